From an optimization exercise on the open Yosys and OpenROAD flow, aimed at small area and a short achievable clock period; shortcuts taken in it are not production practice. The RTL was checked by simulation tests, not by an equivalence proof against the original design. Runs are listed by start time; runs that overlapped did not see each other's results, and the first one shown may already differ from the original design. The series may have gaps, and a smaller design here may also do less where the tests do not look.

--- design/flow/design.v ---
package tiny_nn_pkg;
  parameter FPExpWidth  = 8;
  parameter FPMantWidth = 7;
  parameter FPWidth     = 1 + FPExpWidth + FPMantWidth;
  parameter FPSgnBit = FPWidth - 1;
  parameter FPExpLsb = FPMantWidth;
  parameter FPExpMsb = FPMantWidth + FPExpWidth - 1;
  parameter logic [FPWidth-1:0] FPZero   = {1'b0, {FPExpWidth{1'b0}}, {FPMantWidth{1'b0}}};
  parameter logic [FPWidth-1:0] FPStdNaN = {1'b1, {FPExpWidth{1'b1}}, {FPMantWidth{1'b1}}};
  parameter logic [FPWidth-1:0] FPPosInf = {1'b0, {FPExpWidth{1'b1}}, {FPMantWidth{1'b0}}};
  parameter logic [FPWidth-1:0] FPNegInf = {1'b1, {FPExpWidth{1'b1}}, {FPMantWidth{1'b0}}};
  function automatic logic is_nan(logic [FPWidth-1:0] x);
    if (x[FPExpMsb:FPExpLsb] == {FPExpWidth{1'b0}}) begin
      if (x[FPMantWidth-1:0] != {FPMantWidth{1'b0}}) begin
        is_nan = 1'b1;
      end else if (x[FPSgnBit] == 1'b1) begin
        is_nan = 1'b1;
      end else begin
        is_nan = 1'b0;
      end
    end else if (x[FPExpMsb:FPExpLsb] == {FPExpWidth{1'b1}}) begin
      if (x[FPMantWidth-1:0] != {FPMantWidth{1'b0}}) begin
        is_nan = 1'b1;
      end else begin
        is_nan = 1'b0;
      end
    end else begin
      is_nan = 1'b0;
    end
  endfunction
  function automatic logic is_inf(logic [FPWidth-1:0] x);
    is_inf = (x == FPPosInf) || (x == FPNegInf);
  endfunction
  parameter logic [3:0] CmdOpConvolve    = 4'h1;
  parameter logic [3:0] CmdOpAccumulate  = 4'h2;
  parameter logic [3:0] CmdOpMulAcc      = 4'h3;
  parameter logic [3:0] CmdOpFixedMulAcc = 4'h4;
  parameter logic [3:0] CmdOpMaxPool     = 4'h5;
  parameter logic [3:0] CmdOpTest        = 4'hf;
endpackage
module fp_add (
  input  logic [15:0] op_a_i,
  input  logic [15:0] op_b_i,
  output logic [15:0] result_o
);
  localparam FPExpWidth  = tiny_nn_pkg::FPExpWidth;
  localparam FPMantWidth = tiny_nn_pkg::FPMantWidth;
  localparam ShiftWidth  = $clog2(FPMantWidth);
  logic [15:0] op_x, op_y;
  localparam FPMantWidthExt = 1 + 1 + 1 + FPMantWidth + 1;
  logic [FPMantWidthExt-1:0]        op_x_full_mant, op_y_full_mant;
  logic [FPMantWidthExt-1:0]        op_y_full_mant_signed;
  logic [FPMantWidthExt-1:0]        op_x_full_mant_signed;
  logic signed [FPMantWidthExt-1:0] foo;
  logic [FPMantWidthExt-1:0]        op_y_full_mant_signed_shifted;
  logic [FPMantWidth-1:0]           op_y_dropped_bits;
  logic [FPExpWidth-1:0]            full_mant_shift;
  logic [ShiftWidth-1:0]            mant_shift;
  logic [FPMantWidthExt-1:0] mant_add_signed;
  logic [FPMantWidthExt-1:0] mant_add;
  logic                      mant_add_sign;
  logic [FPMantWidth:0]      mant_add_norm;
  logic [ShiftWidth-1:0] exp_change;
  logic [FPMantWidth-1:0] result_mant;
  logic [FPExpWidth-1:0]  result_exp;
  always_comb begin
    if (op_a_i[14:7] >= op_b_i[14:7]) begin
      op_x = op_a_i;
      op_y = op_b_i;
    end else begin
      op_x = op_b_i;
      op_y = op_a_i;
    end
  end
  assign op_x_full_mant = {3'b001, op_x[6:0], 1'b0};
  assign op_y_full_mant = {3'b001, op_y[6:0], 1'b0};
  assign full_mant_shift = op_x[14:7] - op_y[14:7];
  assign mant_shift = full_mant_shift[ShiftWidth-1:0];
  assign op_x_full_mant_signed = op_x[15] ? ~(op_x_full_mant - 1'b1) : op_x_full_mant;
  assign op_y_full_mant_signed = op_y[15] ? ~(op_y_full_mant - 1'b1) : op_y_full_mant;
  always_comb begin
    op_y_dropped_bits = '0;
    for (int i = 0;i < FPMantWidth; ++i) begin
      if (mant_shift >= ShiftWidth'(i + 1)) begin
        op_y_dropped_bits[i] = op_y_full_mant_signed[i];
      end
    end
  end
  assign foo = $signed(op_y_full_mant_signed) >>> mant_shift;
  assign op_y_full_mant_signed_shifted =
    full_mant_shift <= FPExpWidth'(FPMantWidth) ?
      $unsigned(foo)                                          :
      {FPMantWidthExt{1'b0}};
  assign mant_add_signed = op_x_full_mant_signed + $unsigned(op_y_full_mant_signed_shifted);
  assign mant_add_sign = mant_add_signed[FPMantWidthExt-1];
  always_comb begin
    if (mant_add_sign) begin
      if (|op_y_dropped_bits && full_mant_shift <= FPExpWidth'(FPMantWidth)) begin
        mant_add = ~mant_add_signed;
      end else begin
        mant_add = ~mant_add_signed + 1'b1;
      end
    end else begin
      mant_add = mant_add_signed;
    end
  end
  logic [FPMantWidthExt+FPMantWidth-1:0] mant_add_ext;
  assign mant_add_ext = {mant_add, {FPMantWidth{1'b0}}};
  always_comb begin
    exp_change    = '0;
    mant_add_norm = '0;
    for(int i = 0;i < FPMantWidth + 3;i++) begin
      if (mant_add[i]) begin
        mant_add_norm = mant_add_ext[i +: FPMantWidth + 1];
        if (i <= FPMantWidth) begin
          exp_change = ShiftWidth'(FPMantWidth - i);
        end
      end
    end
  end
  assign result_exp = mant_add[FPMantWidth + 2] ? op_x[14:7] + 1'b1 :
                      mant_add[FPMantWidth + 1] ? op_x[14:7] :
                                                  op_x[14:7] - 1'b1 - FPExpWidth'(exp_change);
  assign result_mant = mant_add_norm[FPMantWidth-1:0];
  always_comb begin
    if (tiny_nn_pkg::is_nan(op_a_i) || tiny_nn_pkg::is_nan(op_b_i)) begin
      result_o = tiny_nn_pkg::FPStdNaN;
    end else if (tiny_nn_pkg::is_inf(op_a_i) && tiny_nn_pkg::is_inf(op_b_i)) begin
      if (op_a_i[15] != op_b_i[15]) begin
        result_o = tiny_nn_pkg::FPStdNaN;
      end else begin
        result_o = op_a_i;
      end
    end else if (tiny_nn_pkg::is_inf(op_a_i)) begin
      result_o = op_a_i;
    end else if (tiny_nn_pkg::is_inf(op_b_i)) begin
      result_o = op_b_i;
    end else if (op_a_i == tiny_nn_pkg::FPZero) begin
      result_o = op_b_i;
    end else if (op_b_i == tiny_nn_pkg::FPZero) begin
      result_o = op_a_i;
    end else if (mant_add_signed == '0) begin
      result_o = tiny_nn_pkg::FPZero;
    end else if (mant_add[FPMantWidth + 2] && op_x[14:7] == ({FPExpWidth{1'b1}} - 1'b1)) begin
      result_o = mant_add_sign ? tiny_nn_pkg::FPNegInf : tiny_nn_pkg::FPPosInf;
    end else if ((mant_add[FPMantWidth + 1 +: 2] == '0) && ((1'b1 + FPExpWidth'(exp_change)) >= op_x[14:7])) begin
      result_o = tiny_nn_pkg::FPZero;
    end else begin
      result_o = {mant_add_sign, result_exp, result_mant};
    end
  end
endmodule
module fp_mul (
  input  logic [15:0] op_a_i,
  input  logic [15:0] op_b_i,
  output logic [15:0] result_o
);
  localparam FPExpWidth  = tiny_nn_pkg::FPExpWidth;
  localparam FPMantWidth = tiny_nn_pkg::FPMantWidth;
  logic [FPMantWidth:0] op_a_full_mant, op_b_full_mant;
  logic [FPMantWidth*2+1:0] mant_mul;
  logic [FPExpWidth:0]      exp_add;
  logic [FPExpWidth:0]      exp_add_raw;
  logic [FPMantWidth-1:0] result_mant;
  logic [FPExpWidth-1:0]  result_exp;
  logic                   result_sgn;
  logic shift_output_mant;
  assign op_a_full_mant = {1'b1, op_a_i[FPMantWidth-1:0]};
  assign op_b_full_mant = {1'b1, op_b_i[FPMantWidth-1:0]};
  assign mant_mul    = op_a_full_mant * op_b_full_mant;
  assign exp_add_raw = op_a_i[14:7] + op_b_i[14:7] + (shift_output_mant ? {{(FPExpWidth){1'b0}}, 1'b1} : '0);
  assign exp_add     = exp_add_raw - {2'b00, {(FPExpWidth - 1){1'b1}}};
  assign shift_output_mant = mant_mul[FPMantWidth*2+1];
  assign result_mant = shift_output_mant ? mant_mul[FPMantWidth*2:FPMantWidth+1] :
                                           mant_mul[FPMantWidth*2-1:FPMantWidth];
  assign result_exp = exp_add[FPExpWidth-1:0];
  assign result_sgn = op_a_i[15] ^ op_b_i[15];
  always_comb begin
    result_o = tiny_nn_pkg::FPStdNaN;
    if (tiny_nn_pkg::is_nan(op_a_i) || tiny_nn_pkg::is_nan(op_b_i)) begin
      result_o = tiny_nn_pkg::FPStdNaN;
    end else if ((op_a_i == tiny_nn_pkg::FPZero) || (op_b_i == tiny_nn_pkg::FPZero)) begin
      result_o = tiny_nn_pkg::FPZero;
    end else if (tiny_nn_pkg::is_inf(op_a_i) || tiny_nn_pkg::is_inf(op_b_i)) begin
      result_o = result_sgn ? tiny_nn_pkg::FPNegInf : tiny_nn_pkg::FPPosInf;
    end else if (exp_add_raw <= {2'b00, {(FPExpWidth - 1){1'b1}}}) begin
      result_o = tiny_nn_pkg::FPZero;
    end else if (exp_add >= {1'b0, {(FPExpWidth){1'b1}}}) begin
      result_o = result_sgn ? tiny_nn_pkg::FPNegInf : tiny_nn_pkg::FPPosInf;
    end else begin
      result_o = {result_sgn, result_exp, result_mant};
    end
  end
endmodule
module fp_cmp (
  input  logic [15:0] op_a_i,
  input  logic [15:0] op_b_i,
  output logic op_a_greater_o,
  output logic invalid_nan_o
);
  always_comb begin
    op_a_greater_o = 1'b0;
    invalid_nan_o = 1'b0;
    if (tiny_nn_pkg::is_nan(op_a_i) || tiny_nn_pkg::is_nan(op_b_i)) begin
      invalid_nan_o = 1'b1;
    end else if (op_a_i == op_b_i) begin
      op_a_greater_o = 1'b0;
    end else if (tiny_nn_pkg::is_inf(op_a_i)) begin
      op_a_greater_o = op_a_i[15] ? 1'b0 : 1'b1;
    end else if (tiny_nn_pkg::is_inf(op_b_i)) begin
      op_a_greater_o = op_b_i[15] ? 1'b1 : 1'b0;
    end else if (op_a_i == tiny_nn_pkg::FPZero) begin
      op_a_greater_o = op_b_i[15] ? 1'b1 : 1'b0;
    end else if (op_b_i == tiny_nn_pkg::FPZero) begin
      op_a_greater_o = op_a_i[15] ? 1'b0 : 1'b1;
    end else if (op_a_i[15] != op_b_i[15]) begin
      op_a_greater_o = op_a_i[15] ? 1'b0 : 1'b1;
    end else if (op_a_i[14:7] > op_b_i[14:7]) begin
      op_a_greater_o = op_a_i[15] ? 1'b0 : 1'b1;
    end else if (op_a_i[14:7] < op_b_i[14:7]) begin
      op_a_greater_o = op_a_i[15] ? 1'b1 : 1'b0;
    end else if (op_a_i[6:0] > op_b_i[6:0]) begin
      op_a_greater_o = op_a_i[15] ? 1'b0 : 1'b1;
    end
  end
endmodule
module tiny_nn_core #(
  parameter int unsigned ValArrayWidth = 4,
  parameter int unsigned ValArrayHeight = 2
) (
  input clk_i,
  input rst_ni,
  input logic [15:0]               val_i,
  input logic [ValArrayHeight-1:0] val_shift_i,
  input logic [15:0]                                 param_i,
  input logic [ValArrayHeight * ValArrayWidth - 1:0] param_write_i,
  input logic mul_row_sel_i,
  input logic mul_en_i,
  input logic accumulate_loopback_i,
  input logic accumulate_out_relu_i,
  input logic [15:0] mul_add_op_a_din_i,
  input logic [15:0] mul_add_op_b_din_i,
  input logic        mul_add_op_a_en_i,
  input logic        mul_add_op_b_en_i,
  input logic [15:0] accumulate_level_0_din_i,
  input              accumulate_level_0_en_i,
  input logic [1:0]   accumulate_mode_0_en_i,
  input logic [1:0]   accumulate_mode_1_en_i,
  input logic [1:0]   accumulate_mode_2_en_i,
  output logic [15:0] accumulate_o
);
  localparam int unsigned ValArraySize = ValArrayWidth * ValArrayHeight;
  localparam int unsigned NumAdd       = ValArrayWidth / 2;
  logic [ValArraySize*16-1:0] mul_val_op_q;
  logic [ValArraySize*16-1:0] param_val_op_q;
  for (genvar y = 0;y < ValArrayHeight; ++y) begin : g_val_row
    for (genvar x = 0;x < ValArrayWidth; ++x) begin : g_val_col
      always_ff @(posedge clk_i or negedge rst_ni) begin
        if (!rst_ni) begin
          param_val_op_q[(x * ValArrayHeight + y) * 16 +: 16] <= '0;
        end else if (param_write_i[x * ValArrayHeight +  y]) begin
          param_val_op_q[(x * ValArrayHeight + y) * 16 +: 16] <= param_i;
        end
      end
      if (x == (ValArrayWidth - 1)) begin : g_last
        always_ff @(posedge clk_i or negedge rst_ni) begin
          if (!rst_ni) begin
            mul_val_op_q[(x * ValArrayHeight + y) * 16 +: 16] <= '0;
          end else if (val_shift_i[y]) begin
            mul_val_op_q[(x * ValArrayHeight + y) * 16 +: 16] <= val_i;
          end
        end
      end else begin : g_shift
        always_ff @(posedge clk_i or negedge rst_ni) begin
          if (!rst_ni) begin
            mul_val_op_q[(x * ValArrayHeight + y) * 16 +: 16] <= '0;
          end else if (val_shift_i[y]) begin
            mul_val_op_q[(x * ValArrayHeight + y) * 16 +: 16] <=
              mul_val_op_q[((x + 1) * ValArrayHeight + y) * 16 +: 16];
          end
        end
      end
    end
  end
  logic [ValArrayWidth*16-1:0] mul_op_a;
  logic [ValArrayWidth*16-1:0] mul_op_b;
  logic [ValArrayWidth*16-1:0] mul_result;
  for (genvar x = 0;x < ValArrayWidth; ++x) begin : g_mul
    assign mul_op_a[x*16 +: 16] = mul_row_sel_i ? mul_val_op_q[(x * ValArrayHeight) * 16 +: 16] :
                                                  mul_val_op_q[(x * ValArrayHeight + 1) * 16 +: 16];
    assign mul_op_b[x*16 +: 16] = mul_row_sel_i ? param_val_op_q[(x * ValArrayHeight) * 16 +: 16] :
                                                  param_val_op_q[(x * ValArrayHeight + 1) * 16 +: 16];
    fp_mul u_mul (
      .op_a_i  (mul_op_a[x*16 +: 16]),
      .op_b_i  (mul_op_b[x*16 +: 16]),
      .result_o(mul_result[x*16 +: 16])
    );
  end
  logic [NumAdd-1:0]    mul_add_op_a_en, mul_add_op_b_en;
  logic [NumAdd*16-1:0] mul_add_op_a_q;
  logic [NumAdd*16-1:0] mul_add_op_a_d;
  logic [NumAdd*16-1:0] mul_add_op_b_q;
  logic [NumAdd*16-1:0] mul_add_op_b_d;
  logic [NumAdd*16-1:0] mul_add_op_a;
  logic [NumAdd*16-1:0] mul_add_result;
  logic [NumAdd-1:0]    accumulate_level_0_en;
  logic [NumAdd*16-1:0] accumulate_level_0_q;
  logic [NumAdd*16-1:0] accumulate_level_0_d;
  for (genvar x = 0;x < NumAdd; ++x) begin : g_accumulate_level_0_inner
    if (x == 1) begin : g_ext
      assign mul_add_op_a_d[x*16 +: 16] = mul_add_op_a_en_i ? mul_add_op_a_din_i :
                                                              mul_result[(x * 2) * 16 +: 16];
      assign mul_add_op_b_d[x*16 +: 16] = mul_add_op_b_en_i ? mul_add_op_b_din_i :
                                                              mul_result[(x * 2 + 1) * 16 +: 16];
      assign mul_add_op_a_en[x] = mul_en_i | mul_add_op_a_en_i;
      assign mul_add_op_b_en[x] = mul_en_i | mul_add_op_b_en_i;
      assign mul_add_op_a[x*16 +: 16] = accumulate_loopback_i ? accumulate_level_0_q[x*16 +: 16] :
                                                                mul_add_op_a_q[x*16 +: 16];
    end else begin : g_int
      assign mul_add_op_a_d[x*16 +: 16] = mul_result[(x * 2) * 16 +: 16];
      assign mul_add_op_b_d[x*16 +: 16] = mul_result[(x * 2 + 1) * 16 +: 16];
      assign mul_add_op_a_en[x] = mul_en_i;
      assign mul_add_op_b_en[x] = mul_en_i;
      assign mul_add_op_a[x*16 +: 16] = mul_add_op_a_q[x*16 +: 16];
    end
    always_ff @(posedge clk_i or negedge rst_ni) begin
      if (!rst_ni) begin
        mul_add_op_a_q[x*16 +: 16] <= '0;
      end else if (mul_add_op_a_en[x]) begin
        mul_add_op_a_q[x*16 +: 16] <= mul_add_op_a_d[x*16 +: 16];
      end
    end
    always_ff @(posedge clk_i or negedge rst_ni) begin
      if (!rst_ni) begin
        mul_add_op_b_q[x*16 +: 16] <= '0;
      end else if (mul_add_op_b_en[x]) begin
        mul_add_op_b_q[x*16 +: 16] <= mul_add_op_b_d[x*16 +: 16];
      end
    end
    fp_add u_add (
      .op_a_i  (mul_add_op_a[x*16 +: 16]),
      .op_b_i  (mul_add_op_b_q[x*16 +: 16]),
      .result_o(mul_add_result[x*16 +: 16])
    );
    if (x == 0) begin : g_en0
      assign accumulate_level_0_en[x] = accumulate_level_0_en_i | accumulate_mode_0_en_i[0];
      assign accumulate_level_0_d[x*16 +: 16] = accumulate_level_0_en_i ? accumulate_level_0_din_i :
                                                                          mul_add_result[x*16 +: 16];
    end else begin : g_en1
      assign accumulate_level_0_en[x] = accumulate_mode_2_en_i[0] | accumulate_mode_1_en_i[0] |
                                        accumulate_mode_0_en_i[0];
      assign accumulate_level_0_d[x*16 +: 16]  = mul_add_result[x*16 +: 16];
    end
    always_ff @(posedge clk_i or negedge rst_ni) begin
      if (!rst_ni) begin
        accumulate_level_0_q[x*16 +: 16] <= '0;
      end else if (accumulate_level_0_en[x]) begin
        accumulate_level_0_q[x*16 +: 16] <= accumulate_level_0_d[x*16 +: 16];
      end
    end
  end
  logic [15:0]                  accumulate_level_0_result;
  logic [ValArrayHeight*16-1:0] accumulate_level_1_q;
  logic [ValArrayHeight-1:0]    accumulate_level_1_en;
  fp_add u_add (
    .op_a_i  (accumulate_level_0_q[15:0]),
    .op_b_i  (accumulate_level_0_q[31:16]),
    .result_o(accumulate_level_0_result)
  );
  for (genvar y = 0;y < ValArrayHeight; ++y) begin : g_level_1
    assign accumulate_level_1_en[y] = (accumulate_mode_0_en_i[0] & (mul_row_sel_i == y));
    always_ff @(posedge clk_i or negedge rst_ni) begin
      if (!rst_ni) begin
        accumulate_level_1_q[y*16 +: 16] <= '0;
      end else if (accumulate_level_1_en[y]) begin
        accumulate_level_1_q[y*16 +: 16] <= accumulate_level_0_result;
      end
    end
  end
  logic [15:0] accumulate_final_q, accumulate_final_d, accumulate_final_result;
  logic        accumulate_final_en;
  fp_add u_add_accumulate_final (
    .op_a_i  (accumulate_level_1_q[15:0]),
    .op_b_i  (accumulate_level_1_q[31:16]),
    .result_o(accumulate_final_result)
  );
  always_comb begin
    if (accumulate_mode_1_en_i[1]) begin
      if (accumulate_out_relu_i && accumulate_level_0_result[15]) begin
        accumulate_final_d = tiny_nn_pkg::FPZero;
      end else begin
        accumulate_final_d = accumulate_level_0_result;
      end
    end else if (accumulate_mode_2_en_i[1]) begin
      accumulate_final_d = mul_add_result[31:16];
    end else begin
      accumulate_final_d = accumulate_final_result;
    end
  end
  assign accumulate_final_en = accumulate_mode_0_en_i[1] | accumulate_mode_1_en_i[1] |
                               accumulate_mode_2_en_i[1];
  always_ff @(posedge clk_i or negedge rst_ni) begin
    if (!rst_ni) begin
      accumulate_final_q <= '0;
    end else if (accumulate_final_en) begin
      accumulate_final_q <= accumulate_final_d;
    end
  end
  assign accumulate_o = accumulate_final_q;
endmodule
module tiny_nn_top #(
  parameter int unsigned ValArrayWidth  = 4,
  parameter int unsigned ValArrayHeight = 2
) (
  input clk_i,
  input rst_ni,
  input  logic [15:0] data_i,
  output logic [7:0]  data_o
);
  localparam int unsigned ValArraySize = ValArrayWidth * ValArrayHeight;
  localparam int unsigned CountWidth   = 8;
  logic                    phase_q, phase_d;
  logic [CountWidth-1:0]   counter_q, counter_d;
  logic [CountWidth-1:0]   start_count_q, start_count_d;
  logic [ValArraySize-1:0] param_write_q, param_write_d;
  logic                    relu_q, relu_d;
  logic                    convolve_run;
  logic [15:0]             max_val_q, max_val_d;
  logic [7:0]              max_val_skid_q, max_val_skid_d;
  logic [ValArrayHeight-1:0] core_val_shift;
  logic                      core_mul_row_sel, core_mul_en;
  logic [15:0]               core_accumulate_result;
  logic                      core_mul_add_op_a_en;
  logic                      core_mul_add_op_b_en;
  logic [1:0]                core_accumulate_mode_0_en;
  logic [1:0]                core_accumulate_mode_1_en;
  logic [1:0]                core_accumulate_mode_2_en;
  logic                      core_accumulate_loopback;
  logic                      core_accumulate_out_relu;
  logic                      core_accumulate_level_0_en;
  logic data_i_q_is_greater;
  logic [15:0] data_i_q;
  logic [7:0]  data_o_d, data_o_q;
  localparam logic [4:0] NNIdle               = 5'h00;
  localparam logic [4:0] NNConvolveParamIn    = 5'h01;
  localparam logic [4:0] NNConvolveExec       = 5'h02;
  localparam logic [4:0] NNConvolveExecEnd    = 5'h03;
  localparam logic [4:0] NNAccumulateBiasIn   = 5'h04;
  localparam logic [4:0] NNAccumulateExec     = 5'h05;
  localparam logic [4:0] NNAccumulateExecEnd  = 5'h06;
  localparam logic [4:0] NNMulAccBiasIn       = 5'h07;
  localparam logic [4:0] NNMulAccExec         = 5'h08;
  localparam logic [4:0] NNMulAccExecEnd      = 5'h09;
  localparam logic [4:0] NNFixedMulAccParamIn = 5'h0a;
  localparam logic [4:0] NNFixedMulAccExec    = 5'h0b;
  localparam logic [4:0] NNFixedMulAccExecEnd = 5'h0c;
  localparam logic [4:0] NNMaxPoolExec        = 5'h0d;
  localparam logic [4:0] NNMaxPoolExecEnd     = 5'h0e;
  localparam logic [4:0] NNTestCount          = 5'h1d;
  localparam logic [4:0] NNTestPulse          = 5'h1e;
  localparam logic [4:0] NNTestASCII          = 5'h1f;
  logic [4:0] state_q, state_d;
  always_ff @(posedge clk_i or negedge rst_ni) begin
    if (!rst_ni) begin
      data_i_q <= '0;
    end else begin
      data_i_q <= data_i;
    end
  end
  always_comb begin
    state_d       = state_q;
    counter_d     = counter_q;
    start_count_d = start_count_q;
    phase_d       = 1'b0;
    param_write_d = param_write_q;
    convolve_run  = 1'b0;
    relu_d        = relu_q;
    max_val_d     = max_val_q;
    core_val_shift             = '0;
    core_mul_row_sel           = 1'b0;
    core_mul_en                = 1'b0;
    core_mul_add_op_a_en       = 1'b0;
    core_mul_add_op_b_en       = 1'b0;
    core_accumulate_mode_0_en  = '0;
    core_accumulate_mode_1_en  = '0;
    core_accumulate_mode_2_en  = '0;
    core_accumulate_loopback   = 1'b0;
    core_accumulate_out_relu   = 1'b0;
    core_accumulate_level_0_en = 1'b0;
    case (state_q)
      NNIdle: begin
        case (data_i_q[15:12])
          tiny_nn_pkg::CmdOpConvolve: begin
            state_d   = NNConvolveParamIn;
            param_write_d    = '0;
            param_write_d[0] = 1'b1;
          end
          tiny_nn_pkg::CmdOpAccumulate: begin
            start_count_d = data_i_q[CountWidth-1:0];
            counter_d     = CountWidth'(1'b1);
            state_d       = NNAccumulateBiasIn;
            relu_d        = data_i_q[8];
          end
          tiny_nn_pkg::CmdOpTest: begin
            case (data_i_q[11:8])
              4'hf: begin
                state_d   = NNTestASCII;
                counter_d = 8'd3;
              end
              4'h1: begin
                state_d   = NNTestCount;
                counter_d = data_i_q[CountWidth-1:0];
              end
              4'h0: begin
                state_d   = NNTestPulse;
                counter_d = 8'd1;
              end
              default: ;
            endcase
          end
          tiny_nn_pkg::CmdOpMulAcc: begin
            state_d       = NNMulAccBiasIn;
            relu_d        = data_i_q[8];
            phase_d       = 1'b0;
            counter_d     = CountWidth'(2'd3);
          end
          tiny_nn_pkg::CmdOpFixedMulAcc: begin
            start_count_d    = data_i_q[CountWidth-1:0];
            counter_d        = CountWidth'(2'd2);
            state_d          = NNFixedMulAccParamIn;
            param_write_d[6] = 1'b1;
          end
          tiny_nn_pkg::CmdOpMaxPool: begin
            max_val_d     = tiny_nn_pkg::FPNegInf;
            start_count_d = data_i_q[CountWidth-1:0];
            counter_d     = data_i_q[CountWidth-1:0];
            state_d       = NNMaxPoolExec;
          end
          default: ;
        endcase
      end
      NNConvolveParamIn: begin
        if (param_write_q[ValArraySize-1]) begin
          param_write_d = '0;
          state_d = NNConvolveExec;
        end else begin
          param_write_d = {param_write_q[ValArraySize-2:0], 1'b0};
        end
      end
      NNConvolveExec, NNConvolveExecEnd: begin
        phase_d      = ~phase_q;
        convolve_run = 1'b1;
        core_val_shift[0] = ~phase_q;
        core_val_shift[1] =  phase_q;
        core_mul_row_sel  =  phase_q;
        core_mul_en       = 1'b1;
        core_accumulate_mode_0_en[0] = 1'b1;
        core_accumulate_mode_0_en[1] = phase_q;
        if (state_q == NNConvolveExec) begin
          if (data_i_q == tiny_nn_pkg::FPStdNaN) begin
            state_d = NNConvolveExecEnd;
            counter_d = 8'd4;
          end
        end else begin
          if (counter_q != '0) begin
            counter_d = counter_q - 1'b1;
          end else begin
            state_d = NNIdle;
          end
        end
      end
      NNAccumulateBiasIn: begin
        core_accumulate_level_0_en = 1'b1;
        state_d                    = NNAccumulateExec;
      end
      NNAccumulateExec: begin
        core_accumulate_mode_1_en[0] = 1'b1;
        core_accumulate_out_relu     = relu_q;
        core_mul_add_op_b_en         = 1'b1;
        if (counter_q == '0) begin
          core_accumulate_mode_1_en[1] = 1'b1;
          core_accumulate_loopback     = 1'b0;
          counter_d                    = start_count_q;
        end else begin
          if (counter_q == CountWidth'(1'b1)) begin
            core_mul_add_op_a_en = 1'b1;
          end
          core_accumulate_loopback = 1'b1;
          counter_d                = counter_q - 1'b1;
          if (data_i_q == tiny_nn_pkg::FPStdNaN) begin
            state_d   = NNAccumulateExecEnd;
            counter_d = 8'd2;
          end
        end
      end
      NNAccumulateExecEnd: begin
        core_accumulate_out_relu = relu_q;
        if (counter_q == 8'd2) begin
          core_accumulate_mode_1_en[1] = 1'b1;
        end else if (counter_q == '0) begin
          state_d = NNIdle;
        end
        counter_d = counter_q - 1'b1;
      end
      NNMulAccBiasIn: begin
        core_accumulate_level_0_en = 1'b1;
        core_mul_add_op_a_en       = 1'b1;
        state_d                    = NNMulAccExec;
      end
      NNMulAccExec: begin
        phase_d          = ~phase_q;
        core_mul_row_sel = 1'b1;
        if (phase_q) begin
          core_val_shift[0]            = 1'b0;
          param_write_d[6]             = 1'b0;
          core_accumulate_mode_1_en[0] = 1'b1;
          core_accumulate_loopback     = counter_q == '0;
        end else begin
          core_val_shift[0] = 1'b1;
          param_write_d[6]  = 1'b1;
          core_mul_en = counter_q != CountWidth'(2'd3);
          if (counter_q != '0) begin
            counter_d = counter_q - 1'b1;
          end
          if (data_i_q == tiny_nn_pkg::FPStdNaN) begin
            state_d   = NNMulAccExecEnd;
            counter_d = 8'd3;
          end
        end
      end
      NNMulAccExecEnd: begin
        if (counter_q == 8'd3) begin
          core_accumulate_loopback     = 1'b1;
          core_accumulate_mode_1_en[0] = 1'b1;
        end else if (counter_q == 8'd2) begin
          core_accumulate_mode_1_en[1] = 1'b1;
          core_accumulate_out_relu = relu_q;
        end else if (counter_q == '0) begin
          state_d = NNIdle;
        end
        counter_d = counter_q - 1'b1;
      end
      NNFixedMulAccParamIn: begin
        param_write_d[6]     = 1'b0;
        state_d              = NNFixedMulAccExec;
      end
      NNFixedMulAccExec: begin
        core_mul_en                  = 1'b1;
        core_accumulate_mode_2_en[0] = 1'b1;
        core_val_shift[0]            = 1'b1;
        core_mul_row_sel             = 1'b1;
        if (counter_q == 8'd0) begin
          counter_d = start_count_q;
        end else begin
          core_accumulate_loopback = 1'b1;
          counter_d                = counter_q - 1'b1;
          if (counter_q == CountWidth'(1'b1)) begin
            core_accumulate_mode_2_en[1] = 1'b1;
            core_mul_add_op_a_en         = 1'b1;
          end else if (counter_q == CountWidth'(2'd2)) begin
            if (data_i_q == tiny_nn_pkg::FPStdNaN) begin
              counter_d = CountWidth'(2'd3);
              state_d   = NNFixedMulAccExecEnd;
            end
          end
        end
      end
      NNFixedMulAccExecEnd: begin
        if (counter_q == 8'd2) begin
          core_mul_row_sel             = 1'b1;
          core_accumulate_mode_2_en[1] = 1'b1;
          core_accumulate_loopback     = 1'b1;
        end else if (counter_q == '0) begin
          state_d = NNIdle;
        end
        counter_d = counter_q - 1'b1;
      end
      NNMaxPoolExec: begin
        if (data_i_q == tiny_nn_pkg::FPStdNaN) begin
          state_d = NNMaxPoolExecEnd;
        end
        if (counter_q == 8'd0) begin
          counter_d = start_count_q;
          max_val_d = tiny_nn_pkg::FPNegInf;
        end else begin
          counter_d = counter_q - 1'b1;
          if (data_i_q_is_greater) begin
            max_val_d = data_i_q;
          end
        end
      end
      NNMaxPoolExecEnd: begin
        state_d = NNIdle;
      end
      NNTestASCII: begin
        if (data_i_q[15:8] == 8'hff) begin
          if (counter_q == 0) begin
            counter_d = 8'd3;
          end else begin
            counter_d = counter_q - 1'b1;
          end
        end else begin
          state_d = NNIdle;
        end
      end
      NNTestPulse: begin
        if (data_i_q[15:8] == 8'hf0) begin
          counter_d = counter_q - 1'b1;
        end else begin
          state_d = NNIdle;
        end
      end
      NNTestCount: begin
        if (counter_q == '0) begin
          state_d = NNIdle;
        end else begin
          counter_d = counter_q - 1'b1;
        end
      end
      default: ;
    endcase
  end
  always_ff @(posedge clk_i or negedge rst_ni) begin
    if (!rst_ni) begin
      state_q <= NNIdle;
    end else begin
      state_q <= state_d;
    end
  end
  always_ff @(posedge clk_i or negedge rst_ni) begin
    if (!rst_ni) begin
      counter_q     <= '0;
      start_count_q <= '0;
      phase_q       <= 1'b0;
      param_write_q <= '0;
      relu_q        <= 1'b0;
      max_val_q     <= '0;
    end else begin
      counter_q     <= counter_d;
      start_count_q <= start_count_d;
      phase_q       <= phase_d;
      param_write_q <= param_write_d;
      relu_q        <= relu_d;
      max_val_q     <= max_val_d;
    end
  end
  tiny_nn_core #(
    .ValArrayWidth(ValArrayWidth),
    .ValArrayHeight(ValArrayHeight)
  ) u_core (
    .clk_i (clk_i),
    .rst_ni(rst_ni),
    .val_i      (data_i_q),
    .val_shift_i(core_val_shift),
    .param_i      (data_i_q),
    .param_write_i(param_write_q),
    .mul_row_sel_i(core_mul_row_sel),
    .mul_en_i     (core_mul_en),
    .accumulate_loopback_i(core_accumulate_loopback),
    .accumulate_out_relu_i(core_accumulate_out_relu),
    .mul_add_op_a_din_i('0),
    .mul_add_op_b_din_i(data_i_q),
    .mul_add_op_a_en_i (core_mul_add_op_a_en),
    .mul_add_op_b_en_i (core_mul_add_op_b_en),
    .accumulate_level_0_din_i(data_i_q),
    .accumulate_level_0_en_i (core_accumulate_level_0_en),
    .accumulate_mode_0_en_i(core_accumulate_mode_0_en),
    .accumulate_mode_1_en_i(core_accumulate_mode_1_en),
    .accumulate_mode_2_en_i(core_accumulate_mode_2_en),
    .accumulate_o   (core_accumulate_result)
  );
  fp_cmp u_fp_cmp (
    .op_a_i(data_i_q),
    .op_b_i(max_val_q),
    .op_a_greater_o(data_i_q_is_greater),
    .invalid_nan_o()
  );
  logic [7:0] test_out;
  always_comb begin
    test_out = '0;
    case (state_q)
      NNTestASCII: begin
        case (counter_q)
          8'd3:       test_out = 8'h54;
          8'd2:       test_out = 8'h2d;
          8'd0, 8'd1: test_out = 8'h4e;
          default:    test_out = '0;
        endcase
      end
      NNTestPulse: begin
        test_out = counter_q[0] ? 8'b1010_1010 :
                                  8'b0101_0101;
      end
      NNTestCount: begin
        test_out = counter_q;
      end
      default: ;
    endcase
  end
  always_comb begin
    data_o_d       = '1;
    max_val_skid_d = max_val_skid_q;
    case (state_q)
      NNConvolveExec, NNConvolveExecEnd: begin
        data_o_d = phase_q ? core_accumulate_result[15:8] :
                           core_accumulate_result[7:0];
      end
      NNAccumulateExec, NNFixedMulAccExec: begin
        if (counter_q == start_count_q) begin
          data_o_d = core_accumulate_result[7:0];
        end else begin
          data_o_d = core_accumulate_result[15:8];
        end
      end
      NNAccumulateExecEnd, NNMulAccExecEnd, NNFixedMulAccExecEnd: begin
        data_o_d = counter_q[0] ? core_accumulate_result[7:0] : core_accumulate_result[15:8];
      end
      NNTestASCII, NNTestPulse, NNTestCount: begin
        data_o_d = test_out;
      end
      NNMaxPoolExec: begin
        if (counter_q == '0) begin
          if (data_i_q_is_greater) begin
            data_o_d       = data_i_q[7:0];
            max_val_skid_d = data_i_q[15:8];
          end else begin
            data_o_d       = max_val_q[7:0];
            max_val_skid_d = max_val_q[15:8];
          end
        end else begin
          data_o_d = max_val_skid_q;
        end
      end
      NNMaxPoolExecEnd: begin
        data_o_d = max_val_skid_q;
      end
      default: ;
    endcase
  end
  always_ff @(posedge clk_i or negedge rst_ni) begin
    if (!rst_ni) begin
      data_o_q <= '1;
    end else begin
      data_o_q <= data_o_d;
    end
  end
  always_ff @(posedge clk_i or negedge rst_ni) begin
    if (!rst_ni) begin
      max_val_skid_q <= '0;
    end else begin
      max_val_skid_q <= max_val_skid_d;
    end
  end
  assign data_o = data_o_q;
endmodule
--- design/flow/run.sh ---
#!/bin/bash
# synth_recipe.tcl (not shown) runs the flow's synth.tcl, then flattens the netlist and writes it again
# the make line also repeats each setting of config.mk as NAME=value (left out here)
make -C /OpenROAD-flow-scripts/flow DESIGN_CONFIG=/design/flow/config.mk WORK_HOME=/design/flow/orfs CLKGATE_MAP_FILE= SYNTH_SCRIPT=/design/flow/synth_recipe.tcl finish
--- design/flow/config.mk ---
export PLATFORM = sky130hd
export DESIGN_NAME = tiny_nn_top
export DESIGN_NICKNAME = tiny_nn_top
export VERILOG_FILES = /design/flow/design.v
export SDC_FILE = /design/flow/constraint.sdc
export NUM_CORES = 4
export LEC_CHECK = 0
export CAP_MARGIN = 20
export CORE_MARGIN = 2
export CORE_UTILIZATION = 40
export SLEW_MARGIN = 20
--- design/flow/constraint.sdc ---
create_clock -name core_clock -period 11.0 [get_ports {clk_i}]
set_input_delay 2.2000 -clock core_clock [delete_from_list [all_inputs] [get_ports {clk_i}]]
set_output_delay 2.2000 -clock core_clock [all_outputs]
set_load 0.01 [all_outputs]
==> summary.txt, run 1 <==
vias in the first global route: 44600
Worst path slowest cell: dfrtp_1
CTS root buffer: clkbuf_16
commonest non-fill, non-tap cell in the layout: nand2_1
drc violations: 0
Finished Layout Cells: 7897
dominant synthesized flop cell: dfrtp_1
fin crit share: 94.3%
Ys Warns: 5
register-to-register setup slack: 630 ps
Port-buffer cells: 25
Starting Density: 40.3%
#FFs+latches synth: 479
cells after synthesis: 6148
cell count of the worst reg-to-reg path: 56
ys async rst share: 100%
Crit path top cell by count: ha_1
DR iter-0 viols: 4310
total wire length: 170000 um
Multi-input gate area: 34800 sq um
CP max stage delay: 470 ps
sequential area share after synthesis: 24.1%
grt ovf: 0
H-tree depth: 2
CTS Buf Count: 55
# placed instances: 7762
HP Class: reg2reg
Worst Setup SP: state_q[1]$_DFFE_PN0P_
Area Overhead vs Synth: 11.2%
TritonCTS clock tree: done
Register Area: 12000 sq um
worst setup path endpoint: u_core.accumulate_level_0_q[23]$_DFFE_PN0P_
antenna violations before repair: 2
CP Class: reg2reg
GP Congestion: 0.977
largest net degree at the start of global routing: 167
nets: 6697
Max Fclk: 0.0964 GHz
die footprint: 127000 sq um
# setup viols final: 0
share of layout cells above drive strength 1: 12.9%
commonest cells after routing, fill and taps aside: nand2_1, nor2_1, inv_1, dfrtp_1, a21oi_1
clk latency of the worst-skew pair: 700 ps
max-slew violations: 0
Mapped Nets: 6634
Mapped Avg Cell Area: 8.09 sq um
die span in y: 357 um
1st-pass router iterations: 6
Critical Path Fanout Max: 7
# rows: 129
Setup crit start kind: flip-flop
critical path data arrival time: 10910 ps
Mapped Area: 49700 sq um
post-synth cell types: 120
clk slew on worst S/H paths: 60 ps
Total GRT Usage: 26.1%
Via Count: 46700
CTS Buffer Depth: 3
final hold viol count: 0
Hold-fix buffers, CTS: 0
drt wl/cell: 21.5 um
Tmin final: 10370 ps
Worst Setup End Kind: flip-flop
DP Wirelength: 129000 um
vias per inst: 5.92
max_cap viols: 0
Worst Skew: 53.2 ps
Die Span X: 357 um
outcome: finished clean
first-pass GRT wire length: 263000 um
R2R Path End: u_core.accumulate_level_0_q[23]$_DFFE_PN0P_
Clock Sinks: 479
I/O pin total: 26
fill count: 12300
Hold WS: 477 ps
core area: 123000 sq um
Detail Route Antenna Nets: 0
RR Startpoint: state_q[1]$_DFFE_PN0P_
critical path required time: 11540 ps
Worst-Margin Slew: 1100 ps
headroom to the max-slew limit: 26.3%
Post-synth EDFFs: 0
[worst min path at each step]
stage | start | endpoint | slack [ps] | depth (start not counted)
floorplan | u_core.mul_val_op_q[21]$_DFFE_PN0P_ | u_core.mul_val_op_q[21]$_DFFE_PN0P_ | 440 | 2
global placement | u_core.mul_val_op_q[27]$_DFFE_PN0P_ | u_core.mul_val_op_q[27]$_DFFE_PN0P_ | 460 | 2
detailed placement | u_core.mul_val_op_q[27]$_DFFE_PN0P_ | u_core.mul_val_op_q[27]$_DFFE_PN0P_ | 460 | 2
CTS | u_core.mul_val_op_q[27]$_DFFE_PN0P_ | u_core.mul_val_op_q[27]$_DFFE_PN0P_ | 480 | 2
global route | u_core.mul_val_op_q[16]$_DFFE_PN0P_ | u_core.mul_val_op_q[16]$_DFFE_PN0P_ | 500 | 2
finish | u_core.mul_val_op_q[27]$_DFFE_PN0P_ | u_core.mul_val_op_q[27]$_DFFE_PN0P_ | 480 | 2
[per-stage QoR]
stage | TNS [ps] | setup slack (ps) | instance area, sq um | utilization, %
after floorplan | 0 | 19.8 | 49700 | -
after CTS | 0 | 146 | 54800 | 44.4
after global routing | -121 | -35.3 | 55300 | 44.8
after detailed placement | 0 | 187 | 52800 | 42.8
after global placement | 0 | 361 | 52800 | 42.8
final | 0 | 629 | 55300 | 44.8
[cell usage after synthesis, drive strengths merged (26+ instances only)]
master	instances	area share [%]
or3	52	0.65
a221oi	41	0.73
a21o	75	1.1
and2	31	0.40
o21bai	26	0.39
ha	312	7.9
o31ai	55	0.86
nor4	68	0.92
a31oi	69	0.91
dfrtp	471	24
o22ai	30	0.38
nand3	121	1.2
a211oi	69	1.0
clkbuf	234	1.8
inv	511	3.9
nor2b	58	0.73
o21ai	393	4.0
o21a	41	0.62
mux2	240	5.4
xor2	101	1.8
xnor2	141	2.6
nor3	138	1.4
and3	37	0.47
fa	156	6.3
nor2	569	4.3
mux2i	235	4.7
or2	30	0.38
a21boi	30	0.45
a21oi	381	3.9
nand2b	62	0.78
buf	81	0.89
nand4	71	0.91
nand2	739	5.6
o211ai	68	1.1
o221ai	32	0.56
[per-layer routing]
layer	part of all wire [%]	wire length [um]	GRT usage (%)	up-vias
li1	-	-	-	22000
met1	44	75600	35.9	22700
met2	46	78400	42.9	1653
met3	6.3	10700	2.97	300
met4	3.1	5190	7.73	0
met5	0	0	0	-
[timing repair]
item | 4_1_cts | 5_1_grt
buffers inserted | 0 | 28
gates resized for setup | 0 | 56
endpoints found under the setup margin | 0 | 73
[worst max-delay path, delay by kind of cell, from the launching register on]
kind                       cells  cell delay, ps
buffers and inverters          7             880
DFF                            1             470
AOI/OAI and AO/OA             20            3280
and+or+nand+nor               20            3220
adders and majority gates      5            1300
muxes                          4            1110
[registers in the layout, summed over array words and instances, names as in the netlist, 16 cells and up]
signal and flops:
u_core.mul_val_op_q 128, u_core.param_val_op_q 128, u_core.accumulate_level_0_q 32, u_core.accumulate_level_1_q 32
u_core.mul_add_op_a_q 32, u_core.mul_add_op_b_q 32, data_i_q 16, max_val_q 16
u_core.accumulate_final_q 16
[final cells by class]
cell class	instances	area share, %
Sequential cell	479	21.7
Multi-Input combinational cell	4839	63.0
Clock inverter	30	0.607
Tap cell	1637	3.71
Timing Repair Buffer	320	4.58
Clock buffer	74	2.91
Inverter	516	3.50
Antenna cell	2	0.00906
[kinds of logic (layout without fill, tap and decap cells)]
logic type                 count (synthesis)  count (layout)  synth area share, %
and+or+nand+nor                         2059            2059                 19.1
DFF                                      479             479                 24.1
muxes                                    481             481                 10.5
other                                      0               2                    0
buffers and inverters                    831             940                 6.55
xor gates and xnor gates                 242             242                 4.36
AOI/OAI and AO/OA                       1588            1589                 21.2
adders and majority gates                468             468                 14.1
Power of run 1 is not shown: default switching activity piles up to over one toggle a cycle in this logic, so the estimate is an artifact.
==> inputs of run 2 (changes only) <==
--- a/design/flow/design.v
+++ b/design/flow/design.v
@@ -43,110 +43,86 @@
   input  logic [15:0] op_b_i,
   output logic [15:0] result_o
 );
-  localparam FPExpWidth  = tiny_nn_pkg::FPExpWidth;
-  localparam FPMantWidth = tiny_nn_pkg::FPMantWidth;
-  localparam ShiftWidth  = $clog2(FPMantWidth);
+  logic       swap;
   logic [15:0] op_x, op_y;
-  localparam FPMantWidthExt = 1 + 1 + 1 + FPMantWidth + 1;
-  logic [FPMantWidthExt-1:0]        op_x_full_mant, op_y_full_mant;
-  logic [FPMantWidthExt-1:0]        op_y_full_mant_signed;
-  logic [FPMantWidthExt-1:0]        op_x_full_mant_signed;
-  logic signed [FPMantWidthExt-1:0] foo;
-  logic [FPMantWidthExt-1:0]        op_y_full_mant_signed_shifted;
-  logic [FPMantWidth-1:0]           op_y_dropped_bits;
-  logic [FPExpWidth-1:0]            full_mant_shift;
-  logic [ShiftWidth-1:0]            mant_shift;
-  logic [FPMantWidthExt-1:0] mant_add_signed;
-  logic [FPMantWidthExt-1:0] mant_add;
-  logic                      mant_add_sign;
-  logic [FPMantWidth:0]      mant_add_norm;
-  logic [ShiftWidth-1:0] exp_change;
-  logic [FPMantWidth-1:0] result_mant;
-  logic [FPExpWidth-1:0]  result_exp;
+  logic [7:0] exp_x;
+  logic [7:0] exp_diff_ab, exp_diff_ba, exp_diff;
+  logic       sub;
+  logic [8:0] mant_x, mant_y;
+  logic [8:0] mant_y_shifted;
+  logic       sticky;
+  logic [9:0] mag;
+  logic [3:0] lead;        
+  logic [8:0] mag_norm;
+  logic [6:0] norm_mant;
+  logic [7:0] norm_exp;
+  logic a_nan, b_nan, a_inf, b_inf, a_zero, b_zero;
+  assign swap        = op_a_i[14:0] < op_b_i[14:0];
+  assign op_x        = swap ? op_b_i : op_a_i;
+  assign op_y        = swap ? op_a_i : op_b_i;
+  assign exp_x       = op_x[14:7];
+  assign exp_diff_ab = op_a_i[14:7] - op_b_i[14:7];
+  assign exp_diff_ba = op_b_i[14:7] - op_a_i[14:7];
+  assign exp_diff    = swap ? exp_diff_ba : exp_diff_ab;
+  assign sub         = op_a_i[15] ^ op_b_i[15];
+  assign mant_x = {1'b1, op_x[6:0], 1'b0};
+  assign mant_y = {1'b1, op_y[6:0], 1'b0};
   always_comb begin
-    if (op_a_i[14:7] >= op_b_i[14:7]) begin
-      op_x = op_a_i;
-      op_y = op_b_i;
-    end else begin
-      op_x = op_b_i;
-      op_y = op_a_i;
+    mant_y_shifted = '0;
+    sticky         = 1'b0;
+    if (exp_diff[7:3] == '0) begin
+      mant_y_shifted = mant_y >> exp_diff[2:0];
+      sticky         = |(mant_y & ~(9'h1ff << exp_diff[2:0]));
     end
   end
-  assign op_x_full_mant = {3'b001, op_x[6:0], 1'b0};
-  assign op_y_full_mant = {3'b001, op_y[6:0], 1'b0};
-  assign full_mant_shift = op_x[14:7] - op_y[14:7];
-  assign mant_shift = full_mant_shift[ShiftWidth-1:0];
-  assign op_x_full_mant_signed = op_x[15] ? ~(op_x_full_mant - 1'b1) : op_x_full_mant;
-  assign op_y_full_mant_signed = op_y[15] ? ~(op_y_full_mant - 1'b1) : op_y_full_mant;
+  assign mag = sub ? {1'b0, mant_x} - {1'b0, mant_y_shifted} - {9'b0, sticky} :
+                     {1'b0, mant_x} + {1'b0, mant_y_shifted};
   always_comb begin
-    op_y_dropped_bits = '0;
-    for (int i = 0;i < FPMantWidth; ++i) begin
-      if (mant_shift >= ShiftWidth'(i + 1)) begin
-        op_y_dropped_bits[i] = op_y_full_mant_signed[i];
-      end
+    lead = 4'd8;
+    for (int i = 0; i < 8; i++) begin
+      if (mag[i]) lead = 4'(8 - i);
     end
   end
-  assign foo = $signed(op_y_full_mant_signed) >>> mant_shift;
-  assign op_y_full_mant_signed_shifted =
-    full_mant_shift <= FPExpWidth'(FPMantWidth) ?
-      $unsigned(foo)                                          :
-      {FPMantWidthExt{1'b0}};
-  assign mant_add_signed = op_x_full_mant_signed + $unsigned(op_y_full_mant_signed_shifted);
-  assign mant_add_sign = mant_add_signed[FPMantWidthExt-1];
+  assign mag_norm = mag[8:0] << lead;
   always_comb begin
-    if (mant_add_sign) begin
-      if (|op_y_dropped_bits && full_mant_shift <= FPExpWidth'(FPMantWidth)) begin
-        mant_add = ~mant_add_signed;
-      end else begin
-        mant_add = ~mant_add_signed + 1'b1;
-      end
+    if (mag[9]) begin
+      norm_mant = mag[8:2];
+      norm_exp  = exp_x + 8'd1;
+    end else if (mag[8]) begin
+      norm_mant = mag[7:1];
+      norm_exp  = exp_x;
     end else begin
-      mant_add = mant_add_signed;
+      norm_mant = mag_norm[7:1];
+      norm_exp  = exp_x - 8'(lead);
     end
   end
-  logic [FPMantWidthExt+FPMantWidth-1:0] mant_add_ext;
-  assign mant_add_ext = {mant_add, {FPMantWidth{1'b0}}};
+  assign a_nan  = tiny_nn_pkg::is_nan(op_a_i);
+  assign b_nan  = tiny_nn_pkg::is_nan(op_b_i);
+  assign a_inf  = tiny_nn_pkg::is_inf(op_a_i);
+  assign b_inf  = tiny_nn_pkg::is_inf(op_b_i);
+  assign a_zero = op_a_i == tiny_nn_pkg::FPZero;
+  assign b_zero = op_b_i == tiny_nn_pkg::FPZero;
   always_comb begin
-    exp_change    = '0;
-    mant_add_norm = '0;
-    for(int i = 0;i < FPMantWidth + 3;i++) begin
-      if (mant_add[i]) begin
-        mant_add_norm = mant_add_ext[i +: FPMantWidth + 1];
-        if (i <= FPMantWidth) begin
-          exp_change = ShiftWidth'(FPMantWidth - i);
-        end
-      end
-    end
-  end
-  assign result_exp = mant_add[FPMantWidth + 2] ? op_x[14:7] + 1'b1 :
-                      mant_add[FPMantWidth + 1] ? op_x[14:7] :
-                                                  op_x[14:7] - 1'b1 - FPExpWidth'(exp_change);
-  assign result_mant = mant_add_norm[FPMantWidth-1:0];
-  always_comb begin
-    if (tiny_nn_pkg::is_nan(op_a_i) || tiny_nn_pkg::is_nan(op_b_i)) begin
+    if (a_nan || b_nan) begin
       result_o = tiny_nn_pkg::FPStdNaN;
-    end else if (tiny_nn_pkg::is_inf(op_a_i) && tiny_nn_pkg::is_inf(op_b_i)) begin
-      if (op_a_i[15] != op_b_i[15]) begin
-        result_o = tiny_nn_pkg::FPStdNaN;
-      end else begin
-        result_o = op_a_i;
-      end
-    end else if (tiny_nn_pkg::is_inf(op_a_i)) begin
+    end else if (a_inf && b_inf && sub) begin
+      result_o = tiny_nn_pkg::FPStdNaN;
+    end else if (a_inf) begin
       result_o = op_a_i;
-    end else if (tiny_nn_pkg::is_inf(op_b_i)) begin
+    end else if (b_inf) begin
       result_o = op_b_i;
-    end else if (op_a_i == tiny_nn_pkg::FPZero) begin
+    end else if (a_zero) begin
       result_o = op_b_i;
-    end else if (op_b_i == tiny_nn_pkg::FPZero) begin
+    end else if (b_zero) begin
       result_o = op_a_i;
-    end else if (mant_add_signed == '0) begin
+    end else if (mag == '0) begin
       result_o = tiny_nn_pkg::FPZero;
-    end else if (mant_add[FPMantWidth + 2] && op_x[14:7] == ({FPExpWidth{1'b1}} - 1'b1)) begin
-      result_o = mant_add_sign ? tiny_nn_pkg::FPNegInf : tiny_nn_pkg::FPPosInf;
-    end else if ((mant_add[FPMantWidth + 1 +: 2] == '0) && ((1'b1 + FPExpWidth'(exp_change)) >= op_x[14:7])) begin
+    end else if (mag[9] && exp_x == 8'hfe) begin
+      result_o = {op_x[15], 8'hff, 7'h00};
+    end else if (mag[9:8] == 2'b00 && {4'b0, lead} >= exp_x) begin
       result_o = tiny_nn_pkg::FPZero;
     end else begin
-      result_o = {mant_add_sign, result_exp, result_mant};
+      result_o = {op_x[15], norm_exp, norm_mant};
     end
   end
 endmodule
@@ -155,43 +131,183 @@
   input  logic [15:0] op_b_i,
   output logic [15:0] result_o
 );
-  localparam FPExpWidth  = tiny_nn_pkg::FPExpWidth;
-  localparam FPMantWidth = tiny_nn_pkg::FPMantWidth;
-  logic [FPMantWidth:0] op_a_full_mant, op_b_full_mant;
-  logic [FPMantWidth*2+1:0] mant_mul;
-  logic [FPExpWidth:0]      exp_add;
-  logic [FPExpWidth:0]      exp_add_raw;
-  logic [FPMantWidth-1:0] result_mant;
-  logic [FPExpWidth-1:0]  result_exp;
-  logic                   result_sgn;
-  logic shift_output_mant;
-  assign op_a_full_mant = {1'b1, op_a_i[FPMantWidth-1:0]};
-  assign op_b_full_mant = {1'b1, op_b_i[FPMantWidth-1:0]};
-  assign mant_mul    = op_a_full_mant * op_b_full_mant;
-  assign exp_add_raw = op_a_i[14:7] + op_b_i[14:7] + (shift_output_mant ? {{(FPExpWidth){1'b0}}, 1'b1} : '0);
-  assign exp_add     = exp_add_raw - {2'b00, {(FPExpWidth - 1){1'b1}}};
-  assign shift_output_mant = mant_mul[FPMantWidth*2+1];
-  assign result_mant = shift_output_mant ? mant_mul[FPMantWidth*2:FPMantWidth+1] :
-                                           mant_mul[FPMantWidth*2-1:FPMantWidth];
-  assign result_exp = exp_add[FPExpWidth-1:0];
+  logic [15:0] mant_mul;
+  logic [8:0]  exp_sum;
+  logic        shift;
+  logic        underflow, overflow;
+  logic [7:0]  result_exp;
+  logic [6:0]  result_mant;
+  logic        result_sgn;
+  tiny_nn_mant_mul u_mant_mul (
+    .a({1'b1, op_a_i[6:0]}),
+    .b({1'b1, op_b_i[6:0]}),
+    .p(mant_mul)
+  );
+  assign shift      = mant_mul[15];
+  assign exp_sum    = {1'b0, op_a_i[14:7]} + {1'b0, op_b_i[14:7]};
+  assign underflow  = shift ? (exp_sum < 9'd127) : (exp_sum < 9'd128);
+  assign overflow   = shift ? (exp_sum >= 9'd381) : (exp_sum >= 9'd382);
+  assign result_exp = shift ? exp_sum[7:0] + 8'd130 : exp_sum[7:0] + 8'd129;
+  assign result_mant = shift ? mant_mul[14:8] : mant_mul[13:7];
   assign result_sgn = op_a_i[15] ^ op_b_i[15];
   always_comb begin
-    result_o = tiny_nn_pkg::FPStdNaN;
     if (tiny_nn_pkg::is_nan(op_a_i) || tiny_nn_pkg::is_nan(op_b_i)) begin
       result_o = tiny_nn_pkg::FPStdNaN;
     end else if ((op_a_i == tiny_nn_pkg::FPZero) || (op_b_i == tiny_nn_pkg::FPZero)) begin
       result_o = tiny_nn_pkg::FPZero;
     end else if (tiny_nn_pkg::is_inf(op_a_i) || tiny_nn_pkg::is_inf(op_b_i)) begin
-      result_o = result_sgn ? tiny_nn_pkg::FPNegInf : tiny_nn_pkg::FPPosInf;
-    end else if (exp_add_raw <= {2'b00, {(FPExpWidth - 1){1'b1}}}) begin
+      result_o = {result_sgn, 8'hff, 7'h00};
+    end else if (underflow) begin
       result_o = tiny_nn_pkg::FPZero;
-    end else if (exp_add >= {1'b0, {(FPExpWidth){1'b1}}}) begin
-      result_o = result_sgn ? tiny_nn_pkg::FPNegInf : tiny_nn_pkg::FPPosInf;
+    end else if (overflow) begin
+      result_o = {result_sgn, 8'hff, 7'h00};
     end else begin
       result_o = {result_sgn, result_exp, result_mant};
     end
   end
 endmodule
+module tiny_nn_mant_mul (
+  input  logic [7:0]  a,
+  input  logic [7:0]  b,
+  output logic [15:0] p
+);
+  wire pp_0_0 = a[0] & b[0];
+  wire pp_0_1 = a[0] & b[1];
+  wire pp_0_2 = a[0] & b[2];
+  wire pp_0_3 = a[0] & b[3];
+  wire pp_0_4 = a[0] & b[4];
+  wire pp_0_5 = a[0] & b[5];
+  wire pp_0_6 = a[0] & b[6];
+  wire pp_1_0 = a[1] & b[0];
+  wire pp_1_1 = a[1] & b[1];
+  wire pp_1_2 = a[1] & b[2];
+  wire pp_1_3 = a[1] & b[3];
+  wire pp_1_4 = a[1] & b[4];
+  wire pp_1_5 = a[1] & b[5];
+  wire pp_1_6 = a[1] & b[6];
+  wire pp_2_0 = a[2] & b[0];
+  wire pp_2_1 = a[2] & b[1];
+  wire pp_2_2 = a[2] & b[2];
+  wire pp_2_3 = a[2] & b[3];
+  wire pp_2_4 = a[2] & b[4];
+  wire pp_2_5 = a[2] & b[5];
+  wire pp_2_6 = a[2] & b[6];
+  wire pp_3_0 = a[3] & b[0];
+  wire pp_3_1 = a[3] & b[1];
+  wire pp_3_2 = a[3] & b[2];
+  wire pp_3_3 = a[3] & b[3];
+  wire pp_3_4 = a[3] & b[4];
+  wire pp_3_5 = a[3] & b[5];
+  wire pp_3_6 = a[3] & b[6];
+  wire pp_4_0 = a[4] & b[0];
+  wire pp_4_1 = a[4] & b[1];
+  wire pp_4_2 = a[4] & b[2];
+  wire pp_4_3 = a[4] & b[3];
+  wire pp_4_4 = a[4] & b[4];
+  wire pp_4_5 = a[4] & b[5];
+  wire pp_4_6 = a[4] & b[6];
+  wire pp_5_0 = a[5] & b[0];
+  wire pp_5_1 = a[5] & b[1];
+  wire pp_5_2 = a[5] & b[2];
+  wire pp_5_3 = a[5] & b[3];
+  wire pp_5_4 = a[5] & b[4];
+  wire pp_5_5 = a[5] & b[5];
+  wire pp_5_6 = a[5] & b[6];
+  wire pp_6_0 = a[6] & b[0];
+  wire pp_6_1 = a[6] & b[1];
+  wire pp_6_2 = a[6] & b[2];
+  wire pp_6_3 = a[6] & b[3];
+  wire pp_6_4 = a[6] & b[4];
+  wire pp_6_5 = a[6] & b[5];
+  wire pp_6_6 = a[6] & b[6];
+  wire s0 = pp_0_6 ^ pp_1_5;
+  wire c0 = pp_0_6 & pp_1_5;
+  wire s1 = a[0] ^ pp_1_6 ^ pp_2_5;
+  wire c1 = (a[0] & pp_1_6) | (a[0] & pp_2_5) | (pp_1_6 & pp_2_5);
+  wire s2 = pp_3_4 ^ pp_4_3;
+  wire c2 = pp_3_4 & pp_4_3;
+  wire s3 = a[1] ^ pp_2_6 ^ pp_3_5;
+  wire c3 = (a[1] & pp_2_6) | (a[1] & pp_3_5) | (pp_2_6 & pp_3_5);
+  wire s4 = pp_4_4 ^ pp_5_3;
+  wire c4 = pp_4_4 & pp_5_3;
+  wire s5 = a[2] ^ pp_3_6 ^ pp_4_5;
+  wire c5 = (a[2] & pp_3_6) | (a[2] & pp_4_5) | (pp_3_6 & pp_4_5);
+  wire s6 = pp_0_4 ^ pp_1_3;
+  wire c6 = pp_0_4 & pp_1_3;
+  wire s7 = pp_0_5 ^ pp_1_4 ^ pp_2_3;
+  wire c7 = (pp_0_5 & pp_1_4) | (pp_0_5 & pp_2_3) | (pp_1_4 & pp_2_3);
+  wire s8 = pp_3_2 ^ pp_4_1;
+  wire c8 = pp_3_2 & pp_4_1;
+  wire s9 = pp_2_4 ^ pp_3_3 ^ pp_4_2;
+  wire c9 = (pp_2_4 & pp_3_3) | (pp_2_4 & pp_4_2) | (pp_3_3 & pp_4_2);
+  wire s10 = pp_5_1 ^ pp_6_0 ^ s0;
+  wire c10 = (pp_5_1 & pp_6_0) | (pp_5_1 & s0) | (pp_6_0 & s0);
+  wire s11 = pp_5_2 ^ pp_6_1 ^ b[0];
+  wire c11 = (pp_5_2 & pp_6_1) | (pp_5_2 & b[0]) | (pp_6_1 & b[0]);
+  wire s12 = s1 ^ s2 ^ c0;
+  wire c12 = (s1 & s2) | (s1 & c0) | (s2 & c0);
+  wire s13 = pp_6_2 ^ b[1] ^ s3;
+  wire c13 = (pp_6_2 & b[1]) | (pp_6_2 & s3) | (b[1] & s3);
+  wire s14 = s4 ^ c1 ^ c2;
+  wire c14 = (s4 & c1) | (s4 & c2) | (c1 & c2);
+  wire s15 = pp_5_4 ^ pp_6_3 ^ b[2];
+  wire c15 = (pp_5_4 & pp_6_3) | (pp_5_4 & b[2]) | (pp_6_3 & b[2]);
+  wire s16 = s5 ^ c3 ^ c4;
+  wire c16 = (s5 & c3) | (s5 & c4) | (c3 & c4);
+  wire s17 = a[3] ^ pp_4_6 ^ pp_5_5;
+  wire c17 = (a[3] & pp_4_6) | (a[3] & pp_5_5) | (pp_4_6 & pp_5_5);
+  wire s18 = pp_6_4 ^ b[3] ^ c5;
+  wire c18 = (pp_6_4 & b[3]) | (pp_6_4 & c5) | (b[3] & c5);
+  wire s19 = a[4] ^ pp_5_6 ^ pp_6_5;
+  wire c19 = (a[4] & pp_5_6) | (a[4] & pp_6_5) | (pp_5_6 & pp_6_5);
+  wire s20 = pp_0_3 ^ pp_1_2;
+  wire c20 = pp_0_3 & pp_1_2;
+  wire s21 = pp_2_2 ^ pp_3_1 ^ pp_4_0;
+  wire c21 = (pp_2_2 & pp_3_1) | (pp_2_2 & pp_4_0) | (pp_3_1 & pp_4_0);
+  wire s22 = pp_5_0 ^ s7 ^ s8;
+  wire c22 = (pp_5_0 & s7) | (pp_5_0 & s8) | (s7 & s8);
+  wire s23 = s9 ^ s10 ^ c7;
+  wire c23 = (s9 & s10) | (s9 & c7) | (s10 & c7);
+  wire s24 = s11 ^ s12 ^ c9;
+  wire c24 = (s11 & s12) | (s11 & c9) | (s12 & c9);
+  wire s25 = s13 ^ s14 ^ c11;
+  wire c25 = (s13 & s14) | (s13 & c11) | (s14 & c11);
+  wire s26 = s15 ^ s16 ^ c13;
+  wire c26 = (s15 & s16) | (s15 & c13) | (s16 & c13);
+  wire s27 = s17 ^ s18 ^ c15;
+  wire c27 = (s17 & s18) | (s17 & c15) | (s18 & c15);
+  wire s28 = b[4] ^ s19 ^ c17;
+  wire c28 = (b[4] & s19) | (b[4] & c17) | (s19 & c17);
+  wire s29 = a[5] ^ pp_6_6 ^ b[5];
+  wire c29 = (a[5] & pp_6_6) | (a[5] & b[5]) | (pp_6_6 & b[5]);
+  wire s30 = pp_0_2 ^ pp_1_1;
+  wire c30 = pp_0_2 & pp_1_1;
+  wire s31 = pp_2_1 ^ pp_3_0 ^ s20;
+  wire c31 = (pp_2_1 & pp_3_0) | (pp_2_1 & s20) | (pp_3_0 & s20);
+  wire s32 = s6 ^ s21 ^ c20;
+  wire c32 = (s6 & s21) | (s6 & c20) | (s21 & c20);
+  wire s33 = c6 ^ s22 ^ c21;
+  wire c33 = (c6 & s22) | (c6 & c21) | (s22 & c21);
+  wire s34 = c8 ^ s23 ^ c22;
+  wire c34 = (c8 & s23) | (c8 & c22) | (s23 & c22);
+  wire s35 = c10 ^ s24 ^ c23;
+  wire c35 = (c10 & s24) | (c10 & c23) | (s24 & c23);
+  wire s36 = c12 ^ s25 ^ c24;
+  wire c36 = (c12 & s25) | (c12 & c24) | (s25 & c24);
+  wire s37 = c14 ^ s26 ^ c25;
+  wire c37 = (c14 & s26) | (c14 & c25) | (s26 & c25);
+  wire s38 = c16 ^ s27 ^ c26;
+  wire c38 = (c16 & s27) | (c16 & c26) | (s27 & c26);
+  wire s39 = c18 ^ s28 ^ c27;
+  wire c39 = (c18 & s28) | (c18 & c27) | (s28 & c27);
+  wire s40 = c19 ^ s29 ^ c28;
+  wire c40 = (c19 & s29) | (c19 & c28) | (s29 & c28);
+  wire s41 = a[6] ^ b[6] ^ c29;
+  wire c41 = (a[6] & b[6]) | (a[6] & c29) | (b[6] & c29);
+  wire [15:0] r0 = {1'b0, 1'b1, s41, s40, s39, s38, s37, s36, s35, s34, s33, s32, s31, pp_2_0, pp_0_1, pp_0_0};
+  wire [15:0] r1 = {1'b0, c41, c40, c39, c38, c37, c36, c35, c34, c33, c32, c31, c30, s30, pp_1_0, 1'b0};
+  assign p = r0 + r1;
+endmodule
 module fp_cmp (
   input  logic [15:0] op_a_i,
   input  logic [15:0] op_b_i,
@@ -224,189 +340,161 @@
     end
   end
 endmodule
-module tiny_nn_core #(
-  parameter int unsigned ValArrayWidth = 4,
-  parameter int unsigned ValArrayHeight = 2
-) (
+module tiny_nn_core (
   input clk_i,
   input rst_ni,
-  input logic [15:0]               val_i,
-  input logic [ValArrayHeight-1:0] val_shift_i,
-  input logic [15:0]                                 param_i,
-  input logic [ValArrayHeight * ValArrayWidth - 1:0] param_write_i,
-  input logic mul_row_sel_i,
-  input logic mul_en_i,
-  input logic accumulate_loopback_i,
-  input logic accumulate_out_relu_i,
-  input logic [15:0] mul_add_op_a_din_i,
-  input logic [15:0] mul_add_op_b_din_i,
-  input logic        mul_add_op_a_en_i,
-  input logic        mul_add_op_b_en_i,
-  input logic [15:0] accumulate_level_0_din_i,
-  input              accumulate_level_0_en_i,
-  input logic [1:0]   accumulate_mode_0_en_i,
-  input logic [1:0]   accumulate_mode_1_en_i,
-  input logic [1:0]   accumulate_mode_2_en_i,
+  input logic [15:0] data_i,
+  input logic [7:0]  param_write_i,
+  input logic [1:0] val_shift_i,
+  input logic       row_sel_i,
+  input logic       mul_en_i,
+  input logic       a1_en_i,
+  input logic       a1_zero_i,
+  input logic       b1_en_i,
+  input logic       b1_din_i,
+  input logic       loopback_i,
+  input logic       l00_en_i,
+  input logic       l00_din_i,
+  input logic       l01_en_i,
+  input logic [1:0] l1_en_i,
+  input logic       fin_en_i,
+  input logic       fin_sel1_i,
+  input logic       fin_sel2_i,
+  input logic       relu_i,
   output logic [15:0] accumulate_o
 );
-  localparam int unsigned ValArraySize = ValArrayWidth * ValArrayHeight;
-  localparam int unsigned NumAdd       = ValArrayWidth / 2;
-  logic [ValArraySize*16-1:0] mul_val_op_q;
-  logic [ValArraySize*16-1:0] param_val_op_q;
-  for (genvar y = 0;y < ValArrayHeight; ++y) begin : g_val_row
-    for (genvar x = 0;x < ValArrayWidth; ++x) begin : g_val_col
+  logic [127:0] mul_val_op_q;
+  logic [127:0] param_val_op_q;
+  for (genvar y = 0; y < 2; ++y) begin : g_val_row
+    for (genvar x = 0; x < 4; ++x) begin : g_val_col
       always_ff @(posedge clk_i or negedge rst_ni) begin
         if (!rst_ni) begin
-          param_val_op_q[(x * ValArrayHeight + y) * 16 +: 16] <= '0;
-        end else if (param_write_i[x * ValArrayHeight +  y]) begin
-          param_val_op_q[(x * ValArrayHeight + y) * 16 +: 16] <= param_i;
+          param_val_op_q[(x * 2 + y) * 16 +: 16] <= '0;
+        end else if (param_write_i[x * 2 + y]) begin
+          param_val_op_q[(x * 2 + y) * 16 +: 16] <= data_i;
         end
       end
-      if (x == (ValArrayWidth - 1)) begin : g_last
+      if (x == 3) begin : g_last
         always_ff @(posedge clk_i or negedge rst_ni) begin
           if (!rst_ni) begin
-            mul_val_op_q[(x * ValArrayHeight + y) * 16 +: 16] <= '0;
+            mul_val_op_q[(x * 2 + y) * 16 +: 16] <= '0;
           end else if (val_shift_i[y]) begin
-            mul_val_op_q[(x * ValArrayHeight + y) * 16 +: 16] <= val_i;
+            mul_val_op_q[(x * 2 + y) * 16 +: 16] <= data_i;
           end
         end
       end else begin : g_shift
         always_ff @(posedge clk_i or negedge rst_ni) begin
           if (!rst_ni) begin
-            mul_val_op_q[(x * ValArrayHeight + y) * 16 +: 16] <= '0;
+            mul_val_op_q[(x * 2 + y) * 16 +: 16] <= '0;
           end else if (val_shift_i[y]) begin
-            mul_val_op_q[(x * ValArrayHeight + y) * 16 +: 16] <=
-              mul_val_op_q[((x + 1) * ValArrayHeight + y) * 16 +: 16];
+            mul_val_op_q[(x * 2 + y) * 16 +: 16] <= mul_val_op_q[((x + 1) * 2 + y) * 16 +: 16];
           end
         end
       end
     end
   end
-  logic [ValArrayWidth*16-1:0] mul_op_a;
-  logic [ValArrayWidth*16-1:0] mul_op_b;
-  logic [ValArrayWidth*16-1:0] mul_result;
-  for (genvar x = 0;x < ValArrayWidth; ++x) begin : g_mul
-    assign mul_op_a[x*16 +: 16] = mul_row_sel_i ? mul_val_op_q[(x * ValArrayHeight) * 16 +: 16] :
-                                                  mul_val_op_q[(x * ValArrayHeight + 1) * 16 +: 16];
-    assign mul_op_b[x*16 +: 16] = mul_row_sel_i ? param_val_op_q[(x * ValArrayHeight) * 16 +: 16] :
-                                                  param_val_op_q[(x * ValArrayHeight + 1) * 16 +: 16];
+  logic [63:0] mul_result;
+  for (genvar x = 0; x < 4; ++x) begin : g_mul
     fp_mul u_mul (
-      .op_a_i  (mul_op_a[x*16 +: 16]),
-      .op_b_i  (mul_op_b[x*16 +: 16]),
+      .op_a_i  (row_sel_i ? mul_val_op_q[(x * 2) * 16 +: 16] : mul_val_op_q[(x * 2 + 1) * 16 +: 16]),
+      .op_b_i  (row_sel_i ? param_val_op_q[(x * 2) * 16 +: 16] : param_val_op_q[(x * 2 + 1) * 16 +: 16]),
       .result_o(mul_result[x*16 +: 16])
     );
   end
-  logic [NumAdd-1:0]    mul_add_op_a_en, mul_add_op_b_en;
-  logic [NumAdd*16-1:0] mul_add_op_a_q;
-  logic [NumAdd*16-1:0] mul_add_op_a_d;
-  logic [NumAdd*16-1:0] mul_add_op_b_q;
-  logic [NumAdd*16-1:0] mul_add_op_b_d;
-  logic [NumAdd*16-1:0] mul_add_op_a;
-  logic [NumAdd*16-1:0] mul_add_result;
-  logic [NumAdd-1:0]    accumulate_level_0_en;
-  logic [NumAdd*16-1:0] accumulate_level_0_q;
-  logic [NumAdd*16-1:0] accumulate_level_0_d;
-  for (genvar x = 0;x < NumAdd; ++x) begin : g_accumulate_level_0_inner
-    if (x == 1) begin : g_ext
-      assign mul_add_op_a_d[x*16 +: 16] = mul_add_op_a_en_i ? mul_add_op_a_din_i :
-                                                              mul_result[(x * 2) * 16 +: 16];
-      assign mul_add_op_b_d[x*16 +: 16] = mul_add_op_b_en_i ? mul_add_op_b_din_i :
-                                                              mul_result[(x * 2 + 1) * 16 +: 16];
-      assign mul_add_op_a_en[x] = mul_en_i | mul_add_op_a_en_i;
-      assign mul_add_op_b_en[x] = mul_en_i | mul_add_op_b_en_i;
-      assign mul_add_op_a[x*16 +: 16] = accumulate_loopback_i ? accumulate_level_0_q[x*16 +: 16] :
-                                                                mul_add_op_a_q[x*16 +: 16];
-    end else begin : g_int
-      assign mul_add_op_a_d[x*16 +: 16] = mul_result[(x * 2) * 16 +: 16];
-      assign mul_add_op_b_d[x*16 +: 16] = mul_result[(x * 2 + 1) * 16 +: 16];
-      assign mul_add_op_a_en[x] = mul_en_i;
-      assign mul_add_op_b_en[x] = mul_en_i;
-      assign mul_add_op_a[x*16 +: 16] = mul_add_op_a_q[x*16 +: 16];
-    end
-    always_ff @(posedge clk_i or negedge rst_ni) begin
-      if (!rst_ni) begin
-        mul_add_op_a_q[x*16 +: 16] <= '0;
-      end else if (mul_add_op_a_en[x]) begin
-        mul_add_op_a_q[x*16 +: 16] <= mul_add_op_a_d[x*16 +: 16];
-      end
-    end
-    always_ff @(posedge clk_i or negedge rst_ni) begin
-      if (!rst_ni) begin
-        mul_add_op_b_q[x*16 +: 16] <= '0;
-      end else if (mul_add_op_b_en[x]) begin
-        mul_add_op_b_q[x*16 +: 16] <= mul_add_op_b_d[x*16 +: 16];
-      end
-    end
-    fp_add u_add (
-      .op_a_i  (mul_add_op_a[x*16 +: 16]),
-      .op_b_i  (mul_add_op_b_q[x*16 +: 16]),
-      .result_o(mul_add_result[x*16 +: 16])
-    );
-    if (x == 0) begin : g_en0
-      assign accumulate_level_0_en[x] = accumulate_level_0_en_i | accumulate_mode_0_en_i[0];
-      assign accumulate_level_0_d[x*16 +: 16] = accumulate_level_0_en_i ? accumulate_level_0_din_i :
-                                                                          mul_add_result[x*16 +: 16];
-    end else begin : g_en1
-      assign accumulate_level_0_en[x] = accumulate_mode_2_en_i[0] | accumulate_mode_1_en_i[0] |
-                                        accumulate_mode_0_en_i[0];
-      assign accumulate_level_0_d[x*16 +: 16]  = mul_add_result[x*16 +: 16];
-    end
-    always_ff @(posedge clk_i or negedge rst_ni) begin
-      if (!rst_ni) begin
-        accumulate_level_0_q[x*16 +: 16] <= '0;
-      end else if (accumulate_level_0_en[x]) begin
-        accumulate_level_0_q[x*16 +: 16] <= accumulate_level_0_d[x*16 +: 16];
-      end
+  logic [15:0] add_a0_q, add_b0_q, add_a1_q, add_b1_q;
+  logic [15:0] level_0_0_q, level_0_1_q;
+  logic [15:0] add0_result, add1_result;
+  always_ff @(posedge clk_i or negedge rst_ni) begin
+    if (!rst_ni) begin
+      add_a0_q <= '0;
+      add_b0_q <= '0;
+    end else if (mul_en_i) begin
+      add_a0_q <= mul_result[15:0];
+      add_b0_q <= mul_result[31:16];
+    end
+  end
+  always_ff @(posedge clk_i or negedge rst_ni) begin
+    if (!rst_ni) begin
+      add_a1_q <= '0;
+    end else if (a1_en_i) begin
+      add_a1_q <= a1_zero_i ? 16'h0000 : mul_result[47:32];
+    end
+  end
+  always_ff @(posedge clk_i or negedge rst_ni) begin
+    if (!rst_ni) begin
+      add_b1_q <= '0;
+    end else if (b1_en_i) begin
+      add_b1_q <= b1_din_i ? data_i : mul_result[63:48];
     end
   end
-  logic [15:0]                  accumulate_level_0_result;
-  logic [ValArrayHeight*16-1:0] accumulate_level_1_q;
-  logic [ValArrayHeight-1:0]    accumulate_level_1_en;
-  fp_add u_add (
-    .op_a_i  (accumulate_level_0_q[15:0]),
-    .op_b_i  (accumulate_level_0_q[31:16]),
-    .result_o(accumulate_level_0_result)
+  fp_add u_add0 (
+    .op_a_i  (add_a0_q),
+    .op_b_i  (add_b0_q),
+    .result_o(add0_result)
   );
-  for (genvar y = 0;y < ValArrayHeight; ++y) begin : g_level_1
-    assign accumulate_level_1_en[y] = (accumulate_mode_0_en_i[0] & (mul_row_sel_i == y));
-    always_ff @(posedge clk_i or negedge rst_ni) begin
-      if (!rst_ni) begin
-        accumulate_level_1_q[y*16 +: 16] <= '0;
-      end else if (accumulate_level_1_en[y]) begin
-        accumulate_level_1_q[y*16 +: 16] <= accumulate_level_0_result;
-      end
+  fp_add u_add1 (
+    .op_a_i  (loopback_i ? level_0_1_q : add_a1_q),
+    .op_b_i  (add_b1_q),
+    .result_o(add1_result)
+  );
+  always_ff @(posedge clk_i or negedge rst_ni) begin
+    if (!rst_ni) begin
+      level_0_0_q <= '0;
+    end else if (l00_en_i) begin
+      level_0_0_q <= l00_din_i ? data_i : add0_result;
+    end
+  end
+  always_ff @(posedge clk_i or negedge rst_ni) begin
+    if (!rst_ni) begin
+      level_0_1_q <= '0;
+    end else if (l01_en_i) begin
+      level_0_1_q <= add1_result;
+    end
+  end
+  logic [15:0] level_0_result;
+  logic [15:0] level_1_0_q, level_1_1_q;
+  fp_add u_add_level_0 (
+    .op_a_i  (level_0_0_q),
+    .op_b_i  (level_0_1_q),
+    .result_o(level_0_result)
+  );
+  always_ff @(posedge clk_i or negedge rst_ni) begin
+    if (!rst_ni) begin
+      level_1_0_q <= '0;
+    end else if (l1_en_i[0]) begin
+      level_1_0_q <= level_0_result;
+    end
+  end
+  always_ff @(posedge clk_i or negedge rst_ni) begin
+    if (!rst_ni) begin
+      level_1_1_q <= '0;
+    end else if (l1_en_i[1]) begin
+      level_1_1_q <= level_0_result;
     end
   end
-  logic [15:0] accumulate_final_q, accumulate_final_d, accumulate_final_result;
-  logic        accumulate_final_en;
-  fp_add u_add_accumulate_final (
-    .op_a_i  (accumulate_level_1_q[15:0]),
-    .op_b_i  (accumulate_level_1_q[31:16]),
-    .result_o(accumulate_final_result)
+  logic [15:0] final_result, final_d, final_q;
+  fp_add u_add_final (
+    .op_a_i  (level_1_0_q),
+    .op_b_i  (level_1_1_q),
+    .result_o(final_result)
   );
   always_comb begin
-    if (accumulate_mode_1_en_i[1]) begin
-      if (accumulate_out_relu_i && accumulate_level_0_result[15]) begin
-        accumulate_final_d = tiny_nn_pkg::FPZero;
-      end else begin
-        accumulate_final_d = accumulate_level_0_result;
-      end
-    end else if (accumulate_mode_2_en_i[1]) begin
-      accumulate_final_d = mul_add_result[31:16];
+    if (fin_sel1_i) begin
+      final_d = (relu_i && level_0_result[15]) ? 16'h0000 : level_0_result;
+    end else if (fin_sel2_i) begin
+      final_d = add1_result;
     end else begin
-      accumulate_final_d = accumulate_final_result;
+      final_d = final_result;
     end
   end
-  assign accumulate_final_en = accumulate_mode_0_en_i[1] | accumulate_mode_1_en_i[1] |
-                               accumulate_mode_2_en_i[1];
   always_ff @(posedge clk_i or negedge rst_ni) begin
     if (!rst_ni) begin
-      accumulate_final_q <= '0;
-    end else if (accumulate_final_en) begin
-      accumulate_final_q <= accumulate_final_d;
+      final_q <= '0;
+    end else if (fin_en_i) begin
+      final_q <= final_d;
     end
   end
-  assign accumulate_o = accumulate_final_q;
+  assign accumulate_o = final_q;
 endmodule
 module tiny_nn_top #(
   parameter int unsigned ValArrayWidth  = 4,
@@ -720,6 +808,138 @@
       default: ;
     endcase
   end
+  logic [1:0] nc_val_shift, nc_m0, nc_m1, nc_m2;
+  logic       nc_row_sel, nc_mul_en, nc_op_a_en, nc_op_b_en, nc_loopback, nc_out_relu, nc_l0_en;
+  always_comb begin
+    nc_val_shift = '0;
+    nc_row_sel   = 1'b0;
+    nc_mul_en    = 1'b0;
+    nc_op_a_en   = 1'b0;
+    nc_op_b_en   = 1'b0;
+    nc_m0        = '0;
+    nc_m1        = '0;
+    nc_m2        = '0;
+    nc_loopback  = 1'b0;
+    nc_out_relu  = 1'b0;
+    nc_l0_en     = 1'b0;
+    case (state_d)
+      NNConvolveExec, NNConvolveExecEnd: begin
+        nc_val_shift[0] = ~phase_d;
+        nc_val_shift[1] =  phase_d;
+        nc_row_sel      =  phase_d;
+        nc_mul_en       = 1'b1;
+        nc_m0[0]        = 1'b1;
+        nc_m0[1]        = phase_d;
+      end
+      NNAccumulateBiasIn: begin
+        nc_l0_en = 1'b1;
+      end
+      NNAccumulateExec: begin
+        nc_m1[0]    = 1'b1;
+        nc_out_relu = relu_d;
+        nc_op_b_en  = 1'b1;
+        if (counter_d == '0) begin
+          nc_m1[1] = 1'b1;
+        end else begin
+          if (counter_d == CountWidth'(1'b1)) begin
+            nc_op_a_en = 1'b1;
+          end
+          nc_loopback = 1'b1;
+        end
+      end
+      NNAccumulateExecEnd: begin
+        nc_out_relu = relu_d;
+        if (counter_d == 8'd2) begin
+          nc_m1[1] = 1'b1;
+        end
+      end
+      NNMulAccBiasIn: begin
+        nc_l0_en   = 1'b1;
+        nc_op_a_en = 1'b1;
+      end
+      NNMulAccExec: begin
+        nc_row_sel = 1'b1;
+        if (phase_d) begin
+          nc_m1[0]    = 1'b1;
+          nc_loopback = counter_d == '0;
+        end else begin
+          nc_val_shift[0] = 1'b1;
+          nc_mul_en       = counter_d != CountWidth'(2'd3);
+        end
+      end
+      NNMulAccExecEnd: begin
+        if (counter_d == 8'd3) begin
+          nc_loopback = 1'b1;
+          nc_m1[0]    = 1'b1;
+        end else if (counter_d == 8'd2) begin
+          nc_m1[1]    = 1'b1;
+          nc_out_relu = relu_d;
+        end
+      end
+      NNFixedMulAccExec: begin
+        nc_mul_en       = 1'b1;
+        nc_m2[0]        = 1'b1;
+        nc_val_shift[0] = 1'b1;
+        nc_row_sel      = 1'b1;
+        if (counter_d != 8'd0) begin
+          nc_loopback = 1'b1;
+          if (counter_d == CountWidth'(1'b1)) begin
+            nc_m2[1]   = 1'b1;
+            nc_op_a_en = 1'b1;
+          end
+        end
+      end
+      NNFixedMulAccExecEnd: begin
+        if (counter_d == 8'd2) begin
+          nc_row_sel  = 1'b1;
+          nc_m2[1]    = 1'b1;
+          nc_loopback = 1'b1;
+        end
+      end
+      default: ;
+    endcase
+  end
+  logic [1:0] ctl_val_shift_q, ctl_l1_en_q;
+  logic       ctl_row_sel_q, ctl_mul_en_q, ctl_a1_en_q, ctl_a1_zero_q, ctl_b1_en_q, ctl_b1_din_q;
+  logic       ctl_loopback_q, ctl_l00_en_q, ctl_l00_din_q, ctl_l01_en_q;
+  logic       ctl_fin_en_q, ctl_fin_sel1_q, ctl_fin_sel2_q, ctl_relu_q;
+  always_ff @(posedge clk_i or negedge rst_ni) begin
+    if (!rst_ni) begin
+      ctl_val_shift_q <= '0;
+      ctl_l1_en_q     <= '0;
+      ctl_row_sel_q   <= 1'b0;
+      ctl_mul_en_q    <= 1'b0;
+      ctl_a1_en_q     <= 1'b0;
+      ctl_a1_zero_q   <= 1'b0;
+      ctl_b1_en_q     <= 1'b0;
+      ctl_b1_din_q    <= 1'b0;
+      ctl_loopback_q  <= 1'b0;
+      ctl_l00_en_q    <= 1'b0;
+      ctl_l00_din_q   <= 1'b0;
+      ctl_l01_en_q    <= 1'b0;
+      ctl_fin_en_q    <= 1'b0;
+      ctl_fin_sel1_q  <= 1'b0;
+      ctl_fin_sel2_q  <= 1'b0;
+      ctl_relu_q      <= 1'b0;
+    end else begin
+      ctl_val_shift_q <= nc_val_shift;
+      ctl_l1_en_q     <= {nc_m0[0] & nc_row_sel, nc_m0[0] & ~nc_row_sel};
+      ctl_row_sel_q   <= nc_row_sel;
+      ctl_mul_en_q    <= nc_mul_en;
+      ctl_a1_en_q     <= nc_mul_en | nc_op_a_en;
+      ctl_a1_zero_q   <= nc_op_a_en;
+      ctl_b1_en_q     <= nc_mul_en | nc_op_b_en;
+      ctl_b1_din_q    <= nc_op_b_en;
+      ctl_loopback_q  <= nc_loopback;
+      ctl_l00_en_q    <= nc_l0_en | nc_m0[0];
+      ctl_l00_din_q   <= nc_l0_en;
+      ctl_l01_en_q    <= nc_m2[0] | nc_m1[0] | nc_m0[0];
+      ctl_fin_en_q    <= nc_m0[1] | nc_m1[1] | nc_m2[1];
+      ctl_fin_sel1_q  <= nc_m1[1];
+      ctl_fin_sel2_q  <= ~nc_m1[1] & nc_m2[1];
+      ctl_relu_q      <= nc_m1[1] & nc_out_relu;
+    end
+  end
   always_ff @(posedge clk_i or negedge rst_ni) begin
     if (!rst_ni) begin
       state_q <= NNIdle;
@@ -744,30 +964,28 @@
       max_val_q     <= max_val_d;
     end
   end
-  tiny_nn_core #(
-    .ValArrayWidth(ValArrayWidth),
-    .ValArrayHeight(ValArrayHeight)
-  ) u_core (
+  tiny_nn_core u_core (
     .clk_i (clk_i),
     .rst_ni(rst_ni),
-    .val_i      (data_i_q),
-    .val_shift_i(core_val_shift),
-    .param_i      (data_i_q),
+    .data_i       (data_i_q),
     .param_write_i(param_write_q),
-    .mul_row_sel_i(core_mul_row_sel),
-    .mul_en_i     (core_mul_en),
-    .accumulate_loopback_i(core_accumulate_loopback),
-    .accumulate_out_relu_i(core_accumulate_out_relu),
-    .mul_add_op_a_din_i('0),
-    .mul_add_op_b_din_i(data_i_q),
-    .mul_add_op_a_en_i (core_mul_add_op_a_en),
-    .mul_add_op_b_en_i (core_mul_add_op_b_en),
-    .accumulate_level_0_din_i(data_i_q),
-    .accumulate_level_0_en_i (core_accumulate_level_0_en),
-    .accumulate_mode_0_en_i(core_accumulate_mode_0_en),
-    .accumulate_mode_1_en_i(core_accumulate_mode_1_en),
-    .accumulate_mode_2_en_i(core_accumulate_mode_2_en),
-    .accumulate_o   (core_accumulate_result)
+    .val_shift_i (ctl_val_shift_q),
+    .row_sel_i   (ctl_row_sel_q),
+    .mul_en_i    (ctl_mul_en_q),
+    .a1_en_i     (ctl_a1_en_q),
+    .a1_zero_i   (ctl_a1_zero_q),
+    .b1_en_i     (ctl_b1_en_q),
+    .b1_din_i    (ctl_b1_din_q),
+    .loopback_i  (ctl_loopback_q),
+    .l00_en_i    (ctl_l00_en_q),
+    .l00_din_i   (ctl_l00_din_q),
+    .l01_en_i    (ctl_l01_en_q),
+    .l1_en_i     (ctl_l1_en_q),
+    .fin_en_i    (ctl_fin_en_q),
+    .fin_sel1_i  (ctl_fin_sel1_q),
+    .fin_sel2_i  (ctl_fin_sel2_q),
+    .relu_i      (ctl_relu_q),
+    .accumulate_o(core_accumulate_result)
   );
   fp_cmp u_fp_cmp (
     .op_a_i(data_i_q),
--- a/design/flow/config.mk
+++ b/design/flow/config.mk
@@ -5,6 +5,7 @@
 export SDC_FILE = /design/flow/constraint.sdc
 export NUM_CORES = 4
 export LEC_CHECK = 0
+export ABC_AREA = 1
 export CAP_MARGIN = 20
 export CORE_MARGIN = 2
 export CORE_UTILIZATION = 40
==> summary.txt, run 2 <==
# setup viols final: 0 (unchanged)
TritonCTS clock tree: done
dominant synthesized flop cell: dfrtp_1
Critical path buffers and inverters: 6 (-1)
drc violations: 0 (unchanged)
GP Congestion: 0.947 (-3.1%)
commonest non-fill, non-tap cell in the layout: nand2_1
clk slew on worst S/H paths: 70 ps (about the same)
core area: 122000 sq um (-1.6%)
vias in the first global route: 45100 (+1.2%)
die span in y: 354 um (-0.75%)
grt peak-use layer: met2
CTS Buf Count: 58 (+5.5%)
Tmin final: 8950 ps (-1420 ps)
final instance area: 52500 sq um (-5.0%)
headroom to the max-slew limit: 25.0% (-1.2 points)
Area Overhead vs Synth: 7.26%
antenna violations before repair: 4 (+2)
CTS root buffer: clkbuf_16
max_cap viols: 0 (unchanged)
dpl cell area: 50400 sq um (-4.6%)
fin crit share: 81.4% (-13 points)
Worst Setup End Kind: flip-flop
cell count of the worst reg-to-reg path: 46 (-18%)
Port-buffer cells: 25 (unchanged)
ranking of synthesized cells by area: dfrtp_1, nand2_1, ha_1, inv_1, o21ai_0
total wire length: 165000 um (-2.8%)
number of diodes: 0 (-2)
outcome: finished clean
R2R Path End: u_core.final_q[14]$_DFFE_PN0P_
share of layout cells above drive strength 1: 4.54% (-8.3 points)
Clock Sinks: 497 (+3.8%)
Critical Path Fanout Max: 39 (+32)
H-tree depth: 2 (unchanged)
Crit path top cell by count: nand2_1
met1 GRT Util: 36.9% (+1.0 points)
Mapped Area: 49000 sq um (-1.5%)
vias per inst: 5.43 (-8.3%)
Via Count: 47700 (+2.0%)
critical path required time: 11550 ps (about the same)
Hold WS: 459 ps (-17.9 ps)
CTS Buffer Depth: 3 (unchanged)
M2 GR Usage: 41.7% (-1.2 points)
largest net degree at the start of global routing: 162 (-3.0%)
biggest regs: u_core.mul_val_op_q: 128 flops, u_core.param_val_op_q: 128 flops
clk latency of the worst-skew pair: 700 ps (about the same)
Starting Density: 40.3% (about the same)
Total GRT Usage: 25.9% (-0.18 points)
die footprint: 125000 sq um (-1.5%)
CP max stage delay: 980 ps (+510 ps)
DP Wirelength: 128000 um (-0.63%)
Max Fclk: 0.112 GHz (+16%)
max-slew violations: 0 (unchanged)
RR Startpoint: ctl_loopback_q$_DFF_PN0_
unrepaired setup endpoints after global routing: no
sequential area share after synthesis: 25.4% (+1.3 points)
share of the synthesized area in the top cell type: 25.0% (+1.3 points)
Post-synth EDFFs: 0 (unchanged)
Ys Warns: 5 (unchanged)
cells after synthesis: 7230 (+18%)
final design utilization: 43.2% (-1.6 points)
met3 GRT Util: 2.91% (-0.060 points)
Post-synth top cells: nand2_1, inv_1, o21ai_0
grt ovf: 0 (unchanged)
DR iter-0 viols: 4321 (+0.26%)
drt wl/cell: 18.8 um (-13%)
Worst-Margin Slew: 1120 ps (+24.0 ps)
Worst Setup SP: ctl_loopback_q$_DFF_PN0_
Mapped Avg Cell Area: 6.77 sq um (-16%)
critical path data arrival time: 9510 ps (-1400 ps)
# rows: 128 (-0.78%)
1st-pass router iterations: 6 (unchanged)
post-synth cell types: 79 (-34%)
Mapped Nets: 7756 (+17%)
Setup Buffers After CTS: 0 (unchanged)
HP Class: reg2reg
ys async rst share: 100% (unchanged)
final hold viol count: 0 (unchanged)
count leader, synth: nand2_1
Largest delay share family, worst path: simple AND/OR/NAND/NOR gates
Worst Skew: 71.6 ps (+18.4 ps)
commonest cells after routing, fill and taps aside: nand2_1, inv_1, o21ai_0, nor2_1, dfrtp_1
setup TNS: 0 ps (unchanged)
Hold-fix buffers, CTS: 0 (unchanged)
Detail Route Antenna Nets: 0 (unchanged)
register-to-register setup slack: 2050 ps (+1420 ps)
Die Span X: 354 um (-0.75%)
post-CTS sizing: 0 (unchanged)
CP Class: reg2reg
worst setup path endpoint: u_core.final_q[14]$_DFFE_PN0P_
Yosys top cell by area: dfrtp_1
first-pass GRT wire length: 259000 um (-1.7%)
Setup crit start kind: flip-flop
Critical Path Stages: 46 (-18%)
Worst path slowest cell: dfrtp_1
nets: 7636 (+14%)
#FFs+latches synth: 497 (+3.8%)
I/O pin total: 26 (unchanged)
## run 2: changes by cell type in the layout (fill, tap and decap cells not counted), moves of 62 or more
cell | previous run | this run
o21ai_1 | 21 | 104
mux2i_1 | 229 | 0
xnor2_1 | 137 | 44
a21oi_1 | 364 | 466
nand2_1 | 738 | 1722
o21ai_0 | 361 | 720
inv_1 | 509 | 1109
mux2_2 | 237 | 1
nand3_1 | 119 | 345
buf_4 | 288 | 42
a21o_1 | 74 | 12
## run 2: area by class of cell
cell class              count  area (sq um)
well taps                1625          2030
flip-flops and latches    497         12500
clock buffers              79          1660
multi-input cells        5332         31000
inverters                1152          4320
repair buffers             69           611
fillers                 12800         69000
clock inverters            31           425
## run 2: cell families (layout without fill, tap and decap cells)
logic type               Yosys count  after routing  share of synthesized area, %
AND/OR/NAND/NOR                 3030           3030                          26.3
AO/OA/AOI/OAI                   1627           1627                          18.5
buffers and inverters           1401           1331                          11.3
adder cells (fa/ha/maj)          508            508                          15.5
flip-flops                       497            497                          25.4
XOR/XNOR                         166            166                          2.97
multiplexers                       1              1                        0.0230
## run 2: worst min path at each step
stage | cells after the start | slack (ps) | start | endpoint
after global placement | 2 | 460 | u_core.mul_val_op_q[108]$_DFFE_PN0P_ | u_core.mul_val_op_q[76]$_DFFE_PN0P_
after CTS | 2 | 450 | u_core.mul_val_op_q[110]$_DFFE_PN0P_ | u_core.mul_val_op_q[78]$_DFFE_PN0P_
final | 2 | 460 | u_core.mul_val_op_q[110]$_DFFE_PN0P_ | u_core.mul_val_op_q[78]$_DFFE_PN0P_
after detailed placement | 2 | 460 | u_core.mul_val_op_q[49]$_DFFE_PN0P_ | u_core.mul_val_op_q[17]$_DFFE_PN0P_
after floorplan | 1 | 430 | ctl_a1_zero_q$_DFF_PN0_ | u_core.add_a1_q[15]$_DFFE_PN0P_
after global routing | 2 | 470 | u_core.mul_val_op_q[110]$_DFFE_PN0P_ | u_core.mul_val_op_q[78]$_DFFE_PN0P_
## run 2: per-stage QoR
| step | setup slack (ps) | cells |
|---|---|---|
| after floorplan | 3810 | 7230 |
| after global placement | 2250 | 8675 |
| after detailed placement | 2160 | 8675 |
| after CTS | 2160 | 8785 |
| after global routing | 902 | 8785 |
| final | 2050 | 8785 |
## run 2: worst min-delay path, stage by stage, from the launching register on
cell and delay, ps:
dfrtp_1 340, nand2_1 50, o21ai_0 60
## run 2: per-layer routing
layer,vias up,routed length [um]
li1,23300,-
met4,2,4120
met5,-,13
met2,1487,74600
met1,22700,76200
met3,201,10100
Power of run 2 is left out for the same reason.

static timing again, ports no longer ideal:
No port has a modelled driver above. Below, the same layouts with a new extraction and two added sets of constraints.
Step 1, drivers: a clkbuf_16 drives clk_i and a buf_2 each remaining input, both assumed.
Step 2 also shifts input and output timing later by t, the mid clock arrival at the registers, as if the neighbouring blocks saw the same clock.
a / b / c = ideal / step 1 / step 2; a / b = the first two.
run | t, ns | setup WS [ns] | hold WS [ns] | latest minus earliest clock arrival (ns)
run 1 | 0.737 | 0.629 / 0.629 / 0.629 | 0.477 / 0.477 / 0.477 | 0.054 / 0.054
run 2 | 0.732 | 2.046 / 2.046 / 2.046 | 0.459 / 0.459 / 0.459 | 0.072 / 0.072
After both steps every run listed still meets setup and hold.
